Context: an optimization exercise on an open-source flow, tuned for a short achievable clock period and few clock cycles. The choices shown serve that exercise and are no tape-out recipe. RTL that was checked went through simulation tests only; none was proved equivalent to the original. Order is by start time. A run may have started before the one above it ended, and the first run may already hold edits. Not every run is shown, and edits may drop behaviour that the tests do not exercise. The RTL of run 3 was laid out without a check of its function. No activity file was given, so power comes from the tool's default toggle rates.

### flow/run.sh
#!/bin/bash
# synth_recipe.tcl (not shown) runs the flow's synth.tcl, then flattens the netlist and writes it again
# the make line also repeats each setting of config.mk as NAME=value (left out here)
make -C /OpenROAD-flow-scripts/flow DESIGN_CONFIG=/design/flow/config.mk WORK_HOME=/design/flow/orfs CLKGATE_MAP_FILE= SYNTH_SCRIPT=/design/flow/synth_recipe.tcl finish
### flow/config.mk
export PLATFORM = sky130hd
export DESIGN_NAME = cpu
export DESIGN_NICKNAME = cpu
export VERILOG_FILES = /design/flow/design.v
export SDC_FILE = /design/flow/constraint.sdc
export NUM_CORES = 4
export LEC_CHECK = 0
export CAP_MARGIN = 20
export CORE_MARGIN = 2
export CORE_UTILIZATION = 40
export SLEW_MARGIN = 20
### flow/constraint.sdc
create_clock -name core_clock -period 10.0 [get_ports {clk}]
set_input_delay 2.0000 -clock core_clock [delete_from_list [all_inputs] [get_ports {clk}]]
set_output_delay 2.0000 -clock core_clock [all_outputs]
set_load 0.01 [all_outputs]
### flow/design.v
module control_unit (op, regdst, regwrite, branch, jump, memread, memtoreg, memwrite, aluop, aluscr);
	input[5:0] 	op;
  	output reg [1:0] regdst;
  	output reg regwrite;
	output reg branch;
	output reg jump;
	output reg memread;
  	output reg [1:0]memtoreg;
  	output reg memwrite;
	output reg [1:0] aluop;
	output reg aluscr;
	always @(*) begin
		branch 		<= 1'b0;
		jump 		<= 1'b0;
		memread 	<= 1'b0;
		memtoreg[1:0]	<= 2'b00;
		memwrite	<= 1'b0;
		aluop[1:0]	<= 2'b10;
		aluscr		<= 1'b0;
		regdst[1:0] <= 2'b01;
		regwrite	<= 1'b1;
		case(op)
			6'b10_0011: 
			begin  
				regdst[1:0]		<= 2'b00;
				memread     	<= 1'b1;
            aluop[1:0]		<= 2'b00;
				aluscr			<= 1'b1;
            memtoreg[1:0]	<= 2'b01;
			end
			6'b10_1011: 
			begin  
            aluop[1]	<= 1'b0;
				aluscr	<= 1'b1;
				memwrite <= 1'b1;
				regwrite	<= 1'b0;
			end
			6'b00_0100: 
			begin  
				branch		<= 1'b1;
				aluop[1:0]	<= 2'b01;
				regwrite		<= 1'b0;
			end
			6'b00_1000: 
			begin  
            regdst[1:0] <= 2'b00;
				aluop[1] 	<= 1'b0;
				aluscr   	<= 1'b1;
			end
			6'b00_0010: 
			begin  
			  jump		<= 1'b1;
			  regwrite	<= 1'b0;
			end
			6'b00_0011: 
			begin
			  jump 				<= 1'b1;
			  regdst[1:0]		<= 2'b10;
			  memtoreg[1:0]	<= 2'b10;
			end
			6'b00_0000: 
			begin  
			end
		endcase
	end
endmodule 
module aludec(func, aluop, alucontrol);
input   [5:0] func;
input   [1:0] aluop;
output reg [2:0] alucontrol;
always @(*)
begin
    case(aluop)
      2'b00: alucontrol <= 3'b010;   
      2'b01: alucontrol <= 3'b110;   
      default: case(func)           
          6'b100000: alucontrol <= 3'b010;  
          6'b100010: alucontrol <= 3'b110;  
          6'b100100: alucontrol <= 3'b000;  
          6'b100101: alucontrol <= 3'b001;  
          6'b101011: alucontrol <= 3'b111;  
          default:   alucontrol <= 3'b011;  
        endcase
    endcase
end
endmodule
module alu_mips(a, b, control, outalu, zero);
input [31:0] a, b;
input [2:0] control;
output reg [31:0] outalu;
output zero;
always@(*)
begin
	case(control)
		0 : outalu=a&b;
		1 : outalu= a|b;
		2 : outalu=a+b;
		6 : outalu=a-b;
		7 : outalu=a<b?1:0;
		12 : outalu=~(a|b);
		default : outalu=0;
	endcase
end
assign zero=outalu==0?1:0;
endmodule
module regmem(
	 clk,
    rst,
    rgr1,
    rgr2,
    write,
    rgw1,
    rgw1data,
    rg1data,
    rg2data
);
    input [4:0] rgr1;
    input [4:0] rgr2;
    input [4:0]     rgw1;
    input [31:0]  rgw1data;
    input clk;
    input rst;
    input write;
    output reg [31:0] rg1data;
    output reg [31:0] rg2data;
    reg [31:0] regMem [31:0];  
  always @(*)
  begin
    rg1data = regMem[rgr1];
    rg2data = regMem[rgr2];
  end
    integer i;
  always @(posedge clk)
    begin
        if(rst == 1'b1)
        begin 
            for( i = 0; i < 32; i = i + 1 )
                regMem[i] <= i;
        end
        else if(write == 1'b1 && rgw1 != 5'd0)  
            regMem[rgw1] <= rgw1data;
    end
endmodule
module sign_ex(in, out);
input [15:0] in;
output [31:0] out;
assign out = {{16{in[15]}}, in};
endmodule
module mux32_2to1 (out, in0, in1, sel);
	output reg  [31:0] out;
	input [31:0] in0;
	input [31:0] in1;
	input sel;
  	always @(*)
    begin
      if (sel == 0)
			out = in0;
      else
			out = in1;
    end
endmodule 
module mux32_3to1 (out, in0, in1, in2, sel);
  	output reg  [31:0] out;
	input [31:0] in0;
	input [31:0] in1;
	input [31:0] in2;
  	input [1:0] sel;
  	always @(*)
		 begin
			case (sel)
				2'b00: out = in0;
				2'b01: out = in1;
				2'b10: out = in2;
				default: out = in0;
			endcase
		 end
endmodule 
module mux5_3to1 (out, in0, in1, in2, sel);
	output reg  [4:0] out;
	input [4:0] in0;
	input [4:0] in1;
	input [4:0] in2;
  	input [1:0] sel;
  	always @(*)
	begin
		case (sel)
			2'b00: out = in0;
			2'b01: out = in1;
			2'b10: out = in2;
			default: out = in0;
		endcase
	end
endmodule 
module cpu (rst, clk, addr, instruction,
            dmem_addr, dmem_wdata, dmem_write, dmem_read, dmem_readdata);
  	  input rst,clk;
  	  output reg [31:0] addr;
	  input  [31:0] instruction;
	  output [31:0] dmem_addr;
	  output [31:0] dmem_wdata;
	  output dmem_write, dmem_read;
	  input  [31:0] dmem_readdata;
	  wire [1:0] cu_regdst;
	  wire cu_jump, cu_branch, cu_memread;
	  wire [1:0] cu_memtoreg;
	  wire [1:0] cu_aluop;
	  wire cu_memwrite, cu_aluscr, cu_regwrite;
	  wire [4:0] mux1_regwrite;
	  wire [31:0] memdata;
	  wire [31:0] reg_readdata1, reg_readdata2;
	  wire [31:0] signext_out;
	  wire [31:0] mux2_out;
	  wire [31:0] alu_out;
	  wire alu_zero;
	  wire [2:0] aluctrl_out;
	  wire [31:0] dmem_readdata;
	  wire bBranch;
     wire [31:0] j_addr;
     wire [31:0] next_pc;
    wire [31:0] pc;
	 always @(posedge clk)
		if (rst)
			addr <= 32'h00000000;
		else
			addr <= next_pc;
    parameter ra_addr = 5'b11111;
    assign pc = addr + 4;
    control_unit contrlu (instruction[31:26], cu_regdst, cu_regwrite, cu_branch, cu_jump, cu_memread, cu_memtoreg, cu_memwrite, cu_aluop, cu_aluscr);
    mux5_3to1 mux01 (mux1_regwrite, instruction[20:16], instruction[15:11], ra_addr, cu_regdst[1:0]);
    regmem rmem (.clk(clk), .rst(rst), .rgr1(instruction[25:21]), .rgr2(instruction[20:16]), .write(cu_regwrite),
                 .rgw1(mux1_regwrite), .rgw1data(memdata), .rg1data(reg_readdata1), .rg2data(reg_readdata2));
    aludec aluctrl (instruction[5:0], cu_aluop, aluctrl_out);
    sign_ex signext (instruction[15:0], signext_out[31:0]);
    mux32_2to1 mux02 (mux2_out, reg_readdata2, signext_out, cu_aluscr);
    alu_mips ALU (reg_readdata1, mux2_out, aluctrl_out, alu_out, alu_zero);
    assign dmem_addr  = alu_out;
    assign dmem_wdata = reg_readdata2;
    assign dmem_write = cu_memwrite;
    assign dmem_read  = cu_memread;
    mux32_3to1 memmux(memdata, alu_out, dmem_readdata, pc, cu_memtoreg);
    and AND1(bBranch, cu_branch, alu_zero );
    wire [31:0] branch_shiftl2_result;
    wire [31:0] b_addr;
    wire [31:0] mux04_result;
    assign branch_shiftl2_result = signext_out << 2;
    assign b_addr = pc + branch_shiftl2_result;
    assign j_addr = {pc[31:28], instruction[25:0], 2'b00};
    mux32_2to1 mux04 (mux04_result, pc, b_addr, bBranch);
    mux32_2to1 mux05 (next_pc, mux04_result, j_addr, cu_jump);
endmodule
==> impl_metrics.tcl, run 1 <==
set metrics [dict create \
    antenna_found_initial 15 \
    routed_via_density 6.36 \
    r2r-start "rmem.regMem[15][0]$_SDFFCE_PN1P_" \
    worst-setup-path-type "in2out" \
    timing.hold.ws_ns 0.648 \
    drc 0 \
    ir_drop_uv 139 \
    final.period_utilization_pct 98.2 \
    numCtsBuffers 106 \
    ys_seq_elements 1054 \
    yosysSeqAreaShare_pct 51.3 \
    synth_warnings 8 \
    clockBufferDepth 3 \
    cts_max_level 3 \
    cts_hold_buf 0 \
    crit_fanout 45 \
    netlist.area_leader.share_pct 50.3 \
    endpoint_kind "output pin" \
    root_buffer "clkbuf_16" \
    fillCellCount 13400 \
    start_kind "input port" \
    place_area_um2 67000 \
    synth_flop_cell "edfxtp_1" \
    relSlewSlack_pct 14.7 \
    post-route-min-period_ns 9.82 \
    grt_setup_unrepaired "true" \
    routed_wl_mm 227 \
    status "timing/DRC/antenna clean" \
    setup_viol 0 \
    port_buffers 161 \
    netlist_instances 4660 \
    vias 44600 \
    grt_usage_pct 28.7 \
    die_w_um 395 \
    worstMarginPinSlew_ns 1.27 \
    drt_iter0_drc 6028 \
    utilization_pct 46.6 \
    hpwl_mm 149 \
    powerDensity_nw_per_um2 171 \
    path_clk_slew_ns 0.08 \
    cp.required_ns 8.00 \
    worstPathArrival_ns 7.82 \
    grt_overflow_total 0 \
    hold_violations 0 \
    grt_pass1_wl_mm 322 \
    yosysMostFrequentCell "nor2_1" \
    synth_largest_area_cell "edfxtp_1" \
    crit_end "dmem_addr[29]" \
    crit_start "instruction[16]" \
    grt_max_degree 57 \
    synthTopCellsByCount "nor2_1 (1056), edfxtp_1 (1024), mux4_2 (620)" \
    wl_per_cell_um 32.3 \
    syn2layout_area_growth_pct 15.8 \
    synth.area.top_cells "edfxtp_1 (50%), mux4_2 (23%), nor2_1 (6.5%)" \
    r2r_cells 24 \
    final-instance-count-excl-fill 7010 \
    grt_pass1_vias 43800 \
    min_path_type "reg2reg" \
    fin_nets 5089 \
    synth_area_per_cell_um2 13.1 \
    dr.pass1.iters 6 \
    cts.sinks 1054 \
    async_flop_share_pct 0 \
    fp.dieH_um 395 \
    reg2reg_to "addr[17]$_SDFF_PP0_" \
    synth.distinct_cells 86 \
    dieArea_um2 156000 \
    clock.fmax_mhz 102 \
    maxCapViolCount 0 \
    finClkSkew_ns 0.0483 \
    io_pins 164 \
    final_antenna_net_count 0 \
    routabilityCongestion 0.968 \
    start_util_pct 40.3 \
    syn-cell-area_um2 61100 \
    report.final.slew_viol_count 0 \
    synth_edf_count 1024 \
    cts_tree "done" \
    layout-drive-gt1-share_pct 27.2 \
    rows 143 \
    clk_latency_ns 0.76 \
    fin_area_um2 70800 \
    r2r_setup_slack_ns 3.05 \
    leakagePower_nw 24.7 \
    core_um2 152000 \
    dp.cells 6803 \
]
==> worst min path at each step <==
stage / cells past startpoint / to / slack (ns) / start
2_1_floorplan: 3 / addr[31]$_SDFF_PP0_ / 0.66 / addr[31]$_SDFF_PP0_
3_3_place_gp: 3 / addr[31]$_SDFF_PP0_ / 0.62 / addr[31]$_SDFF_PP0_
3_5_place_dp: 3 / addr[31]$_SDFF_PP0_ / 0.64 / addr[31]$_SDFF_PP0_
4_1_cts: 3 / addr[31]$_SDFF_PP0_ / 0.65 / addr[31]$_SDFF_PP0_
5_1_grt: 3 / addr[31]$_SDFF_PP0_ / 0.74 / addr[31]$_SDFF_PP0_
6_report: 3 / addr[31]$_SDFF_PP0_ / 0.65 / addr[31]$_SDFF_PP0_
==> through the flow <==
stage | power [mW] | setup TNS [ns] | worst slack (ns)
2_1_floorplan | 6.79 | 0 | 0.0204
3_3_place_gp | 8.00 | -0.0694 | -0.0694
3_5_place_dp | 8.01 | -0.113 | -0.0860
4_1_cts | 12.1 | 0 | 0.0130
5_1_grt | 12.5 | -0.0916 | -0.0536
6_report | 12.1 | 0 | 0.175
==> logic make-up after synthesis <==
kind of cell    after synthesis  synth area share, %
other cells                   1              0.00614
flops                      1054                 51.3
simple gates               1624                 11.1
mux                         725                 24.7
compound gates              505                 5.74
buf+inv                     549                 3.45
xor+xnor                     68                0.975
fa+ha+maj                   134                 2.78
==> layer usage <==
layer	share of wire, %	track usage (%)	vias to the layer above
met5	0.052	0	-
met4	4.9	12.7	18
met3	11	5.95	575
met1	36	36.4	22800
met2	49	47.6	2949
li1	-	-	18200
==> flip-flops by register name (all words and copies together), names as in the netlist <==
name and count:
addr 30, rmem.regMem 1024
==> layout by cell type, fill, tap and decap left out, types with 16 or more instances in the layout <==
| cell type | n |
|---|---|
| xor2_1 | 27 |
| nand2b_1 | 29 |
| clkinv_2 | 36 |
| clkbuf_16 | 108 |
| o21ai_2 | 33 |
| conb_1 | 34 |
| buf_4 | 330 |
| inv_1 | 109 |
| nor3_1 | 45 |
| mux2_2 | 54 |
| nor2_1 | 1056 |
| a21oi_1 | 105 |
| and3_1 | 37 |
| mux2i_1 | 50 |
| a221o_1 | 32 |
| nand4_1 | 17 |
| o21ai_0 | 78 |
| mux4_2 | 620 |
| nand2_1 | 200 |
| xnor2_1 | 41 |
| clkinv_1 | 19 |
| edfxtp_1 | 1024 |
| nand3_1 | 94 |
| a21o_1 | 39 |
| o21bai_1 | 16 |
| nand2_2 | 61 |
| buf_12 | 27 |
| clkdlybuf4s50_1 | 152 |
| ha_1 | 126 |
| dfxtp_1 | 30 |
==> where the power goes <==
group / leakage [nW] / switching, mW / total (mW) / internal [mW]
registers: 10.6 / 0.0921 / 5.11 / 5.02
logic: 12.4 / 1.79 / 2.91 / 1.12
clock network: 1.73 / 1.81 / 4.10 / 2.29
total: 24.7 / 3.70 / 12.1 / 8.43
==> worst max-delay path: stages <==
cell and delay, ns:
buf_8 0.19, buf_12 0.32, mux4_2 0.58, mux4_2 0.45, mux2_2 0.30, nand2b_1 0.14
o21ai_0 0.17, ha_1 0.25, buf_4 0.16, nand2_1 0.13, o21ai_0 0.55, inv_1 0.29
and3_1 0.22, o21ai_1 0.32, a21oi_1 0.26, o22ai_1 0.30, mux2i_1 0.22, o2111ai_1 0.28
clkdlybuf4s50_1 0.60
==> timing repair <==
item	4_1_cts	5_1_grt
hold endpoints to repair	0	0
cloned	1	0
setup buffers	0	6
endpoints found under the setup margin	3	11
pin swaps	0	7
gates resized for setup	4	29
==> layout make-up <==
type | instances | area, µm² | area share, %
clock inverters | 79 | 741 | 1.05
diodes | 1 | 2.50 | 0.00354
multi-input cells | 3090 | 28200 | 39.9
well taps | 2030 | 2540 | 3.59
inverters | 116 | 440 | 0.622
flip-flops and latches | 1054 | 31400 | 44.3
repair buffers | 521 | 4730 | 6.69
clock buffers | 119 | 2740 | 3.88
Testbench counts, summed over its fixed seeds: cycles 90,589.
==> run 2: changes to the inputs <==
==> flow/design.v (replaced) <==
module cpu (rst, clk, addr, instruction,
            dmem_addr, dmem_wdata, dmem_write, dmem_read, dmem_readdata);
  input rst, clk;
  output reg [31:0] addr;
  input  [31:0] instruction;
  output [31:0] dmem_addr;
  output [31:0] dmem_wdata;
  output dmem_write, dmem_read;
  input  [31:0] dmem_readdata;
  reg [31:0] rf [1:31];
  reg        d_v;
  reg [31:0] d_ir;
  reg [31:0] d_pc;
  reg [31:0] e_a, e_b, e_st;
  reg        e_fa, e_fb, e_fs;
  reg        e_add, e_sub, e_and, e_or, e_sltu;
  reg        e_beq, e_pt;
  reg [31:0] e_alt;
  reg [4:0]  e_dst;
  reg        e_we, e_rd, e_wr;
  reg [31:0] m_res, m_st;
  reg        m_we, m_rd, m_wr;
  reg [4:0]  m_dst;
  assign dmem_addr  = m_res;
  assign dmem_wdata = m_st;
  assign dmem_write = m_we;
  assign dmem_read  = m_rd;
  wire [31:0] m_wdata = m_rd ? dmem_readdata : m_res;
  wire [31:0] ea = e_fa ? m_res : e_a;
  wire [31:0] eb = e_fb ? m_res : e_b;
  wire [31:0] es = e_fs ? m_res : e_st;
  wire [31:0] e_sum = ea + eb;
  wire [32:0] e_dif = {1'b0, ea} - {1'b0, eb};
  wire [31:0] e_res = ({32{e_add}}  & e_sum)
                    | ({32{e_sub}}  & e_dif[31:0])
                    | ({32{e_and}}  & (ea & eb))
                    | ({32{e_or}}   & (ea | eb))
                    | {31'd0, e_sltu & e_dif[32]};
  wire e_eq = (ea == eb);
  wire e_mis = e_beq & (e_eq ^ e_pt);
  wire [5:0]  d_op  = d_ir[31:26];
  wire [4:0]  d_rs  = d_ir[25:21];
  wire [4:0]  d_rt  = d_ir[20:16];
  wire [4:0]  d_rdf = d_ir[15:11];
  wire [5:0]  d_fn  = d_ir[5:0];
  wire [31:0] d_imm = {{16{d_ir[15]}}, d_ir[15:0]};
  wire d_isR    = (d_op == 6'h00);
  wire d_isAddi = (d_op == 6'h08);
  wire d_isLw   = (d_op == 6'h23);
  wire d_isSw   = (d_op == 6'h2b);
  wire d_isBeq  = (d_op == 6'h04);
  wire d_isJal  = (d_op == 6'h03);
  wire d_useRs = d_isR | d_isAddi | d_isLw | d_isSw | d_isBeq;
  wire d_useRt = d_isR | d_isSw | d_isBeq;
  wire [31:0] rf_rs = (d_rs == 5'd0) ? 32'd0 : rf[d_rs];
  wire [31:0] rf_rt = (d_rt == 5'd0) ? 32'd0 : rf[d_rt];
  wire [31:0] d_rsv = (m_wr && m_dst == d_rs) ? m_wdata : rf_rs;
  wire [31:0] d_rtv = (m_wr && m_dst == d_rt) ? m_wdata : rf_rt;
  wire d_fwa = e_wr && (e_dst == d_rs);
  wire d_fwt = e_wr && (e_dst == d_rt);
  wire d_stall = d_v && e_rd && e_wr &&
                 ((d_useRs && e_dst == d_rs) || (d_useRt && e_dst == d_rt));
  wire [31:0] d_pc4 = d_pc + 32'd4;
  wire [31:0] d_tgt = d_pc4 + {d_imm[29:0], 2'b00};
  wire d_pt = d_isBeq && ((d_rs == d_rt) || d_ir[15]);
  wire d_redir = d_v && d_pt && !d_stall;
  wire [4:0] d_dst = d_isR ? d_rdf : d_isJal ? 5'd31 : d_rt;
  wire d_wr = (d_isR | d_isAddi | d_isLw | d_isJal) && (d_dst != 5'd0);
  wire [31:0] f_pc4 = addr + 32'd4;
  wire f_j = (instruction[31:27] == 5'b00001);
  wire [31:0] f_jt = {f_pc4[31:28], instruction[25:0], 2'b00};
  always @(posedge clk) begin
    if (rst)
      addr <= 32'd0;
    else if (e_mis)
      addr <= e_alt;
    else if (d_stall)
      addr <= addr;
    else if (d_redir)
      addr <= d_tgt;
    else if (f_j)
      addr <= f_jt;
    else
      addr <= f_pc4;
  end
  always @(posedge clk) begin
    if (rst || e_mis || d_redir)
      d_v <= 1'b0;
    else if (!d_stall)
      d_v <= 1'b1;
    if (!d_stall) begin
      d_ir <= instruction;
      d_pc <= addr;
    end
  end
  wire d_go = d_v && !d_stall && !e_mis;
  always @(posedge clk) begin
    e_a   <= d_isJal ? 32'd0 : d_rsv;
    e_fa  <= d_fwa && !d_isJal;
    e_b   <= d_isJal ? d_pc4 : (d_isR || d_isBeq) ? d_rtv : d_imm;
    e_fb  <= d_fwt && (d_isR || d_isBeq);
    e_st  <= d_rtv;
    e_fs  <= d_fwt;
    e_add <= d_isAddi | d_isLw | d_isSw | d_isJal | (d_isR && d_fn == 6'h20);
    e_sub <= d_isR && d_fn == 6'h22;
    e_and <= d_isR && d_fn == 6'h24;
    e_or  <= d_isR && d_fn == 6'h25;
    e_sltu <= d_isR && d_fn == 6'h2b;
    e_pt  <= d_pt;
    e_alt <= d_pt ? d_pc4 : d_tgt;
    e_dst <= d_dst;
    if (rst || !d_go) begin
      e_beq <= 1'b0;
      e_we  <= 1'b0;
      e_rd  <= 1'b0;
      e_wr  <= 1'b0;
    end else begin
      e_beq <= d_isBeq;
      e_we  <= d_isSw;
      e_rd  <= d_isLw;
      e_wr  <= d_wr;
    end
  end
  always @(posedge clk) begin
    m_res <= e_res;
    m_st  <= es;
    m_dst <= e_dst;
    if (rst) begin
      m_we <= 1'b0;
      m_rd <= 1'b0;
      m_wr <= 1'b0;
    end else begin
      m_we <= e_we;
      m_rd <= e_rd;
      m_wr <= e_wr;
    end
  end
  integer i;
  always @(posedge clk) begin
    if (rst) begin
      for (i = 1; i < 32; i = i + 1)
        rf[i] <= i;
    end else if (m_wr) begin
      rf[m_dst] <= m_wdata;
    end
  end
endmodule
--- a/flow/config.mk
+++ b/flow/config.mk
@@ -5,7 +5,9 @@
 export SDC_FILE = /design/flow/constraint.sdc
 export NUM_CORES = 4
 export LEC_CHECK = 0
+export ABC_CLOCK_PERIOD_IN_PS = 2500
 export CAP_MARGIN = 20
 export CORE_MARGIN = 2
 export CORE_UTILIZATION = 40
+export SETUP_SLACK_MARGIN = 5
 export SLEW_MARGIN = 20
==> impl_metrics.tcl, run 2 <==
set metrics [dict create \
    final-instance-count-excl-fill 7907 \
    netlist_instances 5486 \
    layout-drive-gt1-share_pct 20.8 \
    synth_adder_area_share_pct 2.46 \
    fp.dieH_um 426 \
    synth.distinct_cells 85 \
    hpwl_mm 159 \
    drt_iter0_drc 6083 \
    cp.required_ns 10.52 \
    crit_buf_inv 2 \
    synth_top_family_by_area "multiplexers" \
    clk_latency_ns 0.80 \
    netlist.area_leader.share_pct 45.9 \
    die_w_um 426 \
    grt_overflow_total 0 \
    routed_wl_mm 240 \
    worst-setup-path-type "reg2reg" \
    grt_usage_pct 26.1 \
    cts_tree "done" \
    start_kind "flop" \
    min_path_type "reg2reg" \
    worstPathArrival_ns 5.28 \
    yosys-mux-area-fraction_pct 23.5 \
    leakagePower_nw 28.0 \
    grt_pass1_vias 47400 \
    final_antenna_net_count 0 \
    cts_max_level 4 \
    ys_seq_elements 1349 \
    rows 154 \
    antenna_found_initial 6 \
    critical_path.cell_chain "buf_6, buf_4, mux4_2, mux4_2, mux2i_1, o22ai_1, o211ai_1, o21ai_0" \
    hold_violations 0 \
    syn-cell-area_um2 71200 \
    synth-simple-area-share_pct 10.2 \
    top_register "rf" \
    root_buffer "clkbuf_16" \
    synth_compound_area_share_pct 5.73 \
    report.final.slew_viol_count 0 \
    synth-xor-area-share_pct 1.34 \
    synth_area_per_cell_um2 13.0 \
    yosysMostFrequentCell "nor2_1" \
    core_um2 176000 \
    wl_per_cell_um 30.3 \
    clockBufferDepth 3 \
    clock.fmax_mhz 210 \
    whs_path_depth 0 \
    synth_edf_count 1088 \
    synth_largest_area_cell "edfxtp_1" \
    worstMarginPinSlew_ns 1.15 \
    path_clk_slew_ns 0.06 \
    path_depth 8 \
    endpoint_kind "flop" \
    fin_nets 5647 \
    setup_viol 0 \
    synth_warnings 1 \
    critical_path.slowest_cell "o211ai_1" \
    final.period_utilization_pct 47.6 \
    postCtsSetupRepairBufs 0 \
    port_buffers 163 \
    critPathTopFamily "multiplexers" \
    final_common_cell "nor2_1" \
    relSlewSlack_pct 23.4 \
    synth.area.top_cells "edfxtp_1 (46%), mux4_2 (20%), dfxtp_1 (7.3%)" \
    r2r_cells 8 \
    powerDensity_nw_per_um2 178 \
    final.setup.tns_ns 0 \
    post-route-min-period_ns 4.76 \
    grt_setup_unrepaired "false" \
    ir_drop_uv 167 \
    crit_fanout 40 \
    status "timing/DRC/antenna clean" \
    maxCapViolCount 0 \
    syn2layout_area_growth_pct 12.7 \
    io_pins 164 \
    dp.cells 7629 \
    cts.sinks 1349 \
    drc 0 \
    finClkSkew_ns 0.0347 \
    slowest_delay_ns 0.64 \
    dieArea_um2 181000 \
    largest_register_ffs 1024 \
    synth_flop_cell "edfxtp_1" \
    async_flop_share_pct 0 \
    grt_pass1_wl_mm 341 \
    synthTopCellsByCount "nor2_1 (1169), edfxtp_1 (1088), mux4_2 (640)" \
    yosysSeqAreaShare_pct 53.2 \
    start_util_pct 40.3 \
    routabilityCongestion 0.938 \
    routed_via_density 6.17 \
    grt_max_degree 109 \
    dr.pass1.iters 5 \
    numCtsBuffers 152 \
    cp_common_cell "mux4_2" \
    vias 48800 \
    layout_common_cells "nor2_1 (1167), edfxtp_1 (1088), mux4_2 (640)" \
]
## run 2: cell types whose count changed after synthesis, moves of 24 or more
| cell | previous run | this run |
|---|---|---|
| inv_1 | 113 | 165 |
| mux2i_1 | 50 | 180 |
| buf_1 | 58 | 82 |
| o211ai_1 | 10 | 55 |
| nand3_1 | 94 | 54 |
| nand2_1 | 261 | 299 |
| xor2_1 | 27 | 56 |
| o22ai_1 | 6 | 38 |
| dfxtp_1 | 30 | 261 |
| edfxtp_1 | 1024 | 1088 |
| a21oi_1 | 110 | 172 |
| a221o_1 | 32 | 5 |
| nor2_1 | 1056 | 1169 |
## run 2: cell type report
class	count	area, µm²
diodes	1	2.50
flip-flops and latches	1349	37900
clock inverters	79	643
fillers	15900	96300
inverters	168	631
well taps	2340	2930
multi-input cells	3482	31300
repair buffers	290	2660
clock buffers	198	4120
## run 2: per-stage QoR
stage	cell area (µm²)	power [mW]	worst slack, ns	utilization [%]	hold WS [ns]
after CTS	80200	14.3	5.07	45.5	0.404
after floorplan	71200	7.90	5.50	-	0.370
final	80200	14.3	5.24	45.5	0.406
after detailed placement	75500	8.88	4.68	42.8	0.391
after global placement	75400	8.85	4.80	42.7	0.392
after global routing	80200	14.7	5.02	45.5	0.411
## run 2: layer usage
metal | track usage [%] | up-vias | share of wire, %
li1 | - | 20500 | -
met1 | 35.5 | 25200 | 39
met2 | 40.0 | 2694 | 46
met3 | 6.86 | 403 | 11
met4 | 10.3 | 6 | 4.2
met5 | 0 | - | 0.014
## run 2: worst paths after layout
check	start	end	slack [ns]
worst min-delay path	e_dst[0]$_DFF_P_	m_dst[0]$_DFF_P_	0.41
worst max-delay path	flop	e_b[20]$_DFF_P_	5.24
worst min register to register	e_dst[0]$_DFF_P_	m_dst[0]$_DFF_P_	0.41
worst max register to register	flop	e_b[20]$_DFF_P_	5.24
## run 2: what timing repair did
action	CTS	global route
setup endpoints to repair	0	1
hold endpoints to repair	0	0
gates resized for setup	0	2
hold buffers	0	0
## run 2: kinds of logic after synthesis
family,count (synthesis)
compound gates,612
fa+ha+maj,138
simple gates,1760
xor+xnor,109
flops,1349
mux,863
buf+inv,655
## run 2: where the power goes
part           switching, mW  total, mW  internal [mW]
Sequential             0.269       6.59           6.32
Clock                   2.38       5.48           3.10
Combinational           1.39       2.23          0.838
Testbench counts for the RTL of run 2, summed over its fixed seeds: cycles 101,064.
==> run 3: changes to the inputs <==
==> flow/design.v (replaced) <==
module ks_add #(parameter W = 32, parameter L = 5) (a, b, cin, s, cout);
  input  [W-1:0] a, b;
  input          cin;
  output [W-1:0] s;
  output         cout;
  wire [W-1:0] p  = a ^ b;
  wire [W-1:0] g0 = a & b;
  wire [(L+1)*W-1:0] gg, pp;
  assign gg[W-1:0] = {g0[W-1:1], g0[0] | (p[0] & cin)};
  assign pp[W-1:0] = p;
  genvar l, i;
  generate
    for (l = 0; l < L; l = l + 1) begin : lvl
      for (i = 0; i < W; i = i + 1) begin : col
        if (i >= (1 << l)) begin : comb
          assign gg[(l+1)*W + i] = gg[l*W + i] | (pp[l*W + i] & gg[l*W + i - (1 << l)]);
          assign pp[(l+1)*W + i] = pp[l*W + i] & pp[l*W + i - (1 << l)];
        end else begin : pass
          assign gg[(l+1)*W + i] = gg[l*W + i];
          assign pp[(l+1)*W + i] = pp[l*W + i];
        end
      end
    end
  endgenerate
  wire [W:0] c = {gg[L*W +: W], cin};
  assign s = p ^ c[W-1:0];
  assign cout = c[W];
endmodule
module mux2w #(parameter W = 32) (s, a, b, y);
  input          s;
  input  [W-1:0] a, b;
  output [W-1:0] y;
  assign y = s ? b : a;
endmodule
module cpu (rst, clk, addr, instruction,
            dmem_addr, dmem_wdata, dmem_write, dmem_read, dmem_readdata);
  input rst, clk;
  output reg [31:0] addr;
  input  [31:0] instruction;
  output [31:0] dmem_addr;
  output [31:0] dmem_wdata;
  output dmem_write, dmem_read;
  input  [31:0] dmem_readdata;
  reg [31:0] rf [1:31];
  reg [31:0] e_a, e_b, e_st;
  reg        e_fa, e_fb, e_fs;
  reg        e_add, e_sub, e_and, e_or, e_sltu;
  reg        e_beq, e_pt, e_again;
  reg [31:0] e_pc;
  reg [15:0] e_off;
  reg [4:0]  e_dst;
  reg        e_we, e_rd, e_wr;
  reg [31:0] m_res, m_st;
  reg        m_we, m_rd, m_wr, m_ldw;
  reg [4:0]  m_dst;
  assign dmem_addr  = m_res;
  assign dmem_wdata = m_st;
  assign dmem_write = m_we;
  assign dmem_read  = m_rd;
  wire [31:0] ea = e_fa ? m_res : e_a;
  wire [31:0] eb = e_fb ? m_res : e_b;
  wire [31:0] es = e_fs ? m_res : e_st;
  wire [31:0] s00, s10, s01, d00, d10, d01;
  wire        sc00, sc10, sc01, dc00, dc10, dc01;
  ks_add #(32) add00 (.a(e_a),   .b(e_b),    .cin(1'b0), .s(s00), .cout(sc00));
  ks_add #(32) add10 (.a(m_res), .b(e_b),    .cin(1'b0), .s(s10), .cout(sc10));
  ks_add #(32) add01 (.a(e_a),   .b(m_res),  .cin(1'b0), .s(s01), .cout(sc01));
  ks_add #(32) sub00 (.a(e_a),   .b(~e_b),   .cin(1'b1), .s(d00), .cout(dc00));
  ks_add #(32) sub10 (.a(m_res), .b(~e_b),   .cin(1'b1), .s(d10), .cout(dc10));
  ks_add #(32) sub01 (.a(e_a),   .b(~m_res), .cin(1'b1), .s(d01), .cout(dc01));
  wire [31:0] e_sum = e_fa ? (e_fb ? {m_res[30:0], 1'b0} : s10) : (e_fb ? s01 : s00);
  wire [31:0] e_dif = e_fa ? (e_fb ? 32'd0 : d10) : (e_fb ? d01 : d00);
  wire        e_dc  = e_fa ? (e_fb ? 1'b1 : dc10) : (e_fb ? dc01 : dc00);
  wire [31:0] e_res = ({32{e_add}}  & e_sum)
                    | ({32{e_sub}}  & e_dif)
                    | ({32{e_and}}  & (ea & eb))
                    | ({32{e_or}}   & (ea | eb))
                    | {31'd0, e_sltu & ~e_dc};
  wire e_eq00 = (e_a == e_b);
  wire e_eq10 = (m_res == e_b);
  wire e_eq01 = (e_a == m_res);
  wire e_eq = e_fa ? (e_fb ? 1'b1 : e_eq10) : (e_fb ? e_eq01 : e_eq00);
  wire [31:0] e_pc4 = e_pc + 32'd4;
  wire [29:0] e_tgt;
  wire        e_tc;
  ks_add #(30) add_t (.a(e_pc[31:2]), .b({{14{e_off[15]}}, e_off}), .cin(1'b1), .s(e_tgt), .cout(e_tc));
  wire [31:0] e_alt = e_again ? e_pc : e_pt ? e_pc4 : {e_tgt, 2'b00};
  wire e_mis = (e_beq & (e_eq ^ e_pt)) | e_again;
  wire [5:0]  f_op  = instruction[31:26];
  wire [4:0]  f_rs  = instruction[25:21];
  wire [4:0]  f_rt  = instruction[20:16];
  wire [4:0]  f_rdf = instruction[15:11];
  wire [5:0]  f_fn  = instruction[5:0];
  wire [15:0] f_im  = instruction[15:0];
  wire [31:0] f_imm = {{16{f_im[15]}}, f_im};
  wire f_isR    = (f_op == 6'h00);
  wire f_isAddi = (f_op == 6'h08);
  wire f_isLw   = (f_op == 6'h23);
  wire f_isSw   = (f_op == 6'h2b);
  wire f_isBeq  = (f_op == 6'h04);
  wire f_isJal  = (f_op == 6'h03);
  wire f_isJ    = (f_op[5:1] == 5'b00001);
  wire f_useRs = f_isR | f_isAddi | f_isLw | f_isSw | f_isBeq;
  wire f_useRt = f_isR | f_isSw | f_isBeq;
  wire [31:0] rf_rs = (f_rs == 5'd0) ? 32'd0 : rf[f_rs];
  wire [31:0] rf_rt = (f_rt == 5'd0) ? 32'd0 : rf[f_rt];
  wire [31:0] m_wdata = m_ldw ? dmem_readdata : m_res;
  wire m_any = m_wr | m_ldw;
  wire [31:0] f_rsv = (m_any && m_dst == f_rs) ? m_wdata : rf_rs;
  wire [31:0] f_rtv = (m_any && m_dst == f_rt) ? m_wdata : rf_rt;
  wire f_fwa = e_wr && (e_dst == f_rs);
  wire f_fwt = e_wr && (e_dst == f_rt);
  wire f_again = e_rd && ((f_useRs && e_dst == f_rs) || (f_useRt && e_dst == f_rt));
  wire [31:0] f_pc4 = addr + 32'd4;
  wire [31:0] f_jt  = {f_pc4[31:28], instruction[25:0], 2'b00};
  wire [7:0]  f_lo;
  wire        f_lc;
  ks_add #(8) add_f (.a(addr[9:2]), .b(f_im[7:0]), .cin(1'b1), .s(f_lo), .cout(f_lc));
  wire [21:0] f_hi  = addr[31:10];
  wire [21:0] f_hip = f_hi + 22'd1;
  wire [21:0] f_him = f_hi - 22'd1;
  wire f_near = (f_im[15:7] == 9'h000) || (f_im[15:7] == 9'h1ff);
  wire f_pt = f_isBeq && ((f_rs == f_rt) || f_im[15]) && f_near;
  wire [4:0] f_dst = f_isR ? f_rdf : f_isJal ? 5'd31 : f_rt;
  wire f_wr  = (f_isR | f_isAddi | f_isJal) && (f_dst != 5'd0);
  wire f_ldw = f_isLw && (f_dst != 5'd0);
  wire f_kill = rst || e_mis;
  wire [31:0] f_early = rst ? 32'd0 : e_mis ? e_alt : f_pc4;
  wire        f_take  = !f_kill && (f_isJ || f_pt);
  wire [7:0]  f_llo   = f_isJ ? instruction[7:0] : f_lo;
  wire [21:0] f_jhi   = {f_pc4[31:28], instruction[25:8]};
  wire [21:0] f_l0    = f_isJ ? f_jhi : (f_im[15] ? f_him : f_hi);
  wire [21:0] f_l1    = f_isJ ? f_jhi : (f_im[15] ? f_hi : f_hip);
  wire [21:0] f_lhi;
  wire [31:0] f_next;
  mux2w #(22) mux_c (.s(f_lc),   .a(f_l0),    .b(f_l1),                  .y(f_lhi));
  mux2w #(32) mux_t (.s(f_take), .a(f_early), .b({f_lhi, f_llo, 2'b00}), .y(f_next));
  always @(posedge clk)
    addr <= f_next;
  always @(posedge clk) begin
    e_a   <= f_isJal ? 32'd0 : f_rsv;
    e_fa  <= f_fwa && !f_isJal;
    e_b   <= f_isJal ? f_pc4 : (f_isR || f_isBeq) ? f_rtv : f_imm;
    e_fb  <= f_fwt && (f_isR || f_isBeq);
    e_st  <= f_rtv;
    e_fs  <= f_fwt;
    e_add <= f_isAddi | f_isLw | f_isSw | f_isJal | (f_isR && f_fn == 6'h20);
    e_sub <= f_isR && f_fn == 6'h22;
    e_and <= f_isR && f_fn == 6'h24;
    e_or  <= f_isR && f_fn == 6'h25;
    e_sltu <= f_isR && f_fn == 6'h2b;
    e_pt  <= f_pt;
    e_pc  <= addr;
    e_off <= f_im;
    e_dst <= f_dst;
    if (f_kill || f_again) begin
      e_beq <= 1'b0;
      e_we  <= 1'b0;
      e_rd  <= 1'b0;
      e_wr  <= 1'b0;
    end else begin
      e_beq <= f_isBeq;
      e_we  <= f_isSw;
      e_rd  <= f_ldw;
      e_wr  <= f_wr;
    end
    e_again <= !f_kill && f_again;
  end
  always @(posedge clk) begin
    m_res <= e_res;
    m_st  <= es;
    m_dst <= e_dst;
    if (rst) begin
      m_we  <= 1'b0;
      m_rd  <= 1'b0;
      m_wr  <= 1'b0;
      m_ldw <= 1'b0;
    end else begin
      m_we  <= e_we;
      m_rd  <= e_rd;
      m_wr  <= e_wr;
      m_ldw <= e_rd;
    end
  end
  integer i;
  always @(posedge clk) begin
    for (i = 1; i < 32; i = i + 1) begin
      if (rst)
        rf[i] <= i;
      else if (m_any && m_dst == i)
        rf[i] <= m_wdata;
    end
  end
endmodule
==> flow/flow/run.sh (new file) <==
#!/bin/bash
set -euo pipefail
export SETUP_SLACK_MARGIN=6.8
bash standard.sh > standard.log 2>&1
==> flow/standard.sh (new file) <==
#!/bin/bash
# synth_recipe.tcl (not shown) runs the flow's synth.tcl, then flattens the netlist and writes it again
# the make line also repeats each setting of config.mk as NAME=value (left out here)
make -C /OpenROAD-flow-scripts/flow DESIGN_CONFIG=/design/flow/config.mk WORK_HOME=/design/flow/orfs CLKGATE_MAP_FILE= SYNTH_SCRIPT=/design/flow/synth_recipe.tcl "${@:-finish}"
==> flow/config.mk (replaced) <==
export PLATFORM = sky130hd
export DESIGN_NAME = cpu
export DESIGN_NICKNAME = cpu
export VERILOG_FILES = /design/flow/design.v
export SDC_FILE = /design/flow/constraint.sdc
export NUM_CORES = 4
export LEC_CHECK = 0
export ABC_CLOCK_PERIOD_IN_PS = 1500
export CAP_MARGIN = 20
export CORE_MARGIN = 2
export CORE_UTILIZATION = 30
export PLACE_DENSITY = 0.35
export SLEW_MARGIN = 20
export SYNTH_HIERARCHICAL = 1
export TNS_END_PERCENT = 0
removed: flow/run.sh
==> impl_metrics.tcl, run 3 <==
set metrics [dict create \
    cts.sinks 1259 \
    syn-cell-area_um2 75900 \
    critical_path.cell_chain "buf_6, and3_4, buf_12, and3_1, a221o_1, nor4_1, a21oi_2, a211oi_1, o21ai_0" \
    grt_setup_unrepaired "true" \
    setup_viol 0 \
    min_path_type "reg2reg" \
    routed_via_density 6.33 \
    status "timing/DRC/antenna clean" \
    hpwl_mm 311 \
    drt_iter0_drc 10900 \
    clk_latency_ns 0.88 \
    endpoint_kind "flop" \
    routabilityCongestion 0.911 \
    cp.required_ns 10.78 \
    grt_max_degree 190 \
    wl_per_cell_um 37.3 \
    fin_area_um2 89600 \
    ir_drop_uv 166 \
    leakagePower_nw 31.1 \
    crit_fanout 89 \
    top_register "rf" \
    clock.fmax_mhz 231 \
    switching_power_mw 3.99 \
    port_buffers 163 \
    hold_violations 0 \
    worstMarginPinSlew_ns 1.37 \
    final_common_cell "dfxtp_1" \
    fin_nets 9706 \
    fp.dieH_um 507 \
    critPathTopFamily "simple AND/OR/NAND/NOR gates" \
    cts_max_level 4 \
    final_antenna_net_count 0 \
    report.final.slew_viol_count 0 \
    worst-setup-path-type "in2reg" \
    grt_pass1_vias 76300 \
    relSlewSlack_pct 8.68 \
    critical_path.slowest_cell "and3_4" \
    start_kind "input port" \
    grt_overflow_total 0 \
    synth_area_per_cell_um2 7.91 \
    die_w_um 507 \
    pwr-share-clk_pct 47.5 \
    routed_wl_mm 481 \
    synth_warnings 40 \
    rows 184 \
    worstPathArrival_ns 5.10 \
    largest_register_ffs 992 \
    fillCellCount 26100 \
    drc 0 \
    powerDensity_nw_per_um2 149 \
    root_buffer "clkbuf_16" \
    grt_pass1_wl_mm 649 \
    final.period_utilization_pct 43.3 \
    layout_common_cells "dfxtp_1 (1221), nor2_1 (1170), a211oi_1 (988)" \
    switching_share_pct 29.8 \
    start_util_pct 30.2 \
    vias 81600 \
    layout-drive-gt1-share_pct 11.9 \
    clockBufferDepth 3 \
    path_clk_slew_ns 0.06 \
    place_area_um2 81500 \
    dr.pass1.iters 8 \
    crit_buf_inv 2 \
    maxCapViolCount 0 \
    antenna_found_initial 28 \
    finClkSkew_ns 0.0536 \
    core_um2 251000 \
    io_pins 164 \
    netlist_instances 9603 \
    numCtsBuffers 161 \
    pwr-share-comb_pct 13.8 \
    grt_usage_pct 35.7 \
    post-route-min-period_ns 4.33 \
    syn2layout_area_growth_pct 18.0 \
    slowest_delay_ns 0.70 \
    cts_tree "done" \
    dieArea_um2 257000 \
    p_int_mw 9.39 \
    power_frac_seq_pct 38.7 \
    final.setup.tns_ns 0 \
]
-- run 3: power groups by stage --
stage / Sequential [mW] / Clock, mW / Combinational [mW]
final: 5.18 / 6.36 / 1.84
after global routing: 5.18 / 6.64 / 1.93
after detailed placement: 5.29 / 0 / 1.71
after floorplan: 5.23 / 0 / 1.03
after global placement: 5.29 / 0 / 1.71
after CTS: 5.18 / 6.44 / 1.77
-- run 3: metrics by stage --
step | util (%) | hold slack (ns) | instances | power, mW | setup WS (ns)
after floorplan | - | 0.373 | 9611 | 6.26 | 5.15
after global placement | 32.4 | 0.386 | 12500 | 6.99 | 3.53
after detailed placement | 32.4 | 0.386 | 12500 | 6.99 | 3.48
after CTS | 35.3 | 0.397 | 12800 | 13.4 | 5.72
after global routing | 35.6 | 0.405 | 12900 | 13.7 | 5.72
final | 35.6 | 0.396 | 12900 | 13.4 | 5.67
-- run 3: final timing paths --
check,from,end,slack (ns),cells after the start
setup / recovery,instruction[16],e_b[29]$_DFF_P_,5.67,9
hold / removal,e_dst[1]$_DFF_P_,m_dst[1]$_DFF_P_,0.40,0
setup reg to reg,e_fb$_DFF_P_,addr[25]$_DFF_P_,5.86,12
hold reg to reg,e_dst[1]$_DFF_P_,m_dst[1]$_DFF_P_,0.40,0
-- run 3: final cells by class --
| class | instances | area [µm²] | share of cell area (%) |
|---|---|---|---|
| tap | 3348 | 4190 | 4.68 |
| timing repair buffer | 542 | 5600 | 6.25 |
| sequential | 1259 | 25300 | 28.2 |
| multi-input combinational | 7300 | 48300 | 53.9 |
| inverter | 134 | 504 | 0.563 |
| clock buffer | 224 | 4600 | 5.13 |
| clock inverter | 73 | 1110 | 1.23 |
| antenna | 12 | 30.0 | 0.0335 |
-- run 3: worst register-to-register path: stages (launching register included) --
cell and delay, ns:
dfxtp_4 0.59, buf_12 0.33, mux2i_1 0.34, xor2_1 0.26
nand4_1 0.44, nor4_4 0.28, buf_4 0.20, buf_4 0.14
a21oi_1 0.13, nor4_4 0.31, buf_6 0.33, mux2_2 0.41
mux2_4 0.26
-- run 3: routing by layer --
layer / part of all wire, % / up-vias / routed length, µm / global-route usage [%]
li1: - / 35600 / - / -
met1: 42 / 40400 / 203000 / 47.5
met2: 44 / 4503 / 214000 / 56.4
met3: 7.7 / 1081 / 37300 / 5.71
met4: 5.5 / 16 / 26400 / 16.6
met5: 0.021 / - / 103 / 0
-- run 3: timing repair --
item	4_1_cts	5_1_grt
endpoints found under the setup margin	999	1031
hold buffers	0	0
buffers inserted	57	33
gates cloned	10	5
hold endpoints to repair	0	0
pin swaps	41	25
resized for setup	211	92
==> run 4: changes to the inputs <==
--- a/flow/design.v
+++ b/flow/design.v
@@ -25,12 +25,6 @@
   wire [W:0] c = {gg[L*W +: W], cin};
   assign s = p ^ c[W-1:0];
   assign cout = c[W];
-endmodule
-module mux2w #(parameter W = 32) (s, a, b, y);
-  input          s;
-  input  [W-1:0] a, b;
-  output [W-1:0] y;
-  assign y = s ? b : a;
 endmodule
 module cpu (rst, clk, addr, instruction,
             dmem_addr, dmem_wdata, dmem_write, dmem_read, dmem_readdata);
@@ -119,24 +113,27 @@
   wire [21:0] f_hi  = addr[31:10];
   wire [21:0] f_hip = f_hi + 22'd1;
   wire [21:0] f_him = f_hi - 22'd1;
+  wire [21:0] f_bhi = f_im[15] ? (f_lc ? f_hi : f_him)
+                               : (f_lc ? f_hip : f_hi);
+  wire [31:0] f_bt  = {f_bhi, f_lo, 2'b00};
   wire f_near = (f_im[15:7] == 9'h000) || (f_im[15:7] == 9'h1ff);
   wire f_pt = f_isBeq && ((f_rs == f_rt) || f_im[15]) && f_near;
   wire [4:0] f_dst = f_isR ? f_rdf : f_isJal ? 5'd31 : f_rt;
   wire f_wr  = (f_isR | f_isAddi | f_isJal) && (f_dst != 5'd0);
   wire f_ldw = f_isLw && (f_dst != 5'd0);
   wire f_kill = rst || e_mis;
-  wire [31:0] f_early = rst ? 32'd0 : e_mis ? e_alt : f_pc4;
-  wire        f_take  = !f_kill && (f_isJ || f_pt);
-  wire [7:0]  f_llo   = f_isJ ? instruction[7:0] : f_lo;
-  wire [21:0] f_jhi   = {f_pc4[31:28], instruction[25:8]};
-  wire [21:0] f_l0    = f_isJ ? f_jhi : (f_im[15] ? f_him : f_hi);
-  wire [21:0] f_l1    = f_isJ ? f_jhi : (f_im[15] ? f_hi : f_hip);
-  wire [21:0] f_lhi;
-  wire [31:0] f_next;
-  mux2w #(22) mux_c (.s(f_lc),   .a(f_l0),    .b(f_l1),                  .y(f_lhi));
-  mux2w #(32) mux_t (.s(f_take), .a(f_early), .b({f_lhi, f_llo, 2'b00}), .y(f_next));
-  always @(posedge clk)
-    addr <= f_next;
+  always @(posedge clk) begin
+    if (rst)
+      addr <= 32'd0;
+    else if (e_mis)
+      addr <= e_alt;
+    else if (f_isJ)
+      addr <= f_jt;
+    else if (f_pt)
+      addr <= f_bt;
+    else
+      addr <= f_pc4;
+  end
   always @(posedge clk) begin
     e_a   <= f_isJal ? 32'd0 : f_rsv;
     e_fa  <= f_fwa && !f_isJal;
--- a/flow/config.mk
+++ b/flow/config.mk
@@ -11,5 +11,4 @@
 export CORE_UTILIZATION = 30
 export PLACE_DENSITY = 0.35
 export SLEW_MARGIN = 20
-export SYNTH_HIERARCHICAL = 1
 export TNS_END_PERCENT = 0
==> impl_metrics.tcl, run 4 <==
set metrics [dict create \
    status "timing/DRC/antenna clean" \
    cts_max_level 4 \
    ir_drop_uv 128 \
    pwr-share-clk_pct 46.8 \
    fillCellCount 24400 \
    ys_seq_elements 1259 \
    fin_nets 8958 \
    worst-setup-path-type "in2reg" \
    powerDensity_nw_per_um2 151 \
    grt_pass1_wl_mm 622 \
    path_clk_slew_ns 0.06 \
    report.final.slew_viol_count 0 \
    hp-start "e_dst[0]$_DFF_P_" \
    p_int_mw 8.99 \
    cts_hold_buf 0 \
    relSlewSlack_pct 14.3 \
    port_buffers 163 \
    final.setup.tns_ns 0 \
    r2r_setup_slack_ns 5.75 \
    largest_register_ffs 992 \
    start_kind "input port" \
    final-instance-count-excl-fill 11900 \
    synth_flop_cell "dfxtp_1" \
    cp_common_cell "buf_4" \
    critical_path.cell_chain "clkdlybuf4s15_2, or2_4, nor3_2, buf_4, buf_4, a21oi_1, nand4_1, nor3_1, o32a_2, nor2_1" \
    cp.required_ns 10.77 \
    crit_fanout 17 \
    dp.cells 11500 \
    synth.distinct_cells 88 \
    synth-xor-area-share_pct 3.57 \
    setup_viol 0 \
    slowest_delay_ns 0.58 \
    routed_via_density 6.34 \
    drt_iter0_drc 10300 \
    netlist.area_leader.share_pct 35.7 \
    fp.dieH_um 489 \
    crit_buf_inv 3 \
    final_common_cell "nor2_1" \
    top_register "rf" \
    endpoint_kind "flop" \
    grt_setup_unrepaired "true" \
    switching_share_pct 29.8 \
    wl_per_cell_um 38.9 \
    synth-simple-area-share_pct 16.1 \
    maxCapViolCount 0 \
    io_pins 164 \
    drc 0 \
    synth_warnings 34 \
    clk_latency_ns 0.88 \
    dr.pass1.iters 11 \
    yosys-mux-area-fraction_pct 2.46 \
    clockBufferDepth 3 \
    final.setup.worst_slack_ns 5.66 \
    netlist_instances 8710 \
    final.period_utilization_pct 43.4 \
    synth_edf_count 0 \
    reg2reg_to "m_res[31]$_DFF_P_" \
    power_frac_seq_pct 40.4 \
    clock.fmax_mhz 231 \
    async_flop_share_pct 0 \
    hold_violations 0 \
    yosysSeqAreaShare_pct 35.7 \
    antenna_found_initial 35 \
    grt_pass1_vias 70300 \
    core_um2 235000 \
    rows 178 \
    start_util_pct 30.1 \
    whs_path_depth 0 \
    hpwl_mm 301 \
    grt_max_degree 185 \
    synth_area_per_cell_um2 8.12 \
    synth.area.top_cells "dfxtp_1 (36%), a211oi_1 (10%), nor2_1 (7.2%)" \
    post-route-min-period_ns 4.34 \
    cts_tree "done" \
    place_area_um2 76500 \
    fin_area_um2 84700 \
    leakagePower_nw 28.8 \
    synth_adder_area_share_pct 4.70 \
    r2r-start "e_a[12]$_SDFF_PP0_" \
    worstPathArrival_ns 5.10 \
    min_path_type "reg2reg" \
    switching_power_mw 3.82 \
    grt_overflow_total 0 \
    vias 75600 \
    critical_path.slowest_cell "buf_4" \
    root_buffer "clkbuf_16" \
    die_w_um 489 \
    yosysMostFrequentCell "nor2_1" \
    routed_wl_mm 463 \
    layout-drive-gt1-share_pct 12.5 \
    pre_cts_ws_ns 3.27 \
    cts.sinks 1259 \
    synth_largest_area_cell "dfxtp_1" \
    final_antenna_net_count 0 \
    pwr-share-comb_pct 12.7 \
    numCtsBuffers 158 \
    hold_end "m_dst[0]$_DFF_P_" \
    r2r_cells 10 \
    finClkSkew_ns 0.0749 \
    dieArea_um2 240000 \
    synth_top_family_by_area "compound AO/OA/AOI/OAI gates" \
    synthTopCellsByCount "nor2_1 (1357), dfxtp_1 (1259), a211oi_1 (953)" \
    critPathTopFamily "buffers and inverters" \
    worstMarginPinSlew_ns 1.29 \
    timing.hold.ws_ns 0.415 \
    synth_compound_area_share_pct 32.2 \
    layout_common_cells "nor2_1 (1262), dfxtp_1 (1220), a211oi_1 (951)" \
    syn-cell-area_um2 70700 \
    syn2layout_area_growth_pct 19.8 \
    grt_usage_pct 37.3 \
    routabilityCongestion 0.918 \
]
run 4: what timing repair did:
| action | in CTS | in global routing |
|---|---|---|
| hold endpoints to repair | 0 | 0 |
| pin swaps | 68 | 22 |
| gates resized for setup | 315 | 106 |
| setup endpoints to repair | 992 | 960 |
| cloned | 6 | 3 |
| setup buffers | 116 | 21 |
run 4: worst register-to-register path, delay by kind of cell (launching register included):
kind,cells,cell delay (ns)
compound gates,6,1.88
flops,1,0.82
simple gates,2,0.61
fa+ha+maj,1,0.48
xor+xnor,1,0.34
run 4: worst max path at each step:
stage                    startpoint               endpoint  slack (ns)  cells past startpoint
floorplan            instruction[0]  addr[31]$_SDFFE_PP0P_        5.23                     15
global placement    instruction[20]        e_b[26]$_DFF_P_        3.27                     12
detailed placement  instruction[18]        e_b[10]$_DFF_P_        3.27                     13
CTS                  instruction[0]  addr[31]$_SDFFE_PP0P_        5.85                     16
global route         instruction[0]  addr[31]$_SDFFE_PP0P_        5.77                     16
finish              instruction[25]     e_a[31]$_SDFF_PP0_        5.66                     10
run 4: cells by family after synthesis:
kind of cell,count (synthesis)
buffers and inverters,992
AOI/OAI and AO/OA,3164
and+or+nand+nor,2587
muxes,160
adders and majority gates,260
DFF,1259
xor gates and xnor gates,288
run 4: through the flow:
step                      util, %  power (mW)
final                        36.1        12.8
after global routing         36.1        13.2
after CTS                    35.8        12.8
after detailed placement     32.6        6.78
after global placement       32.5        6.79
after floorplan                 -        6.10
run 4: cell type report:
cell class	instances	area (µm²)	area share, %
well taps	3150	3940	4.65
clock buffers	229	4570	5.40
inverters	185	708	0.836
diodes	16	40.0	0.0473
clock inverters	56	766	0.904
multi-input cells	6460	43700	51.6
repair buffers	568	5690	6.72
flip-flops and latches	1259	25300	29.8
run 4: power by group through the flow:
| stage | Combinational (mW) | Clock, mW | Sequential [mW] |
|---|---|---|---|
| after floorplan | 0.874 | 0 | 5.23 |
| after detailed placement | 1.50 | 0 | 5.28 |
| after global routing | 1.70 | 6.28 | 5.18 |
| final | 1.63 | 6.00 | 5.18 |
| after global placement | 1.50 | 0 | 5.29 |
| after CTS | 1.56 | 6.09 | 5.17 |
run 4: per-layer routing:
metal | track usage (%) | vias up | wire length [µm]
li1 | - | 32600 | -
met1 | 49.5 | 37000 | 195000
met2 | 56.7 | 4630 | 198000
met3 | 8.01 | 1303 | 40800
met4 | 18.9 | 8 | 28900
met5 | 0.161 | - | 98
Testbench counts for the RTL of run 4, summed over its fixed seeds: cycles 93,515.
==> run 5: changes to the inputs <==
--- a/flow/design.v
+++ b/flow/design.v
@@ -25,6 +25,22 @@
   wire [W:0] c = {gg[L*W +: W], cin};
   assign s = p ^ c[W-1:0];
   assign cout = c[W];
+endmodule
+module mux2w #(parameter W = 32) (s, a, b, y);
+  input          s;
+  input  [W-1:0] a, b;
+  output [W-1:0] y;
+  assign y = s ? b : a;
+endmodule
+module dec5 (a, y);
+  input  [4:0]  a;
+  output [31:1] y;
+  genvar k;
+  generate
+    for (k = 1; k < 32; k = k + 1) begin : d
+      assign y[k] = (a == k);
+    end
+  endgenerate
 endmodule
 module cpu (rst, clk, addr, instruction,
             dmem_addr, dmem_wdata, dmem_write, dmem_read, dmem_readdata);
@@ -96,8 +112,27 @@
   wire f_isJ    = (f_op[5:1] == 5'b00001);
   wire f_useRs = f_isR | f_isAddi | f_isLw | f_isSw | f_isBeq;
   wire f_useRt = f_isR | f_isSw | f_isBeq;
-  wire [31:0] rf_rs = (f_rs == 5'd0) ? 32'd0 : rf[f_rs];
-  wire [31:0] rf_rt = (f_rt == 5'd0) ? 32'd0 : rf[f_rt];
+  wire [31:0] rf_rs, rf_rt;
+  genvar g;
+  generate
+    for (g = 0; g < 4; g = g + 1) begin : slice
+      wire [31:1] rs1h, rt1h;
+      dec5 dec_rs (.a(f_rs), .y(rs1h));
+      dec5 dec_rt (.a(f_rt), .y(rt1h));
+      reg [7:0] vs, vt;
+      integer k;
+      always @(*) begin
+        vs = 8'd0;
+        vt = 8'd0;
+        for (k = 1; k < 32; k = k + 1) begin
+          vs = vs | ({8{rs1h[k]}} & rf[k][8*g +: 8]);
+          vt = vt | ({8{rt1h[k]}} & rf[k][8*g +: 8]);
+        end
+      end
+      assign rf_rs[8*g +: 8] = vs;
+      assign rf_rt[8*g +: 8] = vt;
+    end
+  endgenerate
   wire [31:0] m_wdata = m_ldw ? dmem_readdata : m_res;
   wire m_any = m_wr | m_ldw;
   wire [31:0] f_rsv = (m_any && m_dst == f_rs) ? m_wdata : rf_rs;
@@ -113,27 +148,24 @@
   wire [21:0] f_hi  = addr[31:10];
   wire [21:0] f_hip = f_hi + 22'd1;
   wire [21:0] f_him = f_hi - 22'd1;
-  wire [21:0] f_bhi = f_im[15] ? (f_lc ? f_hi : f_him)
-                               : (f_lc ? f_hip : f_hi);
-  wire [31:0] f_bt  = {f_bhi, f_lo, 2'b00};
   wire f_near = (f_im[15:7] == 9'h000) || (f_im[15:7] == 9'h1ff);
   wire f_pt = f_isBeq && ((f_rs == f_rt) || f_im[15]) && f_near;
   wire [4:0] f_dst = f_isR ? f_rdf : f_isJal ? 5'd31 : f_rt;
   wire f_wr  = (f_isR | f_isAddi | f_isJal) && (f_dst != 5'd0);
   wire f_ldw = f_isLw && (f_dst != 5'd0);
   wire f_kill = rst || e_mis;
-  always @(posedge clk) begin
-    if (rst)
-      addr <= 32'd0;
-    else if (e_mis)
-      addr <= e_alt;
-    else if (f_isJ)
-      addr <= f_jt;
-    else if (f_pt)
-      addr <= f_bt;
-    else
-      addr <= f_pc4;
-  end
+  wire [31:0] f_early = rst ? 32'd0 : e_mis ? e_alt : f_pc4;
+  wire        f_take  = !f_kill && (f_isJ || f_pt);
+  wire [7:0]  f_llo   = f_isJ ? instruction[7:0] : f_lo;
+  wire [21:0] f_jhi   = {f_pc4[31:28], instruction[25:8]};
+  wire [21:0] f_l0    = f_isJ ? f_jhi : (f_im[15] ? f_him : f_hi);
+  wire [21:0] f_l1    = f_isJ ? f_jhi : (f_im[15] ? f_hi : f_hip);
+  wire [21:0] f_lhi;
+  wire [31:0] f_next;
+  mux2w #(22) mux_c (.s(f_lc),   .a(f_l0),    .b(f_l1),                  .y(f_lhi));
+  mux2w #(32) mux_t (.s(f_take), .a(f_early), .b({f_lhi, f_llo, 2'b00}), .y(f_next));
+  always @(posedge clk)
+    addr <= f_next;
   always @(posedge clk) begin
     e_a   <= f_isJal ? 32'd0 : f_rsv;
     e_fa  <= f_fwa && !f_isJal;
--- a/flow/config.mk
+++ b/flow/config.mk
@@ -8,7 +8,8 @@
 export ABC_CLOCK_PERIOD_IN_PS = 1500
 export CAP_MARGIN = 20
 export CORE_MARGIN = 2
-export CORE_UTILIZATION = 30
-export PLACE_DENSITY = 0.35
+export CORE_UTILIZATION = 35
+export PLACE_DENSITY = 0.45
 export SLEW_MARGIN = 20
+export SYNTH_HIERARCHICAL = 1
 export TNS_END_PERCENT = 0
==> impl_metrics.tcl, run 5 <==
set metrics [dict create \
    status "failed layout checks" \
    check.faults "max-capacitance violations, max-slew violations" \
    die_w_um 463 \
    port_buffers 163 \
    powerDensity_nw_per_um2 142 \
    cts_hold_buf 0 \
    syn2layout_area_growth_pct 20.1 \
    netlist_instances 8900 \
    start_kind "flop" \
    grt_overflow_total 0 \
    critPathTopFamily "simple AND/OR/NAND/NOR gates" \
    worstPathArrival_ns 4.74 \
    fp.dieH_um 463 \
    slowest_delay_ns 1.64 \
    grt_usage_pct 40.0 \
    final.setup.worst_slack_ns 5.90 \
    pwr-share-comb_pct 12.0 \
    dieArea_um2 215000 \
    worst-setup-path-type "reg2reg" \
    layout_common_cells "nor2_1 (1244), dfxtp_1 (1180), a211oi_1 (965)" \
    crit_buf_inv 1 \
    critical_path.slowest_cell "nor2_2" \
    maxCapViolCount 5 \
    path_clk_slew_ns 0.06 \
    dr.pass1.iters 10 \
    clock.fmax_mhz 244 \
    clk_latency_ns 0.86 \
    final_common_cell "nor2_1" \
    endpoint_kind "flop" \
    core_um2 210000 \
    antenna_found_initial 32 \
    grt_max_degree 205 \
    clockBufferDepth 3 \
    final_antenna_net_count 0 \
    rows 168 \
    drt_iter0_drc 11100 \
    multi_input_area_um2 47500 \
    report.final.slew_viol_count 65 \
    cts.sinks 1259 \
    power_frac_seq_pct 40.8 \
    worstMarginPinSlew_ns 1.85 \
    fin_area_um2 88800 \
    switching_share_pct 27.8 \
    finClkSkew_ns 0.0439 \
    fillCellCount 21200 \
    numCtsBuffers 152 \
    hpwl_mm 308 \
    seq_area_um2 25400 \
    grt_pass1_wl_mm 611 \
    layout-drive-gt1-share_pct 16.8 \
    critical_path.cell_chain "buf_12, nor2_1, nor2_1, nand3_1, nor2_2, a211oi_1" \
    crit_fanout 12 \
    root_buffer "clkbuf_16" \
    p_int_mw 9.08 \
    pre_cts_ws_ns 4.22 \
    pwr-share-clk_pct 47.2 \
    place_area_um2 79400 \
    synth_warnings 8 \
    largest_register_ffs 992 \
    leakagePower_nw 30.9 \
    switching_power_mw 3.50 \
    synth_area_per_cell_um2 8.30 \
    cp.required_ns 10.64 \
    relSlewSlack_pct -23.7 \
    io_pins 164 \
    cp_common_cell "nor2_1" \
    cts_tree "done" \
    syn-cell-area_um2 73900 \
    cts_max_level 4 \
    grt_pass1_vias 72300 \
    grt_setup_unrepaired "true" \
    final.period_utilization_pct 41.0 \
    top_register "rf" \
    fin_nets 9213 \
    routed_wl_mm 464 \
    hold_violations 0 \
    setup_viol 0 \
    routed_via_density 6.72 \
    post-route-min-period_ns 4.10 \
    ir_drop_uv 203 \
    wl_per_cell_um 39.2 \
    start_util_pct 35.2 \
    min_path_type "reg2reg" \
    routabilityCongestion 1.05 \
    vias 79600 \
    final.setup.tns_ns 0 \
    drc 0 \
]
-- run 5: cell types whose count changed in the layout (fill, tap and decap cells not counted), moves of 44 or more --
cell             delta
buf_4             +126
nor3_1             -57
a22oi_1            -65
mux2_2             +57
dlygate4sd2_1      +66
clkdlybuf4s50_1    -63
a21oi_1           -104
nor2_2             +48
inv_1              -56
a221oi_1           +44
mux2i_1            +47
a22o_1             +66
-- run 5: metal layers --
layer	track usage (%)	wire [µm]	up-vias
met5	0	461	-
met4	23.2	33900	29
met3	9.30	46100	1600
met2	61.4	199000	5274
met1	51.2	185000	39000
li1	-	-	33700
-- run 5: path summary, 6_finish.rpt --
kind,startpoint,to,slack [ns],cells after the start
min reg2reg,e_dst[1]$_DFF_P_,m_dst[1]$_DFF_P_,0.42,0
max reg2reg,m_ldw$_SDFF_PP0_,rf[26][11]$_SDFFE_PP0P_,5.90,6
max,m_ldw$_SDFF_PP0_,rf[26][11]$_SDFFE_PP0P_,5.90,6
min,e_dst[1]$_DFF_P_,m_dst[1]$_DFF_P_,0.42,0
-- run 5: area by class of cell --
class	count	share of cell area, %
Clock inverter	54	0.951
Sequential cell	1259	28.6
Tap cell	2805	3.95
Timing Repair Buffer	681	7.40
Antenna cell	14	0.0395
Inverter	121	0.512
Multi-Input combinational cell	6690	53.6
Clock buffer	217	4.98
-- run 5: per-stage QoR --
| step | instances | util [%] | hold WS [ns] | power (mW) |
|---|---|---|---|---|
| after global placement | 11400 | 37.7 | 0.396 | 6.55 |
| after detailed placement | 11400 | 37.9 | 0.404 | 6.56 |
| after global routing | 11800 | 42.3 | 0.432 | 12.9 |
| final | 11800 | 42.3 | 0.422 | 12.6 |
| after floorplan | 8908 | - | 0.373 | 6.01 |
| after CTS | 11800 | 41.7 | 0.417 | 12.5 |
-- run 5: timing repair --
| item | CTS | global route |
|---|---|---|
| cloned | 8 | 23 |
| setup buffers | 97 | 51 |
| pin swaps | 58 | 78 |
| endpoints found under the setup margin | 1033 | 1009 |
| resized for setup | 578 | 127 |
-- run 5: power by group through the flow --
stage               clock [mW]  sequential [mW]  combinational (mW)
floorplan                    0             5.21               0.801
global placement             0             5.25                1.30
detailed placement           0             5.25                1.31
CTS                       5.99             5.13                1.41
global route              6.18             5.13                1.57
finish                    5.93             5.13                1.51
Testbench counts for the RTL of run 5, summed over its fixed seeds: cycles 93,515.
==> run 6: changes to the inputs <==
--- a/flow/config.mk
+++ b/flow/config.mk
@@ -8,8 +8,8 @@
 export ABC_CLOCK_PERIOD_IN_PS = 1500
 export CAP_MARGIN = 20
 export CORE_MARGIN = 2
-export CORE_UTILIZATION = 35
-export PLACE_DENSITY = 0.45
+export CORE_UTILIZATION = 30
+export PLACE_DENSITY = 0.35
 export SLEW_MARGIN = 20
 export SYNTH_HIERARCHICAL = 1
 export TNS_END_PERCENT = 0
==> impl_metrics.tcl, run 6 <==
set metrics [dict create \
    routed_via_density 6.37 \
    final-instance-count-excl-fill 12300 \
    leakagePower_nw 31.6 \
    multi_input_area_um2 47800 \
    grt_max_degree 176 \
    fin_nets 9294 \
    syn-cell-area_um2 73900 \
    r2r_setup_slack_ns 6.17 \
    ir_drop_uv 121 \
    finClkSkew_ns 0.0462 \
    crit_fanout 36 \
    relSlewSlack_pct 16.8 \
    worst-setup-path-type "in2reg" \
    clk_latency_ns 0.85 \
    endpoint_kind "flop" \
    grt_overflow_total 0 \
    root_buffer "clkbuf_16" \
    synth_warnings 8 \
    die_w_um 500 \
    switching_power_mw 3.66 \
    slowest_delay_ns 0.53 \
    cts_max_level 4 \
    syn2layout_area_growth_pct 22.6 \
    critical_path.slowest_cell "nor2_1" \
    report.final.slew_viol_count 0 \
    fillCellCount 25100 \
    final_common_cell "nor2_1" \
    setup_viol 0 \
    port_buffers 163 \
    final_antenna_net_count 0 \
    antenna_found_initial 25 \
    total_power_mw 12.7 \
    pwr-share-comb_pct 12.4 \
    clock.fmax_mhz 252 \
    pwr-share-clk_pct 47.4 \
    cp_common_cell "nor2_1" \
    layout_common_cells "nor2_1 (1234), dfxtp_1 (1181), a211oi_1 (960)" \
    cts_hold_buf 0 \
    p_int_mw 9.09 \
    rows 182 \
    layout-drive-gt1-share_pct 18.3 \
    numCtsBuffers 158 \
    seq_area_um2 25400 \
    grt_pass1_vias 73100 \
    largest_register_ffs 992 \
    place_area_um2 80300 \
    drt_iter0_drc 10900 \
    cp.required_ns 10.75 \
    synth_area_per_cell_um2 8.30 \
    start_kind "input port" \
    path_clk_slew_ns 0.06 \
    status "timing/DRC/antenna clean" \
    clockBufferDepth 3 \
    routabilityCongestion 0.998 \
    fp.dieH_um 500 \
    vias 78600 \
    hold_violations 0 \
    grt_setup_unrepaired "true" \
    min_path_type "reg2reg" \
    dieArea_um2 250000 \
    dp.cells 11800 \
    grt_usage_pct 36.9 \
    maxCapViolCount 0 \
    top_register "rf" \
    fin_area_um2 90600 \
    final.period_utilization_pct 39.7 \
    core_um2 245000 \
    grt_pass1_wl_mm 646 \
    netlist_instances 8900 \
    critical_path.cell_chain "buf_2, buf_6, or3b_4, nor2_1, buf_4, a22oi_1, nand4_1, nor4_2, mux2_2, nor2_1" \
    hpwl_mm 327 \
    powerDensity_nw_per_um2 141 \
    worstPathArrival_ns 4.72 \
    utilization_pct 36.9 \
    wl_per_cell_um 39.3 \
    drc 0 \
    dr.pass1.iters 9 \
    start_util_pct 30.1 \
    switching_share_pct 28.7 \
    cts.sinks 1259 \
    cts_tree "done" \
    final.setup.tns_ns 0 \
    routed_wl_mm 485 \
    io_pins 164 \
    post-route-min-period_ns 3.97 \
    power_frac_seq_pct 40.2 \
    worstMarginPinSlew_ns 1.25 \
]
-- run 6: cell type report --
type | instances | share of cell area, %
Inverter | 121 | 0.503
Clock buffer | 225 | 5.16
Antenna cell | 14 | 0.0387
Sequential cell | 1259 | 28.0
Clock inverter | 63 | 0.810
Tap cell | 3220 | 4.45
Multi-Input combinational cell | 6685 | 52.8
Timing Repair Buffer | 761 | 8.22
-- run 6: power groups by stage --
stage,Combinational (mW),Clock [mW],Sequential (mW)
2_1_floorplan,0.801,0,5.21
3_3_place_gp,1.36,0,5.24
3_5_place_dp,1.36,0,5.24
4_1_cts,1.48,6.13,5.12
5_1_grt,1.65,6.36,5.12
6_report,1.58,6.04,5.12
-- run 6: final timing paths --
| check | startpoint | to | cells past startpoint |
|---|---|---|---|
| min | e_dst[3]$_DFF_P_ | m_dst[3]$_DFF_P_ | 0 |
| max reg2reg | e_fb$_DFF_P_ | addr[29]$_DFF_P_ | 12 |
| max | instruction[23] | e_a[15]$_SDFF_PP0_ | 10 |
| min reg2reg | e_dst[3]$_DFF_P_ | m_dst[3]$_DFF_P_ | 0 |
-- run 6: routing by layer --
metal	vias to the layer above	track usage [%]	part of all wire (%)
met4	22	18.4	6.4
li1	33800	-	-
met2	4475	57.3	43
met5	-	0	0.029
met3	1371	7.83	8.2
met1	38900	48.2	42
-- run 6: timing repair --
item,in CTS,in global routing
pin swaps,69,77
endpoints found under the setup margin,1050,994
gates resized for setup,619,162
buffers inserted,112,60
cloned,18,9
-- run 6: critical path: cells and delay by family --
kind            cells  cell delay, ns
compound gates      1            0.14
simple gates        5            1.37
mux                 1            0.35
buf+inv             3            0.81
-- run 6: through the flow --
step / hold WS (ns) / setup slack, ns
2_1_floorplan: 0.373 / 5.67
3_3_place_gp: 0.435 / 3.78
3_5_place_dp: 0.418 / 3.99
4_1_cts: 0.429 / 6.18
5_1_grt: 0.435 / 6.06
6_report: 0.428 / 6.03
==> run 7: changes to the inputs <==
--- a/flow/design.v
+++ b/flow/design.v
@@ -115,22 +115,22 @@
   wire [31:0] rf_rs, rf_rt;
   genvar g;
   generate
-    for (g = 0; g < 4; g = g + 1) begin : slice
+    for (g = 0; g < 8; g = g + 1) begin : slice
       wire [31:1] rs1h, rt1h;
       dec5 dec_rs (.a(f_rs), .y(rs1h));
       dec5 dec_rt (.a(f_rt), .y(rt1h));
-      reg [7:0] vs, vt;
+      reg [3:0] vs, vt;
       integer k;
       always @(*) begin
-        vs = 8'd0;
-        vt = 8'd0;
+        vs = 4'd0;
+        vt = 4'd0;
         for (k = 1; k < 32; k = k + 1) begin
-          vs = vs | ({8{rs1h[k]}} & rf[k][8*g +: 8]);
-          vt = vt | ({8{rt1h[k]}} & rf[k][8*g +: 8]);
+          vs = vs | ({4{rs1h[k]}} & rf[k][4*g +: 4]);
+          vt = vt | ({4{rt1h[k]}} & rf[k][4*g +: 4]);
         end
       end
-      assign rf_rs[8*g +: 8] = vs;
-      assign rf_rt[8*g +: 8] = vt;
+      assign rf_rs[4*g +: 4] = vs;
+      assign rf_rt[4*g +: 4] = vt;
     end
   endgenerate
   wire [31:0] m_wdata = m_ldw ? dmem_readdata : m_res;
==> impl_metrics.tcl, run 7 <==
set metrics [dict create \
    grt_max_degree 194 \
    synth_area_per_cell_um2 8.30 \
    path_clk_slew_ns 0.07 \
    io_pins 164 \
    start_util_pct 30.1 \
    fillCellCount 25600 \
    worstPathArrival_ns 4.75 \
    cts_max_level 4 \
    crit_fanout 19 \
    worstMarginPinSlew_ns 1.25 \
    clk_latency_ns 0.84 \
    clockBufferDepth 3 \
    fin_nets 9386 \
    grt_setup_unrepaired "true" \
    final_antenna_net_count 0 \
    report.final.slew_viol_count 0 \
    netlist_instances 9023 \
    routabilityCongestion 1.04 \
    utilization_pct 36.1 \
    slowest_delay_ns 0.47 \
    critical_path.slowest_cell "nor2_1" \
    place_area_um2 80700 \
    leakagePower_nw 30.2 \
    crit_buf_inv 2 \
    grt_pass1_vias 72700 \
    die_w_um 503 \
    dr.pass1.iters 7 \
    final.period_utilization_pct 40.3 \
    critPathTopFamily "simple AND/OR/NAND/NOR gates" \
    start_kind "input port" \
    ir_drop_uv 131 \
    cts.sinks 1259 \
    root_buffer "clkbuf_16" \
    cp.required_ns 10.72 \
    layout-drive-gt1-share_pct 14.5 \
    antenna_found_initial 32 \
    post-route-min-period_ns 4.03 \
    layout_common_cells "nor2_1 (1626), dfxtp_1 (1191), a211oi_1 (960)" \
    synth_warnings 8 \
    min_path_type "reg2reg" \
    timing.hold.ws_ns 0.410 \
    critical_path.cell_chain "buf_8, buf_16, or3b_4, nor2_1, a22o_1, a221oi_2, nand4_1, nor3_2, mux2i_2, a21oi_1, o21ai_0" \
    final_common_cell "nor2_1" \
    routed_wl_mm 471 \
    endpoint_kind "flop" \
    cts_hold_buf 0 \
    syn-cell-area_um2 74800 \
    port_buffers 163 \
    drc 0 \
    grt_overflow_total 0 \
    grt_pass1_wl_mm 632 \
    numCtsBuffers 152 \
    core_um2 248000 \
    drt_iter0_drc 9449 \
    grt_usage_pct 35.5 \
    wl_per_cell_um 37.6 \
    syn2layout_area_growth_pct 19.7 \
    cts_tree "done" \
    total_power_mw 12.5 \
    worst-setup-path-type "in2reg" \
    fin_area_um2 89600 \
    fp.dieH_um 503 \
    final.setup.tns_ns 0 \
    clock.fmax_mhz 248 \
    relSlewSlack_pct 16.6 \
    powerDensity_nw_per_um2 139 \
    finClkSkew_ns 0.0534 \
    vias 79200 \
    setup_viol 0 \
    hold_violations 0 \
    routed_via_density 6.31 \
    top_register "rf" \
    largest_register_ffs 992 \
    status "timing/DRC/antenna clean" \
    rows 183 \
    hpwl_mm 338 \
    dieArea_um2 254000 \
    maxCapViolCount 0 \
]
-- run 7: metal layers --
metal  up-vias  track usage (%)  routed length [µm]
met1     39100             47.1              202000
met5         -                0                 114
met2      4456             55.3              206000
met3      1216             6.15               34900
met4        18             17.4               28400
li1      34400                -                   -
-- run 7: area by class of cell --
| type | count | area, µm² | share of cell area (%) |
|---|---|---|---|
| Clock inverter | 65 | 832 | 0.928 |
| Multi-Input combinational cell | 7024 | 48900 | 54.5 |
| Clock buffer | 208 | 4380 | 4.89 |
| Tap cell | 3330 | 4170 | 4.65 |
| Antenna cell | 11 | 27.5 | 0.0307 |
| Sequential cell | 1259 | 25400 | 28.3 |
| Timing Repair Buffer | 513 | 5490 | 6.13 |
| Inverter | 128 | 488 | 0.545 |
-- run 7: power by group --
group / internal, mW / switching (mW) / total, mW
Clock: 3.42 / 2.41 / 5.82
Combinational: 0.548 / 0.999 / 1.55
Sequential: 5.05 / 0.0794 / 5.13
-- run 7: stage by stage --
stage | std cells | setup WS [ns]
2_1_floorplan | 9031 | 6.16
5_1_grt | 12500 | 6.10
4_1_cts | 12500 | 6.09
3_3_place_gp | 12100 | 3.97
6_report | 12500 | 5.97
3_5_place_dp | 12100 | 4.01
-- run 7: timing repair --
item	in CTS	in global routing
gates cloned	10	14
resized for setup	447	226
pin swaps	21	79
endpoints found under the setup margin	1116	1216
hold endpoints to repair	0	0
buffers inserted	62	48
-- run 7: worst paths after layout --
kind                     from                 to  slack [ns]  depth (start not counted)
min reg2reg  e_dst[0]$_DFF_P_   m_dst[0]$_DFF_P_        0.41                          0
max           instruction[16]    e_b[18]$_DFF_P_        5.97                         11
max reg2reg  m_res[0]$_DFF_P_  m_res[28]$_DFF_P_        6.16                         13
min          e_dst[0]$_DFF_P_   m_dst[0]$_DFF_P_        0.41                          0
Testbench counts for the RTL of run 7, summed over its fixed seeds: cycles 93,515.
==> run 8: changes to the inputs <==
--- a/flow/design.v
+++ b/flow/design.v
@@ -54,7 +54,10 @@
   reg [31:0] rf [1:31];
   reg [31:0] e_a, e_b, e_st;
   reg        e_fa, e_fb, e_fs;
-  reg        e_add, e_sub, e_and, e_or, e_sltu;
+  reg        e_and, e_or;
+  reg        e_add00, e_add10, e_add01, e_add11;
+  reg        e_sub00, e_sub10, e_sub01;
+  reg        e_slt00, e_slt10, e_slt01;
   reg        e_beq, e_pt, e_again;
   reg [31:0] e_pc;
   reg [15:0] e_off;
@@ -78,14 +81,16 @@
   ks_add #(32) sub00 (.a(e_a),   .b(~e_b),   .cin(1'b1), .s(d00), .cout(dc00));
   ks_add #(32) sub10 (.a(m_res), .b(~e_b),   .cin(1'b1), .s(d10), .cout(dc10));
   ks_add #(32) sub01 (.a(e_a),   .b(~m_res), .cin(1'b1), .s(d01), .cout(dc01));
-  wire [31:0] e_sum = e_fa ? (e_fb ? {m_res[30:0], 1'b0} : s10) : (e_fb ? s01 : s00);
-  wire [31:0] e_dif = e_fa ? (e_fb ? 32'd0 : d10) : (e_fb ? d01 : d00);
-  wire        e_dc  = e_fa ? (e_fb ? 1'b1 : dc10) : (e_fb ? dc01 : dc00);
-  wire [31:0] e_res = ({32{e_add}}  & e_sum)
-                    | ({32{e_sub}}  & e_dif)
-                    | ({32{e_and}}  & (ea & eb))
-                    | ({32{e_or}}   & (ea | eb))
-                    | {31'd0, e_sltu & ~e_dc};
+  wire [31:0] e_res = ({32{e_add00}} & s00)
+                    | ({32{e_add10}} & s10)
+                    | ({32{e_add01}} & s01)
+                    | ({32{e_add11}} & {m_res[30:0], 1'b0})
+                    | ({32{e_sub00}} & d00)
+                    | ({32{e_sub10}} & d10)
+                    | ({32{e_sub01}} & d01)
+                    | ({32{e_and}}   & (ea & eb))
+                    | ({32{e_or}}    & (ea | eb))
+                    | {31'd0, (e_slt00 & ~dc00) | (e_slt10 & ~dc10) | (e_slt01 & ~dc01)};
   wire e_eq00 = (e_a == e_b);
   wire e_eq10 = (m_res == e_b);
   wire e_eq01 = (e_a == m_res);
@@ -154,6 +159,11 @@
   wire f_wr  = (f_isR | f_isAddi | f_isJal) && (f_dst != 5'd0);
   wire f_ldw = f_isLw && (f_dst != 5'd0);
   wire f_kill = rst || e_mis;
+  wire f_fa  = f_fwa && !f_isJal;
+  wire f_fb  = f_fwt && (f_isR || f_isBeq);
+  wire f_add = f_isAddi | f_isLw | f_isSw | f_isJal | (f_isR && f_fn == 6'h20);
+  wire f_sub = f_isR && f_fn == 6'h22;
+  wire f_slt = f_isR && f_fn == 6'h2b;
   wire [31:0] f_early = rst ? 32'd0 : e_mis ? e_alt : f_pc4;
   wire        f_take  = !f_kill && (f_isJ || f_pt);
   wire [7:0]  f_llo   = f_isJ ? instruction[7:0] : f_lo;
@@ -168,16 +178,23 @@
     addr <= f_next;
   always @(posedge clk) begin
     e_a   <= f_isJal ? 32'd0 : f_rsv;
-    e_fa  <= f_fwa && !f_isJal;
+    e_fa  <= f_fa;
     e_b   <= f_isJal ? f_pc4 : (f_isR || f_isBeq) ? f_rtv : f_imm;
-    e_fb  <= f_fwt && (f_isR || f_isBeq);
+    e_fb  <= f_fb;
     e_st  <= f_rtv;
     e_fs  <= f_fwt;
-    e_add <= f_isAddi | f_isLw | f_isSw | f_isJal | (f_isR && f_fn == 6'h20);
-    e_sub <= f_isR && f_fn == 6'h22;
+    e_add00 <= f_add && !f_fa && !f_fb;
+    e_add10 <= f_add &&  f_fa && !f_fb;
+    e_add01 <= f_add && !f_fa &&  f_fb;
+    e_add11 <= f_add &&  f_fa &&  f_fb;
+    e_sub00 <= f_sub && !f_fa && !f_fb;
+    e_sub10 <= f_sub &&  f_fa && !f_fb;
+    e_sub01 <= f_sub && !f_fa &&  f_fb;
+    e_slt00 <= f_slt && !f_fa && !f_fb;
+    e_slt10 <= f_slt &&  f_fa && !f_fb;
+    e_slt01 <= f_slt && !f_fa &&  f_fb;
     e_and <= f_isR && f_fn == 6'h24;
     e_or  <= f_isR && f_fn == 6'h25;
-    e_sltu <= f_isR && f_fn == 6'h2b;
     e_pt  <= f_pt;
     e_pc  <= addr;
     e_off <= f_im;
==> impl_metrics.tcl, run 8 <==
set metrics [dict create \
    status "timing/DRC/antenna clean" \
    drc 0 \
    routed_via_density 6.35 \
    start_kind "input port" \
    hp-start "addr[31]$_DFF_P_" \
    numCtsBuffers 159 \
    dp.cells 12000 \
    largest_register_ffs 992 \
    whs_path_depth 0 \
    grt_max_degree 178 \
    clock.fmax_mhz 259 \
    grt_pass1_wl_mm 641 \
    final.period_utilization_pct 38.6 \
    cts_hold_buf 0 \
    worstMarginPinSlew_ns 1.27 \
    synth_warnings 8 \
    endpoint_kind "flop" \
    crit_fanout 25 \
    antenna_found_initial 28 \
    layout-drive-gt1-share_pct 15.2 \
    dieArea_um2 252000 \
    core_um2 246000 \
    min_path_type "reg2reg" \
    fp.dieH_um 502 \
    hold_violations 0 \
    vias 79500 \
    r2r_cells 11 \
    cp.required_ns 10.68 \
    final.setup.tns_ns 0 \
    worst-setup-path-type "in2reg" \
    clockBufferDepth 3 \
    ir_drop_uv 150 \
    fillCellCount 25200 \
    reg2reg_to "m_res[31]$_DFF_P_" \
    grt_setup_unrepaired "true" \
    fin_nets 9366 \
    drt_iter0_drc 10900 \
    grt_overflow_total 0 \
    report.final.slew_viol_count 0 \
    final_common_cell "nor2_1" \
    cts_tree "done" \
    cts_max_level 4 \
    grt_usage_pct 36.2 \
    r2r-start "m_res[7]$_DFF_P_" \
    hpwl_mm 341 \
    synth_area_per_cell_um2 8.26 \
    dr.pass1.iters 10 \
    rows 182 \
    final_antenna_net_count 0 \
    path_clk_slew_ns 0.06 \
    start_util_pct 30.2 \
    routabilityCongestion 1.05 \
    io_pins 164 \
    netlist_instances 8998 \
    leakagePower_nw 31.2 \
    clk_latency_ns 0.87 \
    maxCapViolCount 0 \
    worstPathArrival_ns 4.54 \
    die_w_um 502 \
    grt_pass1_vias 73800 \
    root_buffer "clkbuf_16" \
    wl_per_cell_um 38.1 \
    powerDensity_nw_per_um2 143 \
    syn2layout_area_growth_pct 20.8 \
    final-instance-count-excl-fill 12500 \
    routed_wl_mm 477 \
    post-route-min-period_ns 3.86 \
    r2r_setup_slack_ns 6.24 \
    crit_end "e_b[27]$_DFF_P_" \
    top_register "rf" \
    cts.sinks 1266 \
    syn-cell-area_um2 74300 \
    layout_common_cells "nor2_1 (1541), dfxtp_1 (1170), a211oi_1 (972)" \
    port_buffers 163 \
    setup_viol 0 \
    relSlewSlack_pct 15.2 \
    finClkSkew_ns 0.0502 \
    crit_start "instruction[17]" \
]
run 8: where the power goes:
group          internal (mW)  switching, mW
clock                   3.56           2.60
sequential              5.08         0.0938
combinational          0.527           1.00
total                   9.16           3.70
run 8: worst min path at each step:
stage | endpoint | slack, ns
global route | e_pc[0]$_DFF_P_ | 0.44
floorplan | m_dst[2]$_DFF_P_ | 0.37
global placement | m_dst[1]$_DFF_P_ | 0.42
finish | e_pc[31]$_DFF_P_ | 0.43
CTS | e_pc[0]$_DFF_P_ | 0.43
detailed placement | m_dst[1]$_DFF_P_ | 0.43
run 8: per-layer routing:
layer  GRT usage [%]  wire length, µm  part of all wire [%]
met4            13.9            22500                   4.7
met3            7.00            41700                   8.7
met1            51.7           215000                    45
met5               0               86                 0.018
met2            53.2           198000                    42
run 8: worst max-delay path, stage by stage:
cell,delay [ns]
buf_16,0.18
or3_1,0.23
nor2_2,0.12
a222oi_1,0.58
nand4_1,0.38
nor3_4,0.54
mux2i_2,0.18
a211oi_1,0.24
a21oi_1,0.05
run 8: what timing repair did:
item                                    4_1_cts  5_1_grt
buffers inserted                            123       31
pin swaps                                    57       79
endpoints found under the setup margin      873      973
resized for setup                           639      191
gates cloned                                 17        4
run 8: through the flow:
| stage | area, µm² | power (mW) | hold WS (ns) | setup slack [ns] | utilization [%] |
|---|---|---|---|---|---|
| floorplan | 74400 | 6.04 | 0.373 | 5.85 | - |
| global placement | 79700 | 6.61 | 0.421 | 4.22 | 32.4 |
| detailed placement | 79800 | 6.61 | 0.426 | 4.23 | 32.4 |
| CTS | 88500 | 12.9 | 0.429 | 6.31 | 35.9 |
| global route | 89700 | 13.2 | 0.436 | 6.19 | 36.5 |
| finish | 89800 | 12.9 | 0.432 | 6.14 | 36.5 |
run 8: layout make-up:
class | count | area [µm²] | area share (%)
timing repair buffer | 513 | 5460 | 6.08
antenna | 15 | 37.5 | 0.0418
multi-input combinational | 6986 | 48500 | 54.1
sequential | 1266 | 25600 | 28.5
tap | 3312 | 4140 | 4.62
clock buffer | 217 | 4420 | 4.92
clock inverter | 74 | 1090 | 1.22
inverter | 132 | 497 | 0.553
Testbench counts for the RTL of run 8, summed over its fixed seeds: cycles 93,515.
==> run 9: changes to the inputs <==
--- a/flow/design.v
+++ b/flow/design.v
@@ -32,13 +32,14 @@
   output [W-1:0] y;
   assign y = s ? b : a;
 endmodule
-module dec5 (a, y);
+module dec5 (a, en, y);
   input  [4:0]  a;
+  input         en;
   output [31:1] y;
   genvar k;
   generate
     for (k = 1; k < 32; k = k + 1) begin : d
-      assign y[k] = (a == k);
+      assign y[k] = en && (a == k);
     end
   endgenerate
 endmodule
@@ -108,6 +109,7 @@
   wire [5:0]  f_fn  = instruction[5:0];
   wire [15:0] f_im  = instruction[15:0];
   wire [31:0] f_imm = {{16{f_im[15]}}, f_im};
+  wire [31:0] f_pc4 = addr + 32'd4;
   wire f_isR    = (f_op == 6'h00);
   wire f_isAddi = (f_op == 6'h08);
   wire f_isLw   = (f_op == 6'h23);
@@ -117,13 +119,19 @@
   wire f_isJ    = (f_op[5:1] == 5'b00001);
   wire f_useRs = f_isR | f_isAddi | f_isLw | f_isSw | f_isBeq;
   wire f_useRt = f_isR | f_isSw | f_isBeq;
+  wire [31:0] m_wdata = m_ldw ? dmem_readdata : m_res;
+  wire m_any = m_wr | m_ldw;
+  wire f_brs = m_any && (m_dst == f_rs);
+  wire f_brt = m_any && (m_dst == f_rt);
   wire [31:0] rf_rs, rf_rt;
+  wire f_ens = !f_isJal && !f_brs;
+  wire f_ent = !f_brt;
   genvar g;
   generate
     for (g = 0; g < 8; g = g + 1) begin : slice
       wire [31:1] rs1h, rt1h;
-      dec5 dec_rs (.a(f_rs), .y(rs1h));
-      dec5 dec_rt (.a(f_rt), .y(rt1h));
+      dec5 dec_rs (.a(f_rs), .en(f_ens), .y(rs1h));
+      dec5 dec_rt (.a(f_rt), .en(f_ent), .y(rt1h));
       reg [3:0] vs, vt;
       integer k;
       always @(*) begin
@@ -138,14 +146,16 @@
       assign rf_rt[4*g +: 4] = vt;
     end
   endgenerate
-  wire [31:0] m_wdata = m_ldw ? dmem_readdata : m_res;
-  wire m_any = m_wr | m_ldw;
-  wire [31:0] f_rsv = (m_any && m_dst == f_rs) ? m_wdata : rf_rs;
-  wire [31:0] f_rtv = (m_any && m_dst == f_rt) ? m_wdata : rf_rt;
+  wire f_rb = f_isR || f_isBeq;
+  wire [31:0] f_av  = rf_rs | ({32{!f_isJal && f_brs}} & m_wdata);
+  wire [31:0] f_rtv = rf_rt | ({32{f_brt}} & m_wdata);
+  wire [31:0] f_bv  = ({32{f_rb}} & rf_rt)
+                    | ({32{f_rb && f_brt}} & m_wdata)
+                    | ({32{f_isJal}} & f_pc4)
+                    | ({32{!f_rb && !f_isJal}} & f_imm);
   wire f_fwa = e_wr && (e_dst == f_rs);
   wire f_fwt = e_wr && (e_dst == f_rt);
   wire f_again = e_rd && ((f_useRs && e_dst == f_rs) || (f_useRt && e_dst == f_rt));
-  wire [31:0] f_pc4 = addr + 32'd4;
   wire [31:0] f_jt  = {f_pc4[31:28], instruction[25:0], 2'b00};
   wire [7:0]  f_lo;
   wire        f_lc;
@@ -177,9 +187,9 @@
   always @(posedge clk)
     addr <= f_next;
   always @(posedge clk) begin
-    e_a   <= f_isJal ? 32'd0 : f_rsv;
+    e_a   <= f_av;
     e_fa  <= f_fa;
-    e_b   <= f_isJal ? f_pc4 : (f_isR || f_isBeq) ? f_rtv : f_imm;
+    e_b   <= f_bv;
     e_fb  <= f_fb;
     e_st  <= f_rtv;
     e_fs  <= f_fwt;
==> impl_metrics.tcl, run 9 <==
set metrics [dict create \
    numCtsBuffers 153 \
    place_area_um2 79300 \
    whs_path_depth 0 \
    relSlewSlack_pct 19.1 \
    switching_share_pct 28.4 \
    hpwl_mm 334 \
    p_int_mw 9.02 \
    status "timing/DRC/antenna clean" \
    routabilityCongestion 1.03 \
    worstMarginPinSlew_ns 1.21 \
    synth_warnings 8 \
    r2r-start "e_a[4]$_DFF_P_" \
    netlist_instances 8899 \
    switching_power_mw 3.58 \
    timing.hold.ws_ns 0.396 \
    endpoint_kind "flop" \
    root_buffer "clkbuf_16" \
    slowest_delay_ns 0.51 \
    routed_via_density 6.39 \
    grt_overflow_total 0 \
    cp.required_ns 10.72 \
    cts_max_level 4 \
    antenna_found_initial 20 \
    pwr-share-comb_pct 11.3 \
    worst-setup-path-type "in2reg" \
    clock.fmax_mhz 221 \
    critical_path.slowest_cell "a22oi_1" \
    fin_nets 9175 \
    final_common_cell "nor2_1" \
    routed_wl_mm 455 \
    rows 182 \
    fp.dieH_um 500 \
    final_antenna_net_count 0 \
    start_kind "input port" \
    crit_fanout 9 \
    final.period_utilization_pct 45.3 \
    wl_per_cell_um 37.3 \
    drt_iter0_drc 9663 \
    die_w_um 500 \
    met1_length_mm 201 \
    io_pins 164 \
    largest_register_ffs 992 \
    drc 0 \
    hold_end "m_dst[0]$_DFF_P_" \
    vias 78100 \
    grt_pass1_wl_mm 624 \
    finClkSkew_ns 0.0479 \
    grt_usage_pct 35.1 \
    path_clk_slew_ns 0.06 \
    total_power_mw 12.6 \
    grt_max_degree 165 \
    ir_drop_uv 111 \
    core_um2 245000 \
    met3WireLength_mm 34.0 \
    top_layer "met5" \
    clockBufferDepth 3 \
    grt_pass1_vias 73900 \
    final.setup.tns_ns 0 \
    powerDensity_nw_per_um2 144 \
    hold_violations 0 \
    dieArea_um2 250000 \
    utilization_pct 35.6 \
    reg2reg_to "m_res[0]$_DFF_P_" \
    start_util_pct 30.1 \
    maxCapViolCount 0 \
    layout_common_cells "nor2_1 (1455), dfxtp_1 (1250), a211oi_1 (967)" \
    cts_tree "done" \
    port_buffers 163 \
    power_frac_seq_pct 41.1 \
    layout-drive-gt1-share_pct 13.0 \
    fin_area_um2 87400 \
    setup_viol 0 \
    critical_path.cell_chain "buf_16, xnor2_2, nand4_1, or3_4, buf_4, buf_8, nand4bb_1, nor2_1, a22oi_1, nand4_1, nor3_1, o21ai_0, buf_4, nand2_1, nand2_1" \
    syn-cell-area_um2 73700 \
    worstPathArrival_ns 5.26 \
    cts.sinks 1266 \
    min_path_type "reg2reg" \
    report.final.slew_viol_count 0 \
    dr.pass1.iters 10 \
    top_register "rf" \
    synth_area_per_cell_um2 8.29 \
    grt_setup_unrepaired "true" \
    wl_met2_mm 198 \
    pwr-share-clk_pct 47.6 \
    syn2layout_area_growth_pct 18.6 \
    clk_latency_ns 0.86 \
    hp-start "e_dst[0]$_DFF_P_" \
    r2r_setup_slack_ns 5.50 \
    fillCellCount 25300 \
    leakagePower_nw 29.3 \
    post-route-min-period_ns 4.53 \
    r2r_cells 11 \
]
==> run 9: cell types whose count changed in the layout (fill, tap and decap cells not counted), moves of 48 or more <==
cell | before | now
or3b_4 | 49 | 0
nor2_2 | 68 | 124
dfxtp_1 | 1170 | 1250
buf_4 | 265 | 216
a22oi_1 | 452 | 524
a221oi_1 | 239 | 189
clkdlybuf4s50_1 | 37 | 145
nand3_1 | 223 | 142
dfxtp_4 | 53 | 1
nor2_1 | 1541 | 1455
dlygate4sd2_1 | 98 | 3
nand4_1 | 220 | 299
nand4b_1 | 1 | 49
nand3b_1 | 51 | 1
==> run 9: worst max-delay path by stage <==
stage,from,to,slack [ns],depth (start not counted)
2_1_floorplan,instruction[15],addr[30]$_DFF_P_,5.43,10
3_3_place_gp,instruction[17],e_b[20]$_DFF_P_,2.80,14
3_5_place_dp,instruction[17],e_b[20]$_DFF_P_,2.90,14
4_1_cts,instruction[20],e_b[15]$_DFF_P_,5.63,16
5_1_grt,instruction[17],e_b[17]$_DFF_P_,5.49,15
6_report,instruction[20],e_b[3]$_DFF_P_,5.47,15
==> run 9: through the flow <==
step                      setup WS [ns]  instances
after global placement             2.80      11900
after detailed placement           2.90      11900
final                              5.47      12200
after floorplan                    5.43       8907
after CTS                          5.63      12200
after global routing               5.49      12200
==> run 9: final cells by class <==
type	count	area (µm²)	area share (%)
sequential	1266	25400	29.0
inverter	121	455	0.521
antenna	6	15.0	0.0172
tap	3220	4030	4.61
multi-input combinational	6908	48100	55.0
clock buffer	215	4450	5.09
timing repair buffer	417	4120	4.71
clock inverter	66	907	1.04
==> run 9: power by group through the flow <==
stage | Clock [mW] | Combinational, mW | Sequential (mW)
final | 6.01 | 1.42 | 5.18
after global routing | 6.31 | 1.49 | 5.18
after CTS | 6.12 | 1.38 | 5.18
after detailed placement | 0 | 1.31 | 5.29
after global placement | 0 | 1.31 | 5.29
after floorplan | 0 | 0.792 | 5.24
==> run 9: metal layers <==
layer  global-route usage [%]  vias up
li1                         -    34100
met3                     6.16      939
met2                     54.3     4102
met1                     47.9    38900
met5                        0        -
met4                     14.7        6
==> run 9: worst max-delay path: cells and delay by family <==
family / cells / cell delay (ns)
simple gates: 8 / 1.74
buf+inv: 4 / 0.66
compound gates: 2 / 0.64
xor+xnor: 1 / 0.14
==> run 9: repair_timing <==
action                     in CTS  in global routing
hold buffers                    0                  0
gates resized for setup       324                101
setup endpoints to repair    1045                968
gates cloned                   11                  1
setup buffers                  52                 10
pin swaps                      69                 46
Testbench counts for the RTL of run 9, summed over its fixed seeds: cycles 93,515.
==> run 10: changes to the inputs <==
==> flow/flow/run.sh (replaced) <==
#!/bin/bash
set -euo pipefail
export SETUP_SLACK_MARGIN=6.8
export BUFFER_PORTS_ARGS="-buffer_cell sky130_fd_sc_hd__buf_4"
bash standard.sh > standard.log 2>&1
==> impl_metrics.tcl, run 10 <==
set metrics [dict create \
    start_util_pct 30.1 \
    wl_per_cell_um 37.3 \
    fp.dieH_um 500 \
    reg2reg_to "m_res[0]$_DFF_P_" \
    numCtsBuffers 158 \
    grt_setup_unrepaired "true" \
    r2r-start "e_b[4]$_DFF_P_" \
    synth_area_per_cell_um2 8.29 \
    final.setup.tns_ns 0 \
    dr.pass1.iters 9 \
    dp.cells 11900 \
    report.final.slew_viol_count 0 \
    final_common_cell "nor2_1" \
    grt_overflow_total 0 \
    drc 0 \
    path_clk_slew_ns 0.06 \
    maxCapViolCount 0 \
    cts_hold_buf 0 \
    layout-drive-gt1-share_pct 13.7 \
    netlist_instances 8899 \
    dieArea_um2 250000 \
    worstMarginPinSlew_ns 1.22 \
    rows 182 \
    clk_latency_ns 0.88 \
    syn2layout_area_growth_pct 17.4 \
    whs_path_depth 0 \
    utilization_pct 35.3 \
    root_buffer "clkbuf_16" \
    drt_iter0_drc 9970 \
    hp-start "e_dst[0]$_DFF_P_" \
    die_w_um 500 \
    cp.required_ns 10.71 \
    antenna_found_initial 24 \
    layout_common_cells "nor2_1 (1505), dfxtp_1 (1256), a211oi_1 (965)" \
    final.period_utilization_pct 45.6 \
    relSlewSlack_pct 18.8 \
    fin_nets 9169 \
    hold_violations 0 \
    worst-setup-path-type "reg2reg" \
    synth_warnings 8 \
    status "timing/DRC/antenna clean" \
    crit_fanout 7 \
    routed_wl_mm 456 \
    routabilityCongestion 1.04 \
    io_pins 164 \
    final-instance-count-excl-fill 12200 \
    final_antenna_net_count 0 \
    worstPathArrival_ns 5.27 \
    largest_register_ffs 992 \
    post-route-min-period_ns 4.56 \
    core_um2 245000 \
    leakagePower_nw 29.4 \
    port_buffers 163 \
    setup_viol 0 \
    min_path_type "reg2reg" \
    cts_tree "done" \
    grt_pass1_wl_mm 624 \
    cts.sinks 1266 \
    top_register "rf" \
    hpwl_mm 333 \
    finClkSkew_ns 0.0515 \
    vias 78000 \
    start_kind "flop" \
    grt_max_degree 221 \
    powerDensity_nw_per_um2 145 \
    r2r_setup_slack_ns 5.44 \
    grt_pass1_vias 73600 \
    clock.fmax_mhz 219 \
    syn-cell-area_um2 73700 \
    routed_via_density 6.39 \
    cts_max_level 4 \
    ir_drop_uv 116 \
    endpoint_kind "flop" \
    clockBufferDepth 3 \
    hold_end "m_dst[0]$_DFF_P_" \
    grt_usage_pct 35.1 \
    r2r_cells 12 \
]
[run 10: per-layer routing]
metal | track usage (%) | vias to the layer above | wire, µm
met3 | 5.34 | 929 | 33300
met2 | 55.4 | 4073 | 202000
li1 | - | 34100 | -
met1 | 47.7 | 38900 | 200000
met5 | 0 | - | 42
met4 | 14.3 | 4 | 21300
[run 10: cell type report]
cell class              instances  area (µm²)
flip-flops and latches       1266       25400
fillers                     25400      159000
clock buffers                 224        4490
clock inverters                59         738
multi-input cells            6906       47900
diodes                         10        25.0
well taps                    3220        4030
inverters                     121         455
repair buffers                408        3570
[run 10: worst max-delay path, cell delays in order (launching register included)]
cell and delay, ns:
dfxtp_1 0.71, inv_1 0.17, ha_1 0.40, a21o_1 0.17
a221o_1 0.33, a41oi_4 0.29, nor4_2 0.59, o32ai_2 0.20
o21ai_2 0.59, o21ai_0 0.16, a221o_1 0.28, a221oi_1 0.36
nand4_1 0.14
[run 10: power by group]
part | switching [mW] | internal, mW | total [mW]
clock network | 2.55 | 3.37 | 5.92
registers | 0.107 | 5.08 | 5.19
logic | 0.949 | 0.459 | 1.41
total | 3.60 | 8.91 | 12.5
[run 10: what timing repair did]
action | in CTS | in global routing
cloned | 5 | 4
buffers inserted | 32 | 29
endpoints found under the setup margin | 854 | 1031
hold endpoints to repair | 0 | 0
gates resized for setup | 216 | 126
pin swaps | 38 | 61
[run 10: worst max path at each step]
| stage | slack (ns) | endpoint | cells after the start | start |
|---|---|---|---|---|
| finish | 5.44 | m_res[0]$_DFF_P_ | 12 | e_b[4]$_DFF_P_ |
| global route | 5.45 | e_b[13]$_DFF_P_ | 17 | instruction[16] |
| floorplan | 5.43 | addr[30]$_DFF_P_ | 10 | instruction[15] |
| global placement | 3.35 | e_b[12]$_DFF_P_ | 14 | instruction[17] |
| detailed placement | 3.44 | e_b[12]$_DFF_P_ | 14 | instruction[17] |
| CTS | 5.58 | e_b[7]$_DFF_P_ | 14 | instruction[18] |
[run 10: per-stage QoR]
stage / setup slack [ns] / hold WS, ns / power [mW] / area [µm²]
after floorplan: 5.43 / 0.373 / 6.03 / 74000
final: 5.44 / 0.399 / 12.5 / 86600
after global routing: 5.45 / 0.410 / 12.9 / 86500
after global placement: 3.35 / 0.385 / 6.61 / 78900
after detailed placement: 3.44 / 0.390 / 6.61 / 78900
after CTS: 5.58 / 0.399 / 12.5 / 85500
==> run 11: changes to the inputs <==
==> flow/design.v: back to that of run 8 <==
--- a/flow/config.mk
+++ b/flow/config.mk
@@ -12,4 +12,4 @@
 export PLACE_DENSITY = 0.35
 export SLEW_MARGIN = 20
 export SYNTH_HIERARCHICAL = 1
-export TNS_END_PERCENT = 0
+export TNS_END_PERCENT = 20
==> impl_metrics.tcl, run 11 <==
set metrics [dict create \
    status "timing/DRC/antenna clean" \
    cp.required_ns 10.72 \
    fin_nets 9689 \
    hold_violations 0 \
    ir_drop_uv 136 \
    drt_iter0_drc 10700 \
    synth_area_per_cell_um2 8.26 \
    grt_max_degree 135 \
    clockBufferDepth 3 \
    wl_per_cell_um 38.1 \
    core_um2 246000 \
    report.final.slew_viol_count 0 \
    netlist_instances 8998 \
    grt_pass1_wl_mm 662 \
    powerDensity_nw_per_um2 134 \
    clock.fmax_mhz 256 \
    grt_setup_unrepaired "true" \
    layout_common_cells "dfxtp_1 (1195), nor2_1 (1184), a211oi_1 (960)" \
    routed_via_density 6.33 \
    top_register "rf" \
    grt_overflow_total 0 \
    layout-drive-gt1-share_pct 26.4 \
    start_kind "input port" \
    numCtsBuffers 157 \
    syn2layout_area_growth_pct 31.8 \
    r2r_cells 17 \
    root_buffer "clkbuf_16" \
    min_path_type "reg2reg" \
    final_antenna_net_count 0 \
    start_util_pct 30.2 \
    vias 81300 \
    crit_fanout 7 \
    endpoint_kind "flop" \
    worst-setup-path-type "in2reg" \
    final.setup.tns_ns 0 \
    hpwl_mm 342 \
    path_clk_slew_ns 0.06 \
    dieArea_um2 252000 \
    whs_path_depth 0 \
    antenna_found_initial 27 \
    grt_pass1_vias 76200 \
    setup_viol 0 \
    fillCellCount 24700 \
    drc 0 \
    timing.hold.ws_ns 0.386 \
    post-route-min-period_ns 3.90 \
    critical_path.cell_chain "buf_16, buf_8, buf_16, buf_8, nand3b_1, buf_12, nor2_4, a22o_1, a221oi_2, nand4_1, nor3_4, mux2i_4, a211oi_2, a21oi_1" \
    worstPathArrival_ns 4.63 \
    syn-cell-area_um2 74300 \
    routabilityCongestion 1.04 \
    final_common_cell "dfxtp_1" \
    cts_hold_buf 0 \
    worstMarginPinSlew_ns 1.40 \
    io_pins 164 \
    fp.dieH_um 502 \
    grt_usage_pct 37.4 \
    cts_max_level 4 \
    maxCapViolCount 0 \
    routed_wl_mm 490 \
    cts_tree "done" \
    finClkSkew_ns 0.0536 \
    port_buffers 163 \
    rows 182 \
    final.period_utilization_pct 39.0 \
    slowest_delay_ns 0.41 \
    critical_path.slowest_cell "nor3_4" \
    synth_warnings 8 \
    die_w_um 502 \
    dr.pass1.iters 10 \
    leakagePower_nw 34.0 \
    relSlewSlack_pct 6.37 \
    cts.sinks 1266 \
    clk_latency_ns 0.85 \
    largest_register_ffs 992 \
]
-- run 11: metrics by stage --
step / setup WS (ns) / total power [mW] / util (%) / cells / cell area [µm²]
after floorplan: 5.86 / 6.10 / - / 9006 / 76300
after global routing: 6.11 / 13.5 / 39.8 / 12800 / 97900
after detailed placement: 3.67 / 6.64 / 32.8 / 12100 / 80800
final: 6.10 / 13.2 / 39.8 / 12800 / 98000
after CTS: 6.12 / 13.1 / 38.5 / 12700 / 94900
after global placement: 3.28 / 6.65 / 32.8 / 12100 / 80700
-- run 11: repair_timing --
action                                  4_1_cts  5_1_grt
cloned                                       47        5
gates resized for setup                    1099      433
endpoints found under the setup margin     1015      953
buffers inserted                            274      151
pin swaps                                   279      195
-- run 11: critical path: cells and delay by family --
family	cells	cell delay (ns)
simple gates	4	0.90
buf+inv	5	0.70
compound gates	4	0.80
mux	1	0.19
-- run 11: final timing paths --
kind	startpoint	slack, ns	endpoint
max	instruction[17]	6.10	e_b[19]$_DFF_P_
min	e_dst[3]$_DFF_P_	0.39	m_dst[3]$_DFF_P_
max reg2reg	e_fb$_DFF_P_	6.33	addr[13]$_DFF_P_
min reg2reg	e_dst[3]$_DFF_P_	0.39	m_dst[3]$_DFF_P_
-- run 11: layout make-up --
cell class                      count  area (µm²)  area share (%)
Antenna cell                       17        42.5          0.0434
Clock buffer                      208        4400            4.49
Clock inverter                     80        1110            1.14
Inverter                          132         505           0.516
Multi-Input combinational cell   6987       52900            54.0
Sequential cell                  1266       25500            26.0
Tap cell                         3312        4140            4.23
Timing Repair Buffer              837        9340            9.54
-- run 11: report_power, final --
| group | switching [mW] | internal, mW |
|---|---|---|
| Sequential | 0.0795 | 5.08 |
| Clock | 2.57 | 3.60 |
| Combinational | 1.14 | 0.691 |
-- run 11: routing by layer --
metal	routed length [µm]	vias up	track usage, %
li1	-	35200	-
met1	207000	40700	48.9
met2	222000	4261	59.8
met3	34400	1130	6.09
met4	27100	12	17.7
met5	88	-	0
Testbench counts for the RTL of run 11, summed over its fixed seeds: cycles 93,515.

## re-timing with driven ports
No port has a modelled driver above. Below, the same layouts with a new extraction and two added sets of constraints.
Step 1 (the two cells are an assumption about what drives the block):
set clk [get_ports {clk}]
set_driving_cell -lib_cell sky130_fd_sc_hd__clkbuf_16 $clk
set_driving_cell -lib_cell sky130_fd_sc_hd__buf_2 [delete_from_list [all_inputs] $clk]
Step 2 times the ports against the registers' clock, not the clock port: input delays grow and output delays shrink by t, the midpoint of the rising clock arrivals with the driver on.
a / b / c = ideal / step 1 / step 2; a / b = the first two.
run | t, ns | setup slack, ns | worst hold slack (ns) | worst register clock-pin slew, ns | pins driven straight from the clock port
run 1 | 0.811 | 0.175 / 0.127 / 0.127 | 0.648 / 0.648 / 0.648 | 0.08 / 0.08 | 1
run 2 | 0.871 | 5.240 / 5.240 / 4.648 | 0.406 / 0.406 / 0.406 | 0.07 / 0.07 | 1
run 3 | 0.944 | 5.675 / 5.697 / 4.785 | 0.396 / 0.396 / 0.396 | 0.07 / 0.07 | 1
run 4 | 0.930 | 5.664 / 5.733 / 4.802 | 0.415 / 0.415 / 0.415 | 0.07 / 0.07 | 1
run 5 | 0.922 | 5.903 / 5.903 / 5.118 | 0.422 / 0.422 / 0.422 | 0.07 / 0.07 | 1
run 6 | 0.919 | 6.031 / 6.098 / 5.179 | 0.428 / 0.428 / 0.428 | 0.07 / 0.07 | 1
run 7 | 0.901 | 5.973 / 5.972 / 5.070 | 0.410 / 0.410 / 0.410 | 0.07 / 0.07 | 1
run 8 | 0.930 | 6.144 / 5.950 / 5.020 | 0.432 / 0.432 / 0.432 | 0.07 / 0.07 | 1
run 9 | 0.919 | 5.468 / 5.318 / 4.399 | 0.396 / 0.396 / 0.396 | 0.07 / 0.07 | 1
run 10 | 0.937 | 5.442 / 5.335 / 4.398 | 0.399 / 0.399 / 0.399 | 0.08 / 0.08 | 1
run 11 | 0.932 | 6.096 / 5.929 / 4.997 | 0.386 / 0.386 / 0.386 | 0.07 / 0.07 | 1
The setup slack of run 8, which loses most, moves by -0.194 ns with the drivers and by -1.124 ns with both steps.
